From an optimization exercise on the open Yosys and OpenROAD flow, aimed at a short achievable clock period and few clock cycles; shortcuts taken in it are not production practice. Where RTL was checked, it was by simulation tests only, not by an equivalence proof against the original. Runs are listed by start time; runs that overlapped did not see each other's results, and the first one shown may already differ from the original design. Not every run is shown, and edits may drop behaviour that the tests do not exercise. For run 2, only the layout was checked, not whether the RTL still works. Power is estimated from default activity; no workload was simulated.

### flow/config.mk
export PLATFORM = sky130hd
export DESIGN_NAME = y86_pipe
export DESIGN_NICKNAME = y86_pipe
export VERILOG_FILES = /design/flow/design.v
export SDC_FILE = /design/flow/constraint.sdc
export NUM_CORES = 4
export LEC_CHECK = 0
export CAP_MARGIN = 20
export CORE_MARGIN = 2
export CORE_UTILIZATION = 40
export SLEW_MARGIN = 20
### flow/constraint.sdc
create_clock -name core_clock -period 7.0 [get_ports {clock}]
set_input_delay 1.4000 -clock core_clock [delete_from_list [all_inputs] [get_ports {clock}]]
set_output_delay 1.4000 -clock core_clock [all_outputs]
set_load 0.01 [all_outputs]
### flow/design.v
module split(ibyte, icode, ifun);
input [7:0] ibyte;
output [3:0] icode;
output [3:0] ifun;
assign icode = ibyte[7:4];
assign ifun = ibyte[3:0];
endmodule
module align(ibytes, need_regids, rA, rB, valC);
input [71:0] ibytes;
input need_regids;
output [ 3:0] rA;
output [ 3:0] rB;
output [63:0] valC;
assign rA = ibytes[71:68];
assign rB = ibytes[67:64];
assign valC = need_regids ? ibytes[63:0] : ibytes[71:8];
endmodule
module pc_increment(pc, need_regids, need_valC, valP);
input [63:0] pc;
input need_regids;
input need_valC;
output [63:0] valP;
assign valP = pc + 1 + 8*need_valC + need_regids;
endmodule
 module cenrreg(out, in, enable, reset, resetval, clock);
 parameter width = 8;
 output [width-1:0] out;
 reg [width-1:0] out;
 input [width-1:0] in;
 input enable;
 input reset;
 input [width-1:0] resetval;
 input clock;
 always @(posedge clock) begin
    if (reset)
        out <= resetval;
    else if (enable)
        out <= in;
    end
 endmodule
 module preg(out, in, stall, bubble, bubbleval, clock);
 parameter width = 8;
 output [width-1:0] out;
 input [width-1:0] in;
 input stall, bubble;
 input [width-1:0] bubbleval;
 input clock;
 cenrreg #(width) r(out, in, ~stall, bubble, bubbleval, clock);
 endmodule
 module regfile(dstE, valE, dstM, valM, srcA, valA, srcB, valB, reset, clock,
 rax, rcx, rdx, rbx, rsp, rbp, rsi, rdi,
 r8, r9, r10, r11, r12, r13, r14);
 input [ 3:0] dstE;
 input [63:0] valE;
 input [ 3:0] dstM;
 input [63:0] valM;
 input [ 3:0] srcA;
 output [63:0] valA;
 input [ 3:0] srcB;
 output [63:0] valB;
 input reset;  
 input clock;
 output [63:0] rax, rcx, rdx, rbx, rsp, rbp, rsi, rdi,
 r8, r9, r10, r11, r12, r13, r14;
parameter RRAX = 4'h0;
parameter RRCX = 4'h1;
parameter RRDX = 4'h2;
parameter RRBX = 4'h3;
parameter RRSP = 4'h4;
parameter RRBP = 4'h5;
parameter RRSI = 4'h6;
parameter RRDI = 4'h7;
parameter R8 = 4'h8;
parameter R9 = 4'h9;
parameter R10 = 4'ha;
parameter R11 = 4'hb;
parameter R12 = 4'hc;
parameter R13 = 4'hd;
parameter R14 = 4'he;
parameter RRNONE = 4'hf;
 wire [63:0] rax_dat, rcx_dat, rdx_dat, rbx_dat,
 rsp_dat, rbp_dat, rsi_dat, rdi_dat,
 r8_dat, r9_dat, r10_dat, r11_dat,
 r12_dat, r13_dat, r14_dat;
 wire rax_wrt, rcx_wrt, rdx_wrt, rbx_wrt,
 rsp_wrt, rbp_wrt, rsi_wrt, rdi_wrt,
 r8_wrt, r9_wrt, r10_wrt, r11_wrt,
 r12_wrt, r13_wrt, r14_wrt;
 cenrreg #(64) rax_reg(rax, rax_dat, rax_wrt, 1'b0, 64'b0, clock);
 cenrreg #(64) rcx_reg(rcx, rcx_dat, rcx_wrt, 1'b0, 64'b0, clock);
 cenrreg #(64) rdx_reg(rdx, rdx_dat, rdx_wrt, 1'b0, 64'b0, clock);
 cenrreg #(64) rbx_reg(rbx, rbx_dat, rbx_wrt, 1'b0, 64'b0, clock);
 cenrreg #(64) rsp_reg(rsp, rsp_dat, rsp_wrt, 1'b0, 64'b0, clock);
 cenrreg #(64) rbp_reg(rbp, rbp_dat, rbp_wrt, 1'b0, 64'b0, clock);
 cenrreg #(64) rsi_reg(rsi, rsi_dat, rsi_wrt, 1'b0, 64'b0, clock);
 cenrreg #(64) rdi_reg(rdi, rdi_dat, rdi_wrt, 1'b0, 64'b0, clock);
 cenrreg #(64) r8_reg(r8, r8_dat, r8_wrt, 1'b0, 64'b0, clock);
 cenrreg #(64) r9_reg(r9, r9_dat, r9_wrt, 1'b0, 64'b0, clock);
 cenrreg #(64) r10_reg(r10, r10_dat, r10_wrt, 1'b0, 64'b0, clock);
 cenrreg #(64) r11_reg(r11, r11_dat, r11_wrt, 1'b0, 64'b0, clock);
 cenrreg #(64) r12_reg(r12, r12_dat, r12_wrt, 1'b0, 64'b0, clock);
 cenrreg #(64) r13_reg(r13, r13_dat, r13_wrt, 1'b0, 64'b0, clock);
 cenrreg #(64) r14_reg(r14, r14_dat, r14_wrt, 1'b0, 64'b0, clock);
 assign valA =
 srcA == RRAX ? rax :
 srcA == RRCX ? rcx :
 srcA == RRDX ? rdx :
 srcA == RRBX ? rbx :
 srcA == RRSP ? rsp :
 srcA == RRBP ? rbp :
 srcA == RRSI ? rsi :
 srcA == RRDI ? rdi :
 srcA == R8 ? r8 :
 srcA == R9 ? r9 :
 srcA == R10 ? r10 :
 srcA == R11 ? r11 :
 srcA == R12 ? r12 :
 srcA == R13 ? r13 :
 srcA == R14 ? r14 :
 0;
 assign valB =
 srcB == RRAX ? rax :
 srcB == RRCX ? rcx :
 srcB == RRDX ? rdx :
 srcB == RRBX ? rbx :
 srcB == RRSP ? rsp :
 srcB == RRBP ? rbp :
 srcB == RRSI ? rsi :
 srcB == RRDI ? rdi :
 srcB == R8 ? r8 :
 srcB == R9 ? r9 :
 srcB == R10 ? r10 :
 srcB == R11 ? r11 :
 srcB == R12 ? r12 :
 srcB == R13 ? r13 :
 srcB == R14 ? r14 :
 0;
 assign rax_dat = dstM == RRAX ? valM : valE;
 assign rcx_dat = dstM == RRCX ? valM : valE;
 assign rdx_dat = dstM == RRDX ? valM : valE;
 assign rbx_dat = dstM == RRBX ? valM : valE;
 assign rsp_dat = dstM == RRSP ? valM : valE;
 assign rbp_dat = dstM == RRBP ? valM : valE;
 assign rsi_dat = dstM == RRSI ? valM : valE;
 assign rdi_dat = dstM == RRDI ? valM : valE;
 assign r8_dat = dstM == R8 ? valM : valE;
 assign r9_dat = dstM == R9 ? valM : valE;
 assign r10_dat = dstM == R10 ? valM : valE;
 assign r11_dat = dstM == R11 ? valM : valE;
 assign r12_dat = dstM == R12 ? valM : valE;
 assign r13_dat = dstM == R13 ? valM : valE;
 assign r14_dat = dstM == R14 ? valM : valE;
 assign rax_wrt = dstM == RRAX | dstE == RRAX;
 assign rcx_wrt = dstM == RRCX | dstE == RRCX;
 assign rdx_wrt = dstM == RRDX | dstE == RRDX;
 assign rbx_wrt = dstM == RRBX | dstE == RRBX;
 assign rsp_wrt = dstM == RRSP | dstE == RRSP;
 assign rbp_wrt = dstM == RRBP | dstE == RRBP;
 assign rsi_wrt = dstM == RRSI | dstE == RRSI;
 assign rdi_wrt = dstM == RRDI | dstE == RRDI;
 assign r8_wrt = dstM == R8 | dstE == R8;
 assign r9_wrt = dstM == R9 | dstE == R9;
 assign r10_wrt = dstM == R10 | dstE == R10;
 assign r11_wrt = dstM == R11 | dstE == R11;
 assign r12_wrt = dstM == R12 | dstE == R12;
 assign r13_wrt = dstM == R13 | dstE == R13;
 assign r14_wrt = dstM == R14 | dstE == R14;
 endmodule
module preg2(out, in, stall, bubble, bubbleval, reset, clock);
 parameter width = 8;
 output reg [width-1:0] out;
 input [width-1:0] in;
 input stall;
 input bubble;
 input [width-1:0] bubbleval;
 input reset;
 input clock;
 always @(posedge clock) begin
    if (reset | bubble)
        out <= bubbleval;
    else if (!stall)
        out <= in;
    end
 endmodule
module alu(aluA, aluB, alufun, valE, new_cc);
input [63:0] aluA, aluB;  
input [ 3:0] alufun;  
output [63:0] valE;  
output [ 2:0] new_cc;  
parameter ALUADD = 4'h0;
parameter ALUSUB = 4'h1;
parameter ALUAND = 4'h2;
parameter ALUXOR = 4'h3;
assign valE =
    alufun == ALUSUB ? aluB - aluA :
    alufun == ALUAND ? aluB & aluA :
    alufun == ALUXOR ? aluB ^ aluA :
    aluB + aluA;
assign new_cc[2] = (valE == 0);  
assign new_cc[1] = valE[63];  
assign new_cc[0] =  
    alufun == ALUADD ?
        (aluA[63] == aluB[63]) & (aluA[63] != valE[63]) :
    alufun == ALUSUB ?
        (~aluA[63] == aluB[63]) & (aluB[63] != valE[63]) :
    0;
endmodule
module cc(cc, new_cc, set_cc, reset, clock);
output[2:0] cc;
input [2:0] new_cc;
input set_cc;
input reset;
input clock;
preg2 #(3) c(cc, new_cc, ~set_cc, 1'b0, 3'b100, reset, clock);
endmodule
module cond(ifun, cc, Cnd);
input [3:0] ifun;
input [2:0] cc;
output Cnd;
wire zf = cc[2];
wire sf = cc[1];
wire of = cc[0];
parameter C_YES = 4'h0;
parameter C_LE = 4'h1;
parameter C_L = 4'h2;
parameter C_E = 4'h3;
parameter C_NE = 4'h4;
parameter C_GE = 4'h5;
parameter C_G = 4'h6;
assign Cnd =
(ifun == C_YES) | 
(ifun == C_LE & ((sf^of)|zf)) |  
(ifun == C_L & (sf^of)) |  
(ifun == C_E & zf) |  
(ifun == C_NE & ~zf) |  
(ifun == C_GE & (~sf^of)) |  
(ifun == C_G & (~sf^of)&~zf);  
endmodule
module y86_pipe(clock, reset, imem_addr, imem_data, dmem_addr, dmem_wdata, dmem_we, dmem_rdata, W_stat);
    input clock;
    input reset;
    output [63:0] imem_addr;
    input [79:0] imem_data;
    output [63:0] dmem_addr;
    output [63:0] dmem_wdata;
    output dmem_we;
    input [63:0] dmem_rdata;
    output [2:0] W_stat;
    parameter IHALT = 4'h0;
    parameter INOP = 4'h1;
    parameter IRRMOVQ = 4'h2;
    parameter IIRMOVQ = 4'h3;
    parameter IRMMOVQ = 4'h4;
    parameter IMRMOVQ = 4'h5;
    parameter IOPQ = 4'h6;
    parameter IJXX = 4'h7;
    parameter ICALL = 4'h8;
    parameter IRET = 4'h9;
    parameter IPUSHQ = 4'hA;
    parameter IPOPQ = 4'hB;
    parameter IIADDQ = 4'hC;
    parameter ILEAVE = 4'hD;
    parameter IPOP2 = 4'hE;
    parameter FNONE = 4'h0;
    parameter UNCOND = 4'h0;
    parameter RRSP = 4'h4;
    parameter RRBP = 4'h5;
    parameter RNONE = 4'hF;
    parameter ALUADD = 4'h0;
    parameter SBUB = 3'h0;
    parameter SAOK = 3'h1;
    parameter SHLT = 3'h2;
    parameter SADR = 3'h3;
    parameter SINS = 3'h4;
    wire [63:0] f_predPC, F_predPC, f_pc;
    wire f_ok;
    wire imem_error;
    wire [ 2:0] f_stat;
    wire [7:0] f_ibyte;
    wire[71:0] f_ibytes;
    wire [ 3:0] f_icode;
    wire [ 3:0] f_ifun;
    wire [ 3:0] f_rA;
    wire [ 3:0] f_rB;
    wire [63:0] f_valC;
    wire [63:0] f_valP;
    wire need_regids;
    wire need_valC;
    wire instr_valid;
    wire F_stall, F_bubble, F_reset;
    wire [ 2:0] D_stat;
    wire [63:0] D_pc;
    wire [ 3:0] D_icode;
    wire [ 3:0] D_ifun;
    wire [ 3:0] D_rA;
    wire [ 3:0] D_rB;
    wire [63:0] D_valC;
    wire [63:0] D_valP;
    wire [63:0] d_valA;
    wire [63:0] d_valB;
    wire [63:0] d_rvalA;
    wire [63:0] d_rvalB;
    wire [ 3:0] d_dstE;
    wire [ 3:0] d_dstM;
    wire [ 3:0] d_srcA;
    wire [ 3:0] d_srcB;
    wire D_stall , D_bubble, D_reset;
    wire [ 2:0] M_stat;
    wire [63:0] M_pc;
    wire [ 3:0] M_icode;
    wire [ 3:0] M_ifun;
    wire M_Cnd;
    wire [63:0] M_valE;
    wire [63:0] M_valA;
    wire [ 3:0] M_dstE;
    wire [ 3:0] M_dstM;
    wire [ 2:0] m_stat;
    wire [63:0] mem_addr;
    wire [63:0] mem_data;
    wire mem_read;
    wire mem_write;
    wire dmem_error;
    wire [63:0] m_valM;
    wire M_stall, M_bubble,M_reset;
    wire m_ok;
    wire [ 2:0] W_stat;
    wire [63:0] W_pc;
    wire [ 3:0] W_icode;
    wire [63:0] W_valE;
    wire [63:0] W_valM;
    wire [ 3:0] W_dstE;
    wire [ 3:0] W_dstM;
    wire [63:0] w_valE;
    wire [63:0] w_valM;
    wire [ 3:0] w_dstE;
    wire [ 3:0] w_dstM;
    wire W_stall, W_bubble, resetting;
    assign resetting = reset;
    wire [ 2:0] E_stat;
    wire [63:0] E_pc;
    wire [ 3:0] E_icode;
    wire [ 3:0] E_ifun;
    wire [63:0] E_valC;
    wire [63:0] E_valA;
    wire [63:0] E_valB;
    wire [ 3:0] E_dstE;
    wire [ 3:0] E_dstM;
    wire [ 3:0] E_srcA;
    wire [ 3:0] E_srcB;
    wire [63:0] aluA;
    wire [63:0] aluB;
    wire set_cc;
    wire [ 2:0] cc;
    wire [ 2:0] new_cc;
    wire [ 3:0] alufun;
    wire e_Cnd;
    wire [63:0] e_valE;
    wire [63:0] e_valA;
    wire [ 3:0] e_dstE;
    wire E_stall, E_bubble;
    assign imem_error = 1'b0;
    assign dmem_error = 1'b0;
    assign f_pc =(((M_icode == IJXX) & ~M_Cnd) ? M_valA : (W_icode == IRET) ? W_valM :F_predPC);
    assign instr_valid = 
    f_icode == INOP ? 1'b1 :
    f_icode == IHALT ? 1'b1 :
    f_icode == IRRMOVQ ? 1'b1 :
    f_icode == IIRMOVQ ? 1'b1 :
    f_icode == IRMMOVQ ? 1'b1 :
    f_icode == IMRMOVQ ? 1'b1 :
    f_icode == IOPQ ? 1'b1 :
    f_icode == IJXX ? 1'b1 :
    f_icode == ICALL ? 1'b1 :
    f_icode == IRET ? 1'b1 :
    f_icode == IPUSHQ ? 1'b1 :
    f_icode == IPOPQ ? 1'b1 : 1'b0;
    assign f_stat =(imem_error ? SADR : ~instr_valid ? SINS : (f_icode == IHALT) ? SHLT :SAOK);
    assign need_regids =
    f_icode == IRRMOVQ ? 1'b1:
    f_icode == IOPQ ? 1'b1:
    f_icode == IPUSHQ ? 1'b1:
    f_icode ==IPOPQ ? 1'b1:
    f_icode == IIRMOVQ ? 1'b1:
    f_icode == IRMMOVQ ? 1'b1:
    f_icode == IMRMOVQ ? 1'b1: 1'b0;
    assign need_valC =(f_icode == IIRMOVQ | f_icode == IRMMOVQ | f_icode == IMRMOVQ | f_icode== IJXX | f_icode == ICALL);
    assign f_predPC =((f_icode == IJXX | f_icode == ICALL) ? f_valC : f_valP);
    assign d_srcA =
    D_icode == IRRMOVQ ? D_rA: 
    D_icode == IRMMOVQ ? D_rA:
    D_icode == IOPQ ? D_rA:
    D_icode== IPUSHQ ? D_rA :
    D_icode == IPOPQ ? RRSP:
    D_icode == IRET ? RRSP :RNONE;
    assign d_srcB =
    D_icode == IOPQ ? D_rB:
    D_icode == IRMMOVQ ? D_rB:
    D_icode == IMRMOVQ ? D_rB :
    D_icode == IPUSHQ ? RRSP:
    D_icode == IPOPQ ? RRSP:
    D_icode == ICALL ? RRSP:  
    D_icode== IRET ? RRSP : RNONE;
    assign d_dstE =
    D_icode == IRRMOVQ ? D_rB:
    D_icode == IIRMOVQ ? D_rB :
    D_icode == IOPQ ? D_rB :
    D_icode == IPUSHQ ? RRSP:
    D_icode == IPOPQ ? RRSP:
    D_icode == ICALL ? RRSP: 
    D_icode== IRET ? RRSP : RNONE;
    assign d_dstM =((D_icode == IMRMOVQ | D_icode == IPOPQ) ? D_rA : RNONE);
    assign d_valA =
    D_icode == ICALL ? D_valP: 
    D_icode == IJXX ? D_valP :
    d_srcA == e_dstE ? e_valE : 
    d_srcA == M_dstM ? m_valM : 
    d_srcA == M_dstE ? M_valE :
    d_srcA == W_dstM ? W_valM : 
    d_srcA == W_dstE ? W_valE : d_rvalA;
    assign d_valB =
    d_srcB == e_dstE ? e_valE : 
    d_srcB == M_dstM ? m_valM : 
    d_srcB== M_dstE ? M_valE : 
    d_srcB == W_dstM ? W_valM : 
    d_srcB ==W_dstE ? W_valE : d_rvalB;
    assign aluA =
    E_icode == IRRMOVQ ? E_valA: 
    E_icode == IOPQ ? E_valA : 
    E_icode == IIRMOVQ ? E_valC:
    E_icode == IRMMOVQ ? E_valC: 
    E_icode == IMRMOVQ ? E_valC : 
    E_icode ==ICALL ? -8:
    E_icode == IPUSHQ ? -8 : 
    E_icode == IRET ? 8:
    E_icode == IPOPQ ? 8 : 0;
    assign aluB =
    E_icode == IRMMOVQ ? E_valB:
    E_icode == IMRMOVQ ? E_valB:
    E_icode == IOPQ ? E_valB:
    E_icode== ICALL ? E_valB:
    E_icode == IPUSHQ ? E_valB:
    E_icode == IRET ? E_valB:
    E_icode == IPOPQ ? E_valB : 
    E_icode == IRRMOVQ ? 0:
    E_icode == IIRMOVQ ? 0 : 0;
    assign alufun =((E_icode == IOPQ) ? E_ifun : ALUADD);
    assign set_cc =(((E_icode == IOPQ) & ~(m_stat == SADR | m_stat == SINS | m_stat ==SHLT)) & ~(W_stat == SADR | W_stat == SINS | W_stat == SHLT));
    assign e_valA =E_valA;
    assign e_dstE =(((E_icode == IRRMOVQ) & ~e_Cnd) ? RNONE : E_dstE);
    assign mem_addr =
    M_icode == IRMMOVQ ? M_valE :
    M_icode == IPUSHQ ? M_valE :
    M_icode == ICALL ? M_valE :
    M_icode == IMRMOVQ ? M_valE : 
    M_icode == IPOPQ ? M_valA : 
    M_icode == IRET ? M_valA : 0;
    assign mem_read =(M_icode == IMRMOVQ | M_icode == IPOPQ | M_icode == IRET);
    assign mem_write =(M_icode == IRMMOVQ | M_icode == IPUSHQ | M_icode == ICALL);
    assign m_stat =(dmem_error ? SADR : M_stat);
    assign w_dstE =W_dstE;
    assign w_valE =W_valE;
    assign w_dstM =W_dstM;
    assign w_valM =W_valM;
    assign F_bubble =0;
    assign F_stall =(((E_icode == IMRMOVQ | E_icode == IPOPQ) & (E_dstM == d_srcA | E_dstM == d_srcB)) | (IRET == D_icode | IRET == E_icode | IRET == M_icode));
    assign D_stall =((E_icode == IMRMOVQ | E_icode == IPOPQ) & (E_dstM == d_srcA | E_dstM == d_srcB));
    assign D_bubble =(((E_icode == IJXX) & ~e_Cnd) | (~((E_icode == IMRMOVQ | E_icode ==IPOPQ) & (E_dstM == d_srcA | E_dstM == d_srcB)) & (IRET ==D_icode | IRET == E_icode | IRET == M_icode)));
    assign E_stall =0;
    assign E_bubble =(((E_icode == IJXX) & ~e_Cnd) | ((E_icode == IMRMOVQ | E_icode == IPOPQ) & (E_dstM == d_srcA | E_dstM == d_srcB)));
    assign M_stall =0;
    assign M_bubble =((m_stat == SADR | m_stat == SINS | m_stat == SHLT) | (W_stat == SADR | W_stat == SINS | W_stat == SHLT));
    assign W_stall =(W_stat == SADR | W_stat == SINS | W_stat == SHLT);
    assign W_bubble =0;
    preg2 #(64) F_predPC_reg(F_predPC, f_predPC, F_stall, 1'b0, 64'b0, reset, clock);
    preg2 #(3) D_stat_reg(D_stat, f_stat, D_stall, D_bubble, SBUB, reset, clock);
    preg2 #(64) D_pc_reg(D_pc, f_pc, D_stall, D_bubble, 64'b0, reset, clock);
    preg2 #(4) D_icode_reg(D_icode, f_icode, D_stall, D_bubble, INOP, reset, clock);
    preg2 #(4) D_ifun_reg(D_ifun, f_ifun, D_stall, D_bubble, FNONE, reset, clock);
    preg2 #(4) D_rA_reg(D_rA, f_rA, D_stall, D_bubble, RNONE, reset, clock);
    preg2 #(4) D_rB_reg(D_rB, f_rB, D_stall, D_bubble, RNONE, reset, clock);
    preg2 #(64) D_valC_reg(D_valC, f_valC, D_stall, D_bubble, 64'b0, reset, clock);
    preg2 #(64) D_valP_reg(D_valP, f_valP, D_stall, D_bubble, 64'b0, reset, clock);
    preg2 #(3) E_stat_reg(E_stat, D_stat, E_stall, E_bubble, SBUB, reset, clock);
    preg2 #(64) E_pc_reg(E_pc, D_pc, E_stall, E_bubble, 64'b0, reset, clock);
    preg2 #(4) E_icode_reg(E_icode, D_icode, E_stall, E_bubble, INOP, reset, clock);
    preg2 #(4) E_ifun_reg(E_ifun, D_ifun, E_stall, E_bubble, FNONE, reset, clock);
    preg2 #(64) E_valC_reg(E_valC, D_valC, E_stall, E_bubble, 64'b0, reset, clock);
    preg2 #(64) E_valA_reg(E_valA, d_valA, E_stall, E_bubble, 64'b0, reset, clock);
    preg2 #(64) E_valB_reg(E_valB, d_valB, E_stall, E_bubble, 64'b0, reset, clock);
    preg2 #(4) E_dstE_reg(E_dstE, d_dstE, E_stall, E_bubble, RNONE, reset, clock);
    preg2 #(4) E_dstM_reg(E_dstM, d_dstM, E_stall, E_bubble, RNONE, reset, clock);
    preg2 #(4) E_srcA_reg(E_srcA, d_srcA, E_stall, E_bubble, RNONE, reset, clock);
    preg2 #(4) E_srcB_reg(E_srcB, d_srcB, E_stall, E_bubble, RNONE, reset, clock);
    preg2 #(3) M_stat_reg(M_stat, E_stat, M_stall, M_bubble, SBUB, reset, clock);
    preg2 #(64) M_pc_reg(M_pc, E_pc, M_stall, M_bubble, 64'b0, reset, clock);
    preg2 #(4) M_icode_reg(M_icode, E_icode, M_stall, M_bubble, INOP, reset, clock);
    preg2 #(4) M_ifun_reg(M_ifun, E_ifun, M_stall, M_bubble, FNONE, reset, clock);
    preg2 #(1) M_Cnd_reg(M_Cnd, e_Cnd, M_stall, M_bubble, 1'b0, reset, clock);
    preg2 #(64) M_valE_reg(M_valE, e_valE, M_stall, M_bubble, 64'b0, reset, clock);
    preg2 #(64) M_valA_reg(M_valA, e_valA, M_stall, M_bubble, 64'b0, reset, clock);
    preg2 #(4) M_dstE_reg(M_dstE, e_dstE, M_stall, M_bubble, RNONE, reset, clock);
    preg2 #(4) M_dstM_reg(M_dstM, E_dstM, M_stall, M_bubble, RNONE, reset, clock);
    preg2 #(3) W_stat_reg(W_stat, m_stat, W_stall, W_bubble, SBUB, reset, clock);
    preg2 #(64) W_pc_reg(W_pc, M_pc, W_stall, W_bubble, 64'b0, reset, clock);
    preg2 #(4) W_icode_reg(W_icode, M_icode, W_stall, W_bubble, INOP, reset, clock);
    preg2 #(64) W_valE_reg(W_valE, M_valE, W_stall, W_bubble, 64'b0, reset, clock);
    preg2 #(64) W_valM_reg(W_valM, m_valM, W_stall, W_bubble, 64'b0, reset, clock);
    preg2 #(4) W_dstE_reg(W_dstE, M_dstE, W_stall, W_bubble, RNONE, reset, clock);
    preg2 #(4) W_dstM_reg(W_dstM, M_dstM, W_stall, W_bubble, RNONE, reset, clock);
    assign imem_addr = f_pc;
    assign f_ibyte = imem_data[79:72];
    assign f_ibytes = imem_data[71:0];
    split split(f_ibyte[7:0], f_icode, f_ifun);
    align align(f_ibytes[71:0], need_regids, f_rA, f_rB, f_valC);
    pc_increment pci(f_pc, need_regids, need_valC, f_valP);
    wire [63:0] rax, rcx, rdx, rbx, rsp, rbp, rsi, rdi, r8, r9, r10, r11, r12, r13, r14;
    regfile regf(w_dstE, w_valE, w_dstM, w_valM,
    d_srcA, d_rvalA, d_srcB, d_rvalB, resetting, clock,
    rax, rcx, rdx, rbx, rsp, rbp, rsi, rdi,
    r8, r9, r10, r11, r12, r13, r14);
    alu alu(aluA, aluB, alufun, e_valE, new_cc);
    cc ccreg(cc, new_cc,set_cc, resetting, clock);
    cond cond_check(E_ifun, cc, e_Cnd);
    assign dmem_addr = mem_addr;
    assign dmem_wdata = M_valA;
    assign dmem_we = mem_write;
    assign m_valM = dmem_rdata;
endmodule
### flow/run.sh
#!/bin/bash
# synth_recipe.tcl (not shown) runs the flow's synth.tcl, then flattens the netlist and writes it again
# the make line also repeats each setting of config.mk as NAME=value (left out here)
make -C /OpenROAD-flow-scripts/flow DESIGN_CONFIG=/design/flow/config.mk WORK_HOME=/design/flow/orfs CLKGATE_MAP_FILE= SYNTH_SCRIPT=/design/flow/synth_recipe.tcl finish
==> flow_summary.toml, run 1 <==
[setup_path]
cp_max_fo = 31
cp-end-kind = "flip-flop"
required_ns = 7.75
arrival_ns = 7.49
cp-start-kind = "flip-flop"
criticalPathCategory = "reg -> reg"

[synthesis]
synth.distinct_cells = 100
synth_edf_count = 960
syn_area_per_cell_um2 = 9.53
ys_ff_latch = 1672
synth_top_family_by_area = "compound AO/OA/AOI/OAI gates"
ys.flop_type = "edfxtp_1"
synth_mux_area_share_pct = 12.7
synth_seq_area_share_pct = 44.2
ys_warn_count = 5
async_reset_ff_share_pct = 0
synth_nets = 10519
synth_compound_area_share_pct = 22.2
syn_inst = 10241
synth_xor_area_share_pct = 1.16
synth_adder_area_share_pct = 1.71
synth_area_um2 = 97600
synth-simple-area-share_pct = 13.1

[place]
place_area_um2 = 106000
place.gp.congestion = 1.06
port_buffers = 341
place_hpwl_um = 383000
place_inst = 13197

[layout]
final-instance-count-excl-fill = 13563
multiInputGateArea_um2 = 50500
design_area_um2 = 112000
drive_gt1_share_pct = 18.8
final_nets = 10462
synthToLayoutAreaGrowth_pct = 14.9
final-seq-area_um2 = 43100
final_util_pct = 46.2
num-fill-cells = 23098

[sta]
rsz0062_at_grt = "false"
maxSlewHeadroom_pct = 14.3
fin_crit_sh_pct = 96.4
holdWs_ns = 0.422
min_period_ns = 6.75
drv_slew = 0
worst_pin_slew_ns = 1.28
fmax_mhz = 148
fin_skew_ns = 0.0844
hold_viol_final = 0
setup_viol = 0

[routing]
drt_iter0_drc = 16397
via_per_inst = 7.04
drc = 0
drt-total-wl_um = 535000
wl_per_cell_um = 39.5
ant_nets = 0
dr.pass1.iters = 12
vias = 95417

[clock_tree]
cts_made_buffers = 187
cts_root_buffer = "clkbuf_16"
clockBufferDepth = 3
cts_tree = "built"
htree_levels = 4
clk_pin_slew_worst_paths_ns = 0.07
cts.sinks = 1672
clk_latency_ns = 0.90

[die]
design.core.area_um2 = 243000
num_rows = 181
dieArea_um2 = 248000
initial_core_util_pct = 40.2
dieWidth_um = 498
die_h_um = 498
num_io_pins = 342

[min_path]
hold_path.class = "reg -> reg"

[power]
pwr_density_cell_nw_per_um2 = 266
p_leak_uw = 0.0406
power_uw = 29900
ir_drop_mv = 0.198

[flow_run]
drv_cap = 0

[outcome]
outcome = "no timing/DRC/antenna violations"

[global_route]
track_usage_pct = 41.1
antenna_found_initial = 36
grt_overflow = 0
grt_pass1_vias = 90150
grt_max_degree = 233
grt_first_pass_wirelength_um = 728000
[what timing repair did]
item                                    in CTS  in global routing
gates cloned                                 0                  0
gates resized for setup                      1                  4
hold buffers                                 0                  0
endpoints found under the setup margin       1                  5
buffers inserted                             0                  0
[routing by layer]
metal | share of wire (%) | vias up | global-route usage (%)
met4 | 7.8 | 32 | 26.6
met3 | 12 | 1686 | 9.63
met5 | 0.042 | - | 0
li1 | - | 38766 | -
met2 | 43 | 7614 | 62.1
met1 | 37 | 47319 | 52.7
[report_power, final]
group          leakage (uW)  switching (uW)  total [uW]  internal, uW
Clock               0.00298            4540       10200          5640
Sequential           0.0147             762       11600         10900
Combinational        0.0230            5560        8060          2510
[area by class of cell]
cell class / count / share of cell area (%)
clock inverters: 98 / 0.991
clock buffers: 245 / 4.54
diodes: 23 / 0.0513
well taps: 3202 / 3.57
repair buffers: 844 / 6.80
multi-input cells: 7309 / 45.1
flip-flops and latches: 1672 / 38.4
inverters: 170 / 0.569
[per-stage QoR]
| stage | setup WS [ns] | TNS [ns] |
|---|---|---|
| 6_report | 0.253 | 0 |
| 5_1_grt | 0.00776 | 0 |
| 4_1_cts | 0.248 | 0 |
| 3_5_place_dp | 0.0605 | 0 |
| 3_3_place_gp | -0.434 | -1.05 |
| 2_1_floorplan | 1.25 | 0 |
[cell usage after synthesis (45+ instances only)]
| master | number | area [um2] |
|---|---|---|
| mux2_2 | 971 | 10900 |
| clkbuf_1 | 960 | 3600 |
| edfxtp_1 | 960 | 28800 |
| nor2_1 | 836 | 3140 |
| a21oi_1 | 819 | 4100 |
| nand2_1 | 760 | 2850 |
| dfxtp_1 | 712 | 14300 |
| o21ai_0 | 492 | 2460 |
| a22oi_1 | 331 | 2480 |
| a211oi_1 | 275 | 2060 |
| nor3_1 | 207 | 1040 |
| o22ai_1 | 201 | 1260 |
| nand3_1 | 180 | 901 |
| and2_1 | 169 | 1060 |
| inv_1 | 167 | 627 |
| mux2i_1 | 142 | 1420 |
| a222oi_1 | 130 | 1300 |
| ha_1 | 130 | 1630 |
| and3_1 | 118 | 738 |
| nand4_1 | 116 | 726 |
| a221oi_1 | 105 | 920 |
| nor2b_1 | 96 | 601 |
| a31oi_1 | 94 | 588 |
| a22o_1 | 93 | 815 |
| buf_1 | 93 | 349 |
| xnor2_1 | 82 | 718 |
| o211ai_1 | 80 | 601 |
| o221ai_1 | 73 | 639 |
| nor4_1 | 66 | 413 |
| o22a_1 | 63 | 552 |
| xor2_1 | 47 | 412 |
| a21o_1 | 46 | 345 |
| o31ai_1 | 45 | 338 |
[worst max-delay path, cell delays in order, from the launching register on]
cell	delay, ns
dfxtp_1	0.50
nand2_1	0.19
o21a_1	0.24
nor2_4	0.13
buf_4	0.35
buf_4	0.41
and2_1	0.18
o22a_1	0.15
ha_1	0.51
nand4_1	0.40
nor3_2	0.50
nand4_1	0.25
a21oi_2	0.51
nor3b_1	0.30
o21ai_0	0.25
nand3_1	0.20
o221a_2	0.33
o22ai_1	0.24
nand4_1	0.13
buf_4	0.20
and4b_1	0.29
nand4b_1	0.12
o31ai_1	0.19
[worst paths after layout]
check        cells past startpoint                 to          startpoint  slack (ns)
max                             22     ccreg.c.out[2]  E_icode_reg.out[1]        0.25
min                              1  M_stat_reg.out[1]   E_stat_reg.out[1]        0.42
max reg2reg                     22     ccreg.c.out[2]  E_icode_reg.out[1]        0.25
min reg2reg                      1  M_stat_reg.out[1]   E_stat_reg.out[1]        0.42
[cell usage in the layout, fill, tap and decap left out, types with 272 or more instances in the layout]
cell type / instances
a21oi_1: 813
a211oi_1: 272
mux2_2: 971
dfxtp_1: 709
a22oi_1: 331
o21ai_0: 483
nand2_1: 749
clkdlybuf4s50_1: 340
nor2_1: 816
edfxtp_1: 960
buf_4: 467
[cells by family after synthesis]
logic type | Yosys count
xor+xnor | 129
simple gates | 2729
mux | 1116
flops | 1672
buf+inv | 1260
fa+ha+maj | 132
compound gates | 3203
Testbench counts, summed over its fixed seeds: cycles 57,485.
==> run 2: changes to the inputs <==
==> flow/design.v (replaced) <==
module predecode(ibytes, icode, ifun, rA, rB, valC, need_regids, need_valC,
                 stat, srcA, useA, srcB, useB, dstE, dstM);
input  [79:0] ibytes;
output [3:0] icode, ifun, rA, rB;
output [63:0] valC;
output need_regids, need_valC;
output [2:0] stat;
output [3:0] srcA, srcB, dstE, dstM;
output useA, useB;
assign icode = ibytes[79:76];
assign ifun  = ibytes[75:72];
assign rA    = ibytes[71:68];
assign rB    = ibytes[67:64];
wire i_halt = icode == 4'h0;
wire i_rrm  = icode == 4'h2;
wire i_irm  = icode == 4'h3;
wire i_rmm  = icode == 4'h4;
wire i_mrm  = icode == 4'h5;
wire i_op   = icode == 4'h6;
wire i_jxx  = icode == 4'h7;
wire i_call = icode == 4'h8;
wire i_ret  = icode == 4'h9;
wire i_push = icode == 4'hA;
wire i_pop  = icode == 4'hB;
assign need_regids = i_rrm | i_irm | i_rmm | i_mrm | i_op | i_push | i_pop;
assign need_valC   = i_irm | i_rmm | i_mrm | i_jxx | i_call;
assign valC = need_regids ? ibytes[63:0] : ibytes[71:8];
assign stat = i_halt ? 3'd2 : (icode[3] & icode[2]) ? 3'd4 : 3'd1;
assign useA = i_rrm | i_rmm | i_op | i_push;
assign srcA = useA ? rA : 4'hF;
assign useB = i_op | i_rmm | i_mrm | i_push | i_pop | i_call | i_ret;
assign srcB = (i_op | i_rmm | i_mrm) ? rB : useB ? 4'h4 : 4'hF;
assign dstE = (i_rrm | i_irm | i_op) ? rB :
              (i_push | i_pop | i_call | i_ret) ? 4'h4 : 4'hF;
assign dstM = (i_mrm | i_pop) ? rA : 4'hF;
endmodule
module regfile(dstE, valE, dstM, valM, wen, srcA, valA, srcB, valB, clock);
input [3:0] dstE, dstM, srcA, srcB;
input [63:0] valE, valM;
input wen;
output [63:0] valA, valB;
input clock;
reg [64*15-1:0] r;
wire [64*16-1:0] rall = {64'b0, r};
integer i;
always @(posedge clock)
  for (i = 0; i < 15; i = i + 1)
    if (wen & (dstM == i))
      r[i*64 +: 64] <= valM;
    else if (wen & (dstE == i))
      r[i*64 +: 64] <= valE;
assign valA = rall[srcA*64 +: 64];
assign valB = rall[srcB*64 +: 64];
endmodule
module alu(aluA, aluB, cin, f_and, f_xor, arith, valE, of);
input [63:0] aluA, aluB;
input cin, f_and, f_xor, arith;
output [63:0] valE;
output of;
wire [63:0] sum = aluB + aluA + {63'b0, cin};
assign valE = f_and ? (aluB & aluA) : f_xor ? (aluB ^ aluA) : sum;
assign of = arith & (aluA[63] == aluB[63]) & (sum[63] != aluB[63]);
endmodule
module cond(ifun, zf, sf, of, Cnd);
input [3:0] ifun;
input zf, sf, of;
output Cnd;
assign Cnd =
    (ifun == 4'h0) |
    (ifun == 4'h1 & ((sf ^ of) | zf)) |
    (ifun == 4'h2 & (sf ^ of)) |
    (ifun == 4'h3 & zf) |
    (ifun == 4'h4 & ~zf) |
    (ifun == 4'h5 & ~(sf ^ of)) |
    (ifun == 4'h6 & ~(sf ^ of) & ~zf);
endmodule
module y86_pipe(clock, reset, imem_addr, imem_data, dmem_addr, dmem_wdata, dmem_we, dmem_rdata, W_stat);
    input clock;
    input reset;
    output [63:0] imem_addr;
    input [79:0] imem_data;
    output [63:0] dmem_addr;
    output [63:0] dmem_wdata;
    output dmem_we;
    input [63:0] dmem_rdata;
    output reg [2:0] W_stat;
    localparam RNONE = 4'hF;
    reg [63:0] F_pc;
    reg [63:0] ras0, ras1, ras2, ras3;
    reg [1:0]  ras_ptr;
    reg [2:0]  D_stat;
    reg        D_rrm, D_irm, D_rmm, D_mrm, D_op, D_jxx, D_call, D_ret, D_push, D_pop;
    reg [3:0]  D_ifun, D_srcA, D_srcB, D_dstE, D_dstM;
    reg        D_useA, D_useB;
    reg [63:0] D_valC, D_valP;
    reg [1:0]  D_rasptr;
    reg [2:0]  E_stat;
    reg [63:0] E_aluA, E_aluB, E_valA;
    reg        E_cin, E_and, E_xor, E_arith, E_setcc, E_jxx, E_cmov, E_load, E_store, E_popret, E_ret;
    reg [3:0]  E_ifun, E_dstE, E_dstM;
    reg [1:0]  E_rasptr;
    reg [63:0] CC_val;
    reg        CC_of;
    reg [63:0] M_valE, M_addr, M_wdata;
    reg        M_we, M_ret;
    reg [3:0]  M_dstE, M_dstM;
    reg [1:0]  M_rasptr;
    reg        ret_misp_q;
    reg [63:0] W_rettgt;
    reg [1:0]  W_rasptr;
    wire W_final = W_stat[1] | W_stat[2];
    wire [3:0]  f_icode, f_ifun, f_rA, f_rB, f_srcA, f_srcB, f_dstE, f_dstM;
    wire [63:0] f_valC;
    wire        need_regids, need_valC, f_useA, f_useB;
    wire [2:0]  f_stat;
    predecode pd(imem_data, f_icode, f_ifun, f_rA, f_rB, f_valC, need_regids, need_valC,
                 f_stat, f_srcA, f_useA, f_srcB, f_useB, f_dstE, f_dstM);
    wire f_jxx  = f_icode == 4'h7;
    wire f_call = f_icode == 4'h8;
    wire f_ret  = f_icode == 4'h9;
    wire [63:0] pc_p1  = F_pc + 64'd1;
    wire [63:0] pc_p2  = F_pc + 64'd2;
    wire [63:0] pc_p9  = F_pc + 64'd9;
    wire [63:0] pc_p10 = F_pc + 64'd10;
    wire [63:0] f_valP = need_valC ? (need_regids ? pc_p10 : pc_p9) : (need_regids ? pc_p2 : pc_p1);
    reg [63:0] ras_top;
    always @(*)
        case (ras_ptr)
            2'd0: ras_top = ras0;
            2'd1: ras_top = ras1;
            2'd2: ras_top = ras2;
            default: ras_top = ras3;
        endcase
    wire [63:0] f_pred = (f_jxx | f_call) ? imem_data[71:8] : f_ret ? ras_top : f_valP;
    wire [1:0]  f_rasptr = f_call ? ras_ptr + 2'd1 : f_ret ? ras_ptr - 2'd1 : ras_ptr;
    wire [63:0] e_valE;
    wire        e_of, e_cnd;
    alu alu(E_aluA, E_aluB, E_cin, E_and, E_xor, E_arith, e_valE, e_of);
    cond cond_check(E_ifun, CC_val == 64'b0, CC_val[63], CC_of, e_cnd);
    wire [3:0] e_dstE = (E_cmov & ~e_cnd) ? RNONE : E_dstE;
    wire e_misp = E_jxx & ~e_cnd;
    wire flush = e_misp | ret_misp_q;
    wire lu = E_load & ((D_useA & (E_dstM == D_srcA)) | (D_useB & (E_dstM == D_srcB)));
    wire stall = lu & ~flush;
    wire [63:0] rfA, rfB;
    regfile regf(M_dstE, M_valE, M_dstM, dmem_rdata, ~ret_misp_q, D_srcA, rfA, D_srcB, rfB, clock);
    wire [63:0] mA = (D_srcA == M_dstM) ? dmem_rdata : (D_srcA == M_dstE) ? M_valE : rfA;
    wire [63:0] mB = (D_srcB == M_dstM) ? dmem_rdata : (D_srcB == M_dstE) ? M_valE : rfB;
    wire eA = D_srcA == e_dstE;
    wire eB = D_srcB == e_dstE;
    wire [63:0] fwdA = eA ? e_valE : mA;
    wire [63:0] fwdB = eB ? e_valE : mB;
    wire d_sub = D_op & (D_ifun == 4'h1);
    wire [63:0] inv = {64{d_sub}};
    wire [63:0] d_aluA =
        (D_op | D_rrm) ? (fwdA ^ inv) :
        (D_irm | D_rmm | D_mrm) ? D_valC :
        (D_call | D_push) ? 64'hFFFFFFFFFFFFFFF8 :
        (D_ret | D_pop) ? 64'd8 : 64'd0;
    wire [63:0] d_aluB = (D_op | D_rmm | D_mrm | D_call | D_push | D_ret | D_pop) ? fwdB : 64'd0;
    wire [63:0] d_valA = (D_rmm | D_push) ? fwdA : D_ret ? D_valC : D_valP;
    always @(posedge clock) begin
        if (reset) F_pc <= 64'd0;
        else if (ret_misp_q) F_pc <= W_rettgt;
        else if (e_misp) F_pc <= E_valA;
        else if (!stall) F_pc <= f_pred;
        if (reset) ras_ptr <= 2'd0;
        else if (ret_misp_q) ras_ptr <= W_rasptr;
        else if (e_misp) ras_ptr <= E_rasptr;
        else if (!stall) ras_ptr <= f_rasptr;
        if (!reset & !flush & !stall & f_call)
            case (f_rasptr)
                2'd0: ras0 <= pc_p9;
                2'd1: ras1 <= pc_p9;
                2'd2: ras2 <= pc_p9;
                default: ras3 <= pc_p9;
            endcase
        if (reset | flush) begin
            D_stat <= 3'd0;
            {D_rrm, D_irm, D_rmm, D_mrm, D_op, D_jxx, D_call, D_ret, D_push, D_pop} <= 10'b0;
            D_useA <= 1'b0; D_useB <= 1'b0;
            D_srcA <= RNONE; D_srcB <= RNONE; D_dstE <= RNONE; D_dstM <= RNONE;
        end else if (!stall) begin
            D_stat <= f_stat;
            D_rrm <= f_icode == 4'h2; D_irm <= f_icode == 4'h3; D_rmm <= f_icode == 4'h4;
            D_mrm <= f_icode == 4'h5; D_op <= f_icode == 4'h6; D_jxx <= f_jxx;
            D_call <= f_call; D_ret <= f_ret; D_push <= f_icode == 4'hA; D_pop <= f_icode == 4'hB;
            D_useA <= f_useA; D_useB <= f_useB;
            D_srcA <= f_srcA; D_srcB <= f_srcB; D_dstE <= f_dstE; D_dstM <= f_dstM;
        end
        if (!stall) begin
            D_ifun <= f_ifun;
            D_valC <= f_ret ? ras_top : f_valC;
            D_valP <= f_valP;
            D_rasptr <= f_rasptr;
        end
        if (reset | flush | stall) begin
            E_stat <= 3'd0;
            {E_setcc, E_arith, E_and, E_xor, E_cin, E_jxx, E_cmov, E_load, E_store, E_popret, E_ret} <= 11'b0;
            E_dstE <= RNONE; E_dstM <= RNONE;
        end else begin
            E_stat <= D_stat;
            E_setcc <= D_op;
            E_arith <= D_op & ~D_ifun[1];
            E_and <= D_op & (D_ifun == 4'h2);
            E_xor <= D_op & (D_ifun == 4'h3);
            E_cin <= d_sub;
            E_jxx <= D_jxx;
            E_cmov <= D_rrm;
            E_load <= D_mrm | D_pop;
            E_store <= D_rmm | D_push | D_call;
            E_popret <= D_pop | D_ret;
            E_ret <= D_ret;
            E_dstE <= D_dstE; E_dstM <= D_dstM;
        end
        E_aluA <= d_aluA;
        E_aluB <= d_aluB;
        E_valA <= d_valA;
        E_ifun <= D_ifun;
        E_rasptr <= D_rasptr;
        if (reset) begin
            CC_val <= 64'd0; CC_of <= 1'b0;
        end else if (E_setcc & ~ret_misp_q) begin
            CC_val <= e_valE; CC_of <= e_of;
        end
        if (reset | ret_misp_q) begin
            M_we <= 1'b0; M_ret <= 1'b0;
            M_dstE <= RNONE; M_dstM <= RNONE;
        end else begin
            M_we <= E_store; M_ret <= E_ret;
            M_dstE <= e_dstE; M_dstM <= E_dstM;
        end
        M_valE <= e_valE;
        M_addr <= E_popret ? E_aluB : e_valE;
        M_wdata <= E_valA;
        M_rasptr <= E_rasptr;
        if (reset) ret_misp_q <= 1'b0;
        else ret_misp_q <= M_ret & ~ret_misp_q & (dmem_rdata != M_wdata);
        W_rettgt <= dmem_rdata;
        W_rasptr <= M_rasptr;
        if (reset) W_stat <= 3'd0;
        else if (!W_final)
            W_stat <= (ret_misp_q | (M_ret & (dmem_rdata != M_wdata))) ? 3'd0 : E_stat;
    end
    assign imem_addr = F_pc;
    assign dmem_addr = M_addr;
    assign dmem_wdata = M_wdata;
    assign dmem_we = M_we & ~ret_misp_q & ~W_final;
endmodule
--- a/flow/config.mk
+++ b/flow/config.mk
@@ -7,2 +7,3 @@
 export LEC_CHECK = 0
+export ABC_CLOCK_PERIOD_IN_PS = 2800
 export CAP_MARGIN = 20
@@ -10,2 +11,3 @@
 export CORE_UTILIZATION = 40
+export SETUP_SLACK_MARGIN = 4.2
 export SLEW_MARGIN = 20
==> run 2 against run 1 <==
  * Now fails the layout checks on antenna rules
  * Critical endpoint is now E_aluA[58]
  * Hold slack got worse by 0.11 ns
  * Core utilization rose by 6.9 points
  * Register-to-register slack improved by 2.9 ns
  * Clock-buffer cell count rose by 67
  * Cell count fell by 3.2%
  * Clock power rose by 19%
  * Critical path depth fell by 5
  * Clock skew rose by 0.044 ns
  * First-iteration DRC count fell by 8.7%
  * Setup slack improved by 2.9 ns
  * Synthesized cell count fell by 16%
  * Global-route usage fell by 5.1 points
==> flow_summary.toml, run 2 <==
[routing]
dr.pass1.iters = 9
via_per_inst = 6.76
drc = 0
drt-total-wl_um = 508000
drt_iter0_drc = 14963
wl_per_cell_um = 38.7
vias = 88723
ant_nets = 1

[synthesis]
synth_edf_count = 1350
synth_seq_area_share_pct = 50.6
yosys-top-cells-count = "edfxtp_1 (1350), mux2_2 (1046), clkbuf_1 (683)"
synth_area_leaders = "edfxtp_1 (38%), dfxtp_1 (12%), mux2_2 (11%), mux4_2 (11%), mux2i_1 (3.3%)"
ys.flop_type = "edfxtp_1"
yosys.area.top_type = "edfxtp_1"
synth.distinct_cells = 117
ys_ff_latch = 2006
synth_top_area_share_pct = 38.2
synth_nets = 8772
syn_area_per_cell_um2 = 12.4
synth_area_um2 = 106000
syn_inst = 8554
async_reset_ff_share_pct = 0
ys_warn_count = 2
yosysMostFrequentCell = "edfxtp_1"

[die]
design.core.area_um2 = 263000
num_rows = 188
initial_core_util_pct = 40.3
dieWidth_um = 519
num_io_pins = 342
die_h_um = 519
dieArea_um2 = 269000

[sta]
hold_viol_final = 0
fin_setup_tns_ns = 0
rsz0062_at_grt = "true"
min_period_ns = 3.83
setup_viol = 0
maxSlewHeadroom_pct = 6.64
worst_pin_slew_ns = 1.40
fmax_mhz = 261
drv_slew = 0
fin_skew_ns = 0.129
fin_crit_sh_pct = 54.7

[setup_path]
criticalPathCategory = "reg -> reg"
cp-end-kind = "flip-flop"
crit_chain = "inv_2 > fa_2 > inv_2 > fa_2 > a211oi_4 > o21ai_4 > o211ai_4 > a2111oi_4 > buf_6 > o31ai_4 > o2111ai_4 > nand3_4 > buf_12 > a21oi_4 > o21ai_4 > mux2i_1 > a211oi_2"
arrival_ns = 4.63
cp_max_fo = 5
required_ns = 7.80
crit_slowest_cell = "o31ai_4"
max_stage_delay_ns = 0.48
cp-start-kind = "flip-flop"

[layout]
drive_gt1_share_pct = 46.6
top_register = "regf.r"
layout_commonest_cell = "edfxtp_1"
synthToLayoutAreaGrowth_pct = 31.6
layout_common_cells = "edfxtp_1 (1350), mux2_2 (988), nand2_1 (600), buf_4 (554), mux4_2 (512)"
final_nets = 9612
num-fill-cells = 21864
final-instance-count-excl-fill = 13129
largest_reg_flops = 960

[power]
p_leak_uw = 0.0530
pwr_density_cell_nw_per_um2 = 244
netSwitchingFraction_pct = 30.1
internal_power_uw = 23800
ir_drop_mv = 0.267
pwr-share-comb_pct = 22.1
p_seq_share_pct = 42.2
p_clk_share_pct = 35.7
p_switching_uw = 10300

[clock_tree]
cts.sinks = 2006
cts_made_buffers = 218
cts_tree = "built"
cts_root_buffer = "clkbuf_16"
clk_latency_ns = 0.95
postCtsHoldBufs = 0
htree_levels = 4
clk_pin_slew_worst_paths_ns = 0.07
clockBufferDepth = 3

[outcome]
so_faults = "antenna rules"
outcome = "failed layout checks"

[global_route]
grt_overflow = 0
grt_pass1_vias = 84297
grt_first_pass_wirelength_um = 681000
grt_max_degree = 89
track_usage_pct = 36.0
antenna_found_initial = 23

[min_path]
hold_path.class = "reg -> reg"

[place]
port_buffers = 341
place.gp.congestion = 1.01
place_hpwl_um = 296000
place_inst = 11806

[flow_run]
drv_cap = 0
run 2: cell types whose count changed in the layout (fill, tap and decap cells not counted), moves of 149 or more:
cell / delta
mux4_2: +512
a21oi_1: -493
nor2_1: -402
edfxtp_1: +390
buf_6: +384
a22oi_1: -327
dfxtp_1: -243
clkdlybuf4s50_1: -233
o21ai_0: -226
mux2i_1: +199
o22ai_1: -182
a211oi_1: -176
and2_1: -155
nand2_1: -149
run 2: what timing repair did:
action                                  in CTS  in global routing
endpoints found under the setup margin    3082               1600
pin swaps                                  370                309
cloned                                      90                 18
buffers inserted                           590                184
resized for setup                         2654                624
run 2: metrics by stage:
step           total power [uW]  cell area [um2]  util (%)  hold WS (ns)  worst slack (ns)
3_5_place_dp              19900           114000      43.3         0.322              1.43
4_1_cts                   33200           135000      51.2         0.316              3.23
2_1_floorplan             17500           107000         -         0.310              3.25
3_3_place_gp              19800           114000      43.3         0.312              1.52
5_1_grt                   34700           139000      53.0         0.325              3.10
6_report                  34000           140000      53.1         0.314              3.17
run 2: routing by layer:
metal	GRT usage, %	vias up	wire length, um
met2	51.2	7487	210000
met4	21.5	21	38200
met1	47.0	44954	184000
met5	0	-	238
li1	-	34382	-
met3	12.7	1879	75400
run 2: worst paths after layout:
check,start,end,slack (ns),cells past startpoint
worst min-delay path,E_valA[22],M_wdata[22],0.31,0
worst min register to register,E_valA[22],M_wdata[22],0.31,0
worst max-delay path,E_aluA[0],E_aluA[58],3.17,17
worst max register to register,E_aluA[0],E_aluA[58],3.17,17
run 2: power groups by stage:
stage / Sequential, uW / Clock (uW) / Combinational [uW]
floorplan: 14100 / 0 / 3470
finish: 14400 / 12100 / 7510
CTS: 14300 / 12100 / 6730
detailed placement: 14600 / 0 / 5310
global route: 14400 / 12600 / 7680
global placement: 14600 / 0 / 5230
run 2: kinds of logic (layout without fill, tap and decap cells):
logic type / Yosys count / in the layout / synth area share [%]
flops: 2006 / 2006 / 50.6
mux: 1914 / 1915 / 25.4
simple gates: 1761 / 1785 / 7.55
compound gates: 1555 / 1555 / 9.43
buf+inv: 936 / 1948 / 3.61
xor+xnor: 308 / 308 / 2.54
fa+ha+maj: 74 / 74 / 0.883
other cells: 0 / 23 / 0
run 2: critical path, delay by kind of cell, from the launching register on:
family	cells	cell delay [ns]
AO/OA/AOI/OAI	9	1.82
adder cells (fa/ha/maj)	2	0.59
buffers and inverters	4	0.38
flip-flops	1	0.33
multiplexers	1	0.33
AND/OR/NAND/NOR	1	0.21
run 2: cell type report:
| type | instances | area [um2] | share of cell area [%] |
|---|---|---|---|
| tap | 3515 | 4400 | 3.15 |
| timing repair inverter | 13 | 246 | 0.177 |
| inverter | 60 | 267 | 0.191 |
| timing repair buffer | 1458 | 17000 | 12.2 |
| clock inverter | 105 | 1230 | 0.885 |
| clock buffer | 312 | 6270 | 4.49 |
| multi-input combinational | 5637 | 55700 | 40.0 |
| sequential | 2006 | 54300 | 38.9 |
| antenna | 23 | 57.6 | 0.0413 |
==> run 3: changes to the inputs <==
--- a/flow/design.v
+++ b/flow/design.v
@@ -54,3 +54,3 @@
 endmodule
-module alu(aluA, aluB, cin, f_and, f_xor, arith, valE, of);
+module alu(aluA, aluB, cin, f_and, f_xor, arith, valE, zf, of);
 input [63:0] aluA, aluB;
@@ -58,5 +58,12 @@
 output [63:0] valE;
-output of;
-wire [63:0] sum = aluB + aluA + {63'b0, cin};
-assign valE = f_and ? (aluB & aluA) : f_xor ? (aluB ^ aluA) : sum;
+output zf, of;
+wire [64:0] s65 = {aluB, 1'b1} + {aluA, cin};
+wire [63:0] sum = s65[64:1];
+wire [63:0] t = aluA ^ aluB;
+wire [63:0] k = aluA | aluB;
+wire zsum = ~|(t ^ {k[62:0], cin});
+wire zand = ~|(aluA & aluB);
+wire zxor = ~|t;
+assign valE = f_and ? (aluB & aluA) : f_xor ? t : sum;
+assign zf = f_and ? zand : f_xor ? zxor : zsum;
 assign of = arith & (aluA[63] == aluB[63]) & (sum[63] != aluB[63]);
@@ -101,4 +108,3 @@
     reg [1:0]  E_rasptr;
-    reg [63:0] CC_val;
-    reg        CC_of;
+    reg [2:0]  CC;
     reg [63:0] M_valE, M_addr, M_wdata;
@@ -107,5 +113,2 @@
     reg [1:0]  M_rasptr;
-    reg        ret_misp_q;
-    reg [63:0] W_rettgt;
-    reg [1:0]  W_rasptr;
     wire W_final = W_stat[1] | W_stat[2];
@@ -133,11 +136,21 @@
         endcase
-    wire [63:0] f_pred = (f_jxx | f_call) ? imem_data[71:8] : f_ret ? ras_top : f_valP;
+    wire f_cnd;
+    cond f_cond(f_ifun, CC[2], CC[1], CC[0], f_cnd);
+    wire f_known = ~D_op & ~E_setcc;
+    wire f_jtaken = ~f_known | f_cnd;
+    wire [63:0] f_pred = ((f_jxx & f_jtaken) | f_call) ? imem_data[71:8] : f_ret ? ras_top : f_valP;
     wire [1:0]  f_rasptr = f_call ? ras_ptr + 2'd1 : f_ret ? ras_ptr - 2'd1 : ras_ptr;
     wire [63:0] e_valE;
-    wire        e_of, e_cnd;
-    alu alu(E_aluA, E_aluB, E_cin, E_and, E_xor, E_arith, e_valE, e_of);
-    cond cond_check(E_ifun, CC_val == 64'b0, CC_val[63], CC_of, e_cnd);
+    wire        e_zf, e_of, e_cnd;
+    alu alu(E_aluA, E_aluB, E_cin, E_and, E_xor, E_arith, e_valE, e_zf, e_of);
+    cond cond_check(E_ifun, CC[2], CC[1], CC[0], e_cnd);
     wire [3:0] e_dstE = (E_cmov & ~e_cnd) ? RNONE : E_dstE;
     wire e_misp = E_jxx & ~e_cnd;
-    wire flush = e_misp | ret_misp_q;
+    wire d_cnd;
+    cond d_cond(D_ifun, CC[2], CC[1], CC[0], d_cnd);
+    wire d_resolve = D_jxx & ~E_setcc;
+    wire d_misp = d_resolve & ~d_cnd;
+    wire ret_misp = M_ret & (dmem_rdata != M_wdata);
+    wire flush = e_misp | ret_misp;
+    wire fflush = flush | d_misp;
     wire lu = E_load & ((D_useA & (E_dstM == D_srcA)) | (D_useB & (E_dstM == D_srcB)));
@@ -145,3 +158,3 @@
     wire [63:0] rfA, rfB;
-    regfile regf(M_dstE, M_valE, M_dstM, dmem_rdata, ~ret_misp_q, D_srcA, rfA, D_srcB, rfB, clock);
+    regfile regf(M_dstE, M_valE, M_dstM, dmem_rdata, 1'b1, D_srcA, rfA, D_srcB, rfB, clock);
     wire [63:0] mA = (D_srcA == M_dstM) ? dmem_rdata : (D_srcA == M_dstE) ? M_valE : rfA;
@@ -163,10 +176,12 @@
         if (reset) F_pc <= 64'd0;
-        else if (ret_misp_q) F_pc <= W_rettgt;
+        else if (ret_misp) F_pc <= dmem_rdata;
         else if (e_misp) F_pc <= E_valA;
+        else if (d_misp) F_pc <= D_valP;
         else if (!stall) F_pc <= f_pred;
         if (reset) ras_ptr <= 2'd0;
-        else if (ret_misp_q) ras_ptr <= W_rasptr;
+        else if (ret_misp) ras_ptr <= M_rasptr;
         else if (e_misp) ras_ptr <= E_rasptr;
+        else if (d_misp) ras_ptr <= D_rasptr;
         else if (!stall) ras_ptr <= f_rasptr;
-        if (!reset & !flush & !stall & f_call)
+        if (f_call)
             case (f_rasptr)
@@ -177,3 +192,3 @@
             endcase
-        if (reset | flush) begin
+        if (reset | fflush) begin
             D_stat <= 3'd0;
@@ -185,3 +200,3 @@
             D_rrm <= f_icode == 4'h2; D_irm <= f_icode == 4'h3; D_rmm <= f_icode == 4'h4;
-            D_mrm <= f_icode == 4'h5; D_op <= f_icode == 4'h6; D_jxx <= f_jxx;
+            D_mrm <= f_icode == 4'h5; D_op <= f_icode == 4'h6; D_jxx <= f_jxx & ~f_known;
             D_call <= f_call; D_ret <= f_ret; D_push <= f_icode == 4'hA; D_pop <= f_icode == 4'hB;
@@ -207,3 +222,3 @@
             E_cin <= d_sub;
-            E_jxx <= D_jxx;
+            E_jxx <= D_jxx & ~d_resolve;
             E_cmov <= D_rrm;
@@ -220,8 +235,5 @@
         E_rasptr <= D_rasptr;
-        if (reset) begin
-            CC_val <= 64'd0; CC_of <= 1'b0;
-        end else if (E_setcc & ~ret_misp_q) begin
-            CC_val <= e_valE; CC_of <= e_of;
-        end
-        if (reset | ret_misp_q) begin
+        if (reset) CC <= 3'b100;
+        else if (E_setcc & ~ret_misp) CC <= {e_zf, e_valE[63], e_of};
+        if (reset | ret_misp) begin
             M_we <= 1'b0; M_ret <= 1'b0;
@@ -229,3 +241,3 @@
         end else begin
-            M_we <= E_store; M_ret <= E_ret;
+            M_we <= E_store & ~W_final; M_ret <= E_ret;
             M_dstE <= e_dstE; M_dstM <= E_dstM;
@@ -236,9 +248,4 @@
         M_rasptr <= E_rasptr;
-        if (reset) ret_misp_q <= 1'b0;
-        else ret_misp_q <= M_ret & ~ret_misp_q & (dmem_rdata != M_wdata);
-        W_rettgt <= dmem_rdata;
-        W_rasptr <= M_rasptr;
         if (reset) W_stat <= 3'd0;
-        else if (!W_final)
-            W_stat <= (ret_misp_q | (M_ret & (dmem_rdata != M_wdata))) ? 3'd0 : E_stat;
+        else if (!W_final) W_stat <= ret_misp ? 3'd0 : E_stat;
     end
@@ -247,3 +254,3 @@
     assign dmem_wdata = M_wdata;
-    assign dmem_we = M_we & ~ret_misp_q & ~W_final;
-endmodule
+    assign dmem_we = M_we;
+endmodule
--- a/flow/config.mk
+++ b/flow/config.mk
@@ -7,3 +7,2 @@
 export LEC_CHECK = 0
-export ABC_CLOCK_PERIOD_IN_PS = 2800
 export CAP_MARGIN = 20
@@ -11,3 +10,3 @@
 export CORE_UTILIZATION = 40
-export SETUP_SLACK_MARGIN = 4.2
+export SETUP_SLACK_MARGIN = 4.5
 export SLEW_MARGIN = 20
==> run 3 against run 2 <==
  * Now clean on timing, DRC and antenna
  * Critical path depth shrank 3
  * Power is 1.9% higher
  * Synthesized cell count increased by 3.1%
  * Core utilization rose by 2.2 points
  * Critical path type unchanged
  * Largest power group unchanged
==> flow_summary.toml, run 3 <==
[sta]
drv_slew = 0
fin_skew_ns = 0.0884
holdWs_ns = 0.344
fmax_mhz = 252
rsz0062_at_grt = "true"
hold_viol_final = 0
min_period_ns = 3.97
worst_pin_slew_ns = 1.39
maxSlewHeadroom_pct = 6.26
fin_setup_tns_ns = 0
fin_crit_sh_pct = 56.7
setup_viol = 0

[flow_run]
drv_cap = 0

[layout]
final-instance-count-excl-fill = 13650
layout_commonest_cell = "edfxtp_1"
layout_common_cells = "edfxtp_1 (1350), mux2_2 (897), buf_4 (669), nand2_1 (610)"
largest_reg_flops = 960
top_register = "regf.r"
synthToLayoutAreaGrowth_pct = 37.8
final_nets = 10202
drive_gt1_share_pct = 49.9

[clock_tree]
htree_levels = 4
cts_root_buffer = "clkbuf_16"
clk_latency_ns = 0.94
postCtsHoldBufs = 0
clockBufferDepth = 3
cts_made_buffers = 208
cts_tree = "built"
clk_pin_slew_worst_paths_ns = 0.07
cts.sinks = 1877

[place]
place.gp.congestion = 1.08
place_hpwl_um = 362000
place_inst = 12093
port_buffers = 341

[global_route]
grt_max_degree = 102
antenna_found_initial = 51
grt_first_pass_wirelength_um = 785000
track_usage_pct = 43.5
grt_overflow = 0
grt_pass1_vias = 88061

[min_path]
worstHoldStart = "E_valA[31]"
hold_end = "M_wdata[31]"
hold_path.class = "reg -> reg"
hold_path_depth = 0

[outcome]
outcome = "no timing/DRC/antenna violations"

[synthesis]
synth_top_area_share_pct = 38.6
synth_area_leaders = "edfxtp_1 (39%), mux4_2 (11%), mux2_2 (10%), dfxtp_1 (10%), mux2i_1 (3.6%)"
ys_warn_count = 2
yosysMostFrequentCell = "edfxtp_1"
yosys-top-cells-count = "edfxtp_1 (1350), mux2_2 (951), clkbuf_1 (753)"
synth_area_um2 = 105000
synth_nets = 9096
syn_inst = 8816
synth.distinct_cells = 90
async_reset_ff_share_pct = 0
ys_ff_latch = 1877
ys.flop_type = "edfxtp_1"
synth_seq_area_share_pct = 48.6
yosys.area.top_type = "edfxtp_1"
syn_area_per_cell_um2 = 11.9
synth_edf_count = 1350

[setup_path]
cp-start-kind = "flip-flop"
crit_slowest_cell = "or4_4"
arrival_ns = 4.79
criticalPathCategory = "reg -> reg"
crit_chain = "inv_2 > ha_4 > nand4_4 > or3_4 > or4_4 > a31oi_4 > a211oi_2 > buf_4 > a2111o_1 > a211oi_4 > xnor2_1 > mux2_4 > a21oi_4 > nor2_4"
r2r_end = "E_aluB[53]"
reg2reg_depth = 14
cp-end-kind = "flip-flop"
required_ns = 7.82
max_stage_delay_ns = 0.50
r2r_start = "E_aluA[24]"
cp_max_fo = 3
rrSetupSlack_ns = 3.03

[routing]
ant_nets = 0
drt_iter0_drc = 18189
wl_per_cell_um = 44.5
vias = 95674
drt-total-wl_um = 607000
dr.pass1.iters = 11
via_per_inst = 7.01
drc = 0

[power]
power_uw = 34700
pwr_density_cell_nw_per_um2 = 240
p_leak_uw = 0.0542
ir_drop_mv = 0.325

[die]
design.core.area_um2 = 262000
dieWidth_um = 516
die_h_um = 516
initial_core_util_pct = 40.1
num_io_pins = 342
dieArea_um2 = 267000
num_rows = 188
run 3: changes by cell type after synthesis, sizes merged, moves of 22 or more:
cell	change
inv	+146
o21ai	+142
dfxtp	-129
mux2	-96
ha	+63
clkbuf	+57
a21oi	-42
a31oi	+29
buf	-29
nor4	+24
xor2	+22
run 3: how the worst max path moves through the flow:
stage,from,endpoint,slack [ns],cells past startpoint
after floorplan,imem_data[79],ras1[0],2.76,4
after CTS,E_aluA[24],M_addr[53],3.15,13
after global placement,dmem_rdata[0],F_pc[16],0.71,12
after detailed placement,dmem_rdata[0],F_pc[44],0.84,12
after global routing,E_aluA[23],E_aluA[61],3.00,15
final,E_aluA[24],E_aluB[53],3.03,14
run 3: critical path, delay by kind of cell, from the launching register on:
| family | cells | cell delay (ns) |
|---|---|---|
| xor+xnor | 1 | 0.18 |
| mux | 1 | 0.29 |
| flops | 1 | 0.38 |
| simple gates | 4 | 1.30 |
| fa+ha+maj | 1 | 0.30 |
| buf+inv | 2 | 0.21 |
| compound gates | 5 | 1.20 |
run 3: cells by family after synthesis:
kind of cell	Yosys count	share of synthesized area, %
adders and majority gates	137	1.63
AOI/OAI and AO/OA	1752	10.6
muxes	1838	24.7
xor gates and xnor gates	342	2.85
DFF	1877	48.6
buffers and inverters	1108	4.01
and+or+nand+nor	1762	7.56
run 3: repair_timing:
| item | CTS | global route |
|---|---|---|
| cloned | 102 | 21 |
| pin swaps | 470 | 380 |
| setup buffers | 718 | 292 |
| setup endpoints to repair | 2960 | 1298 |
| gates resized for setup | 3534 | 900 |
run 3: per-layer routing:
layer  part of all wire [%]  up-vias  GRT usage, %
met5                   0.15        -          1.59
met4                     11       36          38.8
met3                     16     2603          19.1
met2                     39     9340          59.0
met1                     33    47822          51.6
li1                       -    35873             -
run 3: report_power, final:
group,internal [uW],switching (uW),total [uW]
Clock,6480,5110,11600
Combinational,4090,5390,9480
Sequential,12700,914,13600
run 3: layout make-up:
cell class / count / area, um2
sequential: 1877 / 51700
tap: 3515 / 4400
multi-input combinational: 5851 / 59500
antenna: 29 / 72.6
timing repair inverter: 4 / 67.6
inverter: 207 / 857
timing repair buffer: 1773 / 21100
clock buffer: 289 / 5840
fill: 21143 / 117000
clock inverter: 105 / 1240
run 3: through the flow:
step,setup slack (ns),area (um2),utilization (%)
6_report,3.03,145000,55.3
5_1_grt,3.00,145000,55.3
4_1_cts,3.15,138000,52.7
3_5_place_dp,0.842,113000,43.1
3_3_place_gp,0.715,113000,43.0
2_1_floorplan,2.76,105000,-
Testbench counts for the RTL of run 3, summed over its fixed seeds: cycles 51,435.
==> run 4: changes to the inputs <==
--- a/flow/design.v
+++ b/flow/design.v
@@ -103,2 +103,5 @@
     reg [1:0]  D_rasptr;
+    reg        D_ptk;               
+    reg        D_kill;              
+    reg [3:0]  D_bidx;              
     reg [2:0]  E_stat;
@@ -108,2 +111,4 @@
     reg [1:0]  E_rasptr;
+    reg        E_ptk;
+    reg [3:0]  E_bidx;
     reg [2:0]  CC;
@@ -111,2 +116,5 @@
     reg        M_we, M_ret;
+    reg        ret_misp_q;
+    reg [63:0] W_rettgt;
+    reg [1:0]  W_rasptr;
     reg [3:0]  M_dstE, M_dstM;
@@ -139,4 +147,9 @@
     wire f_known = ~D_op & ~E_setcc;
-    wire f_jtaken = ~f_known | f_cnd;
+    reg [31:0] bht;
+    wire [3:0] f_bidx = F_pc[3:0];
+    wire [1:0] bht_f = bht[f_bidx*2 +: 2];
+    wire f_bht = bht_f[1];
+    wire f_jtaken = f_known ? f_cnd : f_bht;
     wire [63:0] f_pred = ((f_jxx & f_jtaken) | f_call) ? imem_data[71:8] : f_ret ? ras_top : f_valP;
+    wire [63:0] f_alt = (f_jxx & f_jtaken) ? f_valP : imem_data[71:8];
     wire [1:0]  f_rasptr = f_call ? ras_ptr + 2'd1 : f_ret ? ras_ptr - 2'd1 : ras_ptr;
@@ -147,10 +160,10 @@
     wire [3:0] e_dstE = (E_cmov & ~e_cnd) ? RNONE : E_dstE;
-    wire e_misp = E_jxx & ~e_cnd;
+    wire e_misp = E_jxx & (e_cnd != E_ptk);
+    wire d_zf = E_setcc ? e_zf : CC[2];
     wire d_cnd;
-    cond d_cond(D_ifun, CC[2], CC[1], CC[0], d_cnd);
-    wire d_resolve = D_jxx & ~E_setcc;
-    wire d_misp = d_resolve & ~d_cnd;
-    wire ret_misp = M_ret & (dmem_rdata != M_wdata);
-    wire flush = e_misp | ret_misp;
-    wire fflush = flush | d_misp;
+    cond d_cond(D_ifun, d_zf, CC[1], CC[0], d_cnd);
+    wire d_resolve = D_jxx & ~D_kill & (~E_setcc | (D_ifun == 4'h0) | (D_ifun == 4'h3) | (D_ifun == 4'h4));
+    wire d_misp = d_resolve & (d_cnd != D_ptk);
+    wire ret_misp = M_ret & ~ret_misp_q & (dmem_rdata != M_wdata);
+    wire flush = e_misp | ret_misp_q;
     wire lu = E_load & ((D_useA & (E_dstM == D_srcA)) | (D_useB & (E_dstM == D_srcB)));
@@ -174,5 +187,8 @@
     wire [63:0] d_valA = (D_rmm | D_push) ? fwdA : D_ret ? D_valC : D_valP;
+    function [1:0] ctr_next(input [1:0] c, input t);
+        ctr_next = t ? ((c == 2'b11) ? c : c + 2'b01) : ((c == 2'b00) ? c : c - 2'b01);
+    endfunction
     always @(posedge clock) begin
         if (reset) F_pc <= 64'd0;
-        else if (ret_misp) F_pc <= dmem_rdata;
+        else if (ret_misp_q) F_pc <= W_rettgt;
         else if (e_misp) F_pc <= E_valA;
@@ -181,3 +197,3 @@
         if (reset) ras_ptr <= 2'd0;
-        else if (ret_misp) ras_ptr <= M_rasptr;
+        else if (ret_misp_q) ras_ptr <= W_rasptr;
         else if (e_misp) ras_ptr <= E_rasptr;
@@ -192,3 +208,5 @@
             endcase
-        if (reset | fflush) begin
+        if (reset | flush) D_kill <= 1'b0;
+        else if (!stall) D_kill <= d_misp;
+        if (reset | flush) begin
             D_stat <= 3'd0;
@@ -208,6 +226,8 @@
             D_valC <= f_ret ? ras_top : f_valC;
-            D_valP <= f_valP;
+            D_valP <= (f_jxx & ~f_call) ? f_alt : f_valP;
+            D_ptk <= f_jtaken;
+            D_bidx <= f_bidx;
             D_rasptr <= f_rasptr;
         end
-        if (reset | flush | stall) begin
+        if (reset | flush | stall | D_kill) begin
             E_stat <= 3'd0;
@@ -235,5 +255,14 @@
         E_rasptr <= D_rasptr;
+        E_ptk <= D_ptk;
+        E_bidx <= D_bidx;
+        if (reset) bht <= {16{2'b10}};
+        else begin
+            if (E_jxx & ~ret_misp & ~ret_misp_q)
+                bht[E_bidx*2 +: 2] <= ctr_next(bht[E_bidx*2 +: 2], e_cnd);
+            if (d_resolve & ~flush)
+                bht[D_bidx*2 +: 2] <= ctr_next(bht[D_bidx*2 +: 2], d_cnd);
+        end
         if (reset) CC <= 3'b100;
-        else if (E_setcc & ~ret_misp) CC <= {e_zf, e_valE[63], e_of};
-        if (reset | ret_misp) begin
+        else if (E_setcc & ~ret_misp & ~ret_misp_q) CC <= {e_zf, e_valE[63], e_of};
+        if (reset | ret_misp | ret_misp_q) begin
             M_we <= 1'b0; M_ret <= 1'b0;
@@ -249,3 +278,7 @@
         if (reset) W_stat <= 3'd0;
-        else if (!W_final) W_stat <= ret_misp ? 3'd0 : E_stat;
+        else if (!W_final) W_stat <= (ret_misp | ret_misp_q) ? 3'd0 : E_stat;
+        if (reset) ret_misp_q <= 1'b0;
+        else ret_misp_q <= ret_misp;
+        W_rettgt <= dmem_rdata;
+        W_rasptr <= M_rasptr;
     end
==> run 4 against run 3 <==
  * Wire length increased by 1.9%
  * Clock power increased by 5%
  * Maximum frequency decreased by 0.88%
==> flow_summary.toml, run 4 <==
[outcome]
outcome = "no timing/DRC/antenna violations"

[clock_tree]
cts_root_buffer = "clkbuf_16"
clk_pin_slew_worst_paths_ns = 0.07
clockBufferDepth = 4
cts.sinks = 1987
clk_latency_ns = 0.98
htree_levels = 4
cts_made_buffers = 222
cts_tree = "built"
postCtsHoldBufs = 0

[setup_path]
required_ns = 7.85
cp_max_fo = 7
cp-start-kind = "flip-flop"
arrival_ns = 4.85
cp-end-kind = "flip-flop"
r2r_start = "D_srcA[0]"
startpoint = "D_srcA[0]"
criticalPathCategory = "reg -> reg"

[global_route]
grt_pass1_vias = 94266
grt_overflow = 0
track_usage_pct = 41.6
grt_max_degree = 105
antenna_found_initial = 65
grt_first_pass_wirelength_um = 813000

[place]
port_buffers = 341
place.gp.congestion = 1.04
place_hpwl_um = 363000

[power]
internal_power_uw = 24500
p_clk_share_pct = 33.9
p_seq_share_pct = 39.5
netSwitchingFraction_pct = 31.8
p_leak_uw = 0.0592
p_switching_uw = 11400
pwr-share-comb_pct = 26.6
pwr_density_cell_nw_per_um2 = 229
ir_drop_mv = 0.205

[synthesis]
synth_top_area_share_pct = 36.6
synth_edf_count = 1355
yosys-top-cells-count = "edfxtp_1 (1355), mux2_2 (1055), clkbuf_1 (703)"
ys.flop_type = "edfxtp_1"
ys_ff_latch = 1987
synth_seq_area_share_pct = 47.9
ys_warn_count = 2
synth_area_leaders = "edfxtp_1 (37%), dfxtp_1 (11%), mux4_2 (11%), mux2_2 (11%), mux2i_1 (3.4%)"
syn_area_per_cell_um2 = 11.9
synth_nets = 9656
synth.distinct_cells = 109
yosys.area.top_type = "edfxtp_1"
synth_area_um2 = 111000
yosysMostFrequentCell = "edfxtp_1"
async_reset_ff_share_pct = 0
syn_inst = 9372

[routing]
vias = 101525
drt_iter0_drc = 18476
via_per_inst = 6.94
dr.pass1.iters = 10
drc = 0
wl_per_cell_um = 42.3
ant_nets = 0
drt-total-wl_um = 619000

[die]
num_rows = 193
die_h_um = 531
dieWidth_um = 531
dieArea_um2 = 282000
num_io_pins = 342
design.core.area_um2 = 276000
initial_core_util_pct = 40.2

[sta]
fin_skew_ns = 0.108
fin_crit_sh_pct = 57.2
maxSlewHeadroom_pct = 13.2
hold_viol_final = 0
setup_viol = 0
min_period_ns = 4.00
drv_slew = 0
fin_setup_tns_ns = 0
fmax_mhz = 250
rsz0062_at_grt = "true"
worst_pin_slew_ns = 1.30

[layout]
synthToLayoutAreaGrowth_pct = 40.8
final_nets = 10999
largest_reg_flops = 960
final_util_pct = 56.7
layout_commonest_cell = "edfxtp_1"
top_register = "regf.r"
layout_common_cells = "edfxtp_1 (1355), mux2_2 (980), buf_4 (791), buf_6 (563), mux4_2 (530)"
drive_gt1_share_pct = 50.7

[min_path]
worstHoldStart = "M_rasptr[1]"
hold_path.class = "reg -> reg"

[flow_run]
drv_cap = 0
==> run 4: cell count changes in the layout (fill, tap and decap cells not counted), moves of 48 or more <==
cell / change
nor2_1: +167
mux2i_1: -48
o21ai_0: -82
nand2_1: -134
o211ai_1: +59
buf_4: +122
dfxtp_1: +95
buf_6: +51
buf_12: +57
mux2_2: +83
==> run 4: timing repair <==
action                     4_1_cts  5_1_grt
pin swaps                      568      486
gates cloned                   141       20
setup buffers                  937      317
resized for setup             3882      847
setup endpoints to repair     3188     1368
==> run 4: path summary, 6_finish.rpt <==
check	endpoint	slack, ns	cells after the start
setup / recovery	E_aluA[20]	3.00	14
hold / removal	W_rasptr[1]	0.33	0
setup reg to reg	E_aluA[20]	3.00	14
hold reg to reg	W_rasptr[1]	0.33	0
==> run 4: final cells by class <==
class | instances | area (um2)
fill | 21911 | 120000
multi-input combinational | 6215 | 64600
sequential | 1987 | 54000
timing repair buffer | 2048 | 25100
clock buffer | 320 | 6360
tap | 3705 | 4640
inverter | 239 | 967
clock inverter | 88 | 921
antenna | 30 | 75.1
timing repair inverter | 2 | 31.3
==> run 4: cells by family (layout without fill, tap and decap cells) <==
group / count (synthesis) / in the layout / share of synthesized area, %
simple gates: 1940 / 1951 / 8.05
mux: 1965 / 1965 / 24.8
other cells: 0 / 30 / 0
compound gates: 1808 / 1818 / 10.7
flops: 1987 / 1987 / 47.9
fa+ha+maj: 141 / 142 / 1.59
xor+xnor: 339 / 339 / 2.67
buf+inv: 1192 / 2697 / 4.22
==> run 4: worst max-delay path, stage by stage (launching register included) <==
cell	delay [ns]
dfxtp_4	0.57
buf_6	0.16
buf_6	0.09
buf_6	0.09
buf_6	0.11
buf_12	0.14
buf_16	0.15
mux4_2	0.54
mux4_2	0.50
mux2i_2	0.21
nand2_1	0.09
o211ai_1	0.52
o21ai_4	0.19
xnor2_2	0.22
a21oi_4	0.30
==> run 4: power by group through the flow <==
stage / clock (uW) / combinational (uW) / sequential, uW
2_1_floorplan: 0 / 3510 / 13900
3_3_place_gp: 0 / 5920 / 14400
3_5_place_dp: 0 / 5990 / 14400
4_1_cts: 12100 / 8440 / 14100
5_1_grt: 12500 / 9600 / 14200
6_report: 12200 / 9570 / 14200
==> run 4: per-stage QoR <==
stage | setup WS, ns | instances | area (um2) | hold slack [ns] | power, uW
global route | 3.09 | 14613 | 157000 | 0.343 | 36300
global placement | 0.373 | 12781 | 119000 | 0.311 | 20300
finish | 3.00 | 14634 | 157000 | 0.335 | 35900
detailed placement | 0.605 | 12781 | 119000 | 0.314 | 20400
floorplan | 2.76 | 9372 | 111000 | 0.310 | 17400
CTS | 3.34 | 14267 | 150000 | 0.333 | 34600
==> run 4: per-layer routing <==
layer,vias to the layer above,GRT usage (%),wire length [um]
li1,38529,-,-
met1,50748,51.8,213000
met2,9599,56.5,243000
met3,2593,18.9,103000
met4,56,29.5,59200
met5,-,0.877,1160
Testbench counts for the RTL of run 4, summed over its fixed seeds: cycles 49,423.
==> run 5: changes to the inputs <==
--- a/flow/design.v
+++ b/flow/design.v
@@ -36,10 +36,10 @@
 endmodule
-module regfile(dstE, valE, dstM, valM, wen, srcA, valA, srcB, valB, clock);
-input [3:0] dstE, dstM, srcA, srcB;
+module regfile(dstE, valE, dstM, valM, wen, selA_lo, selA_hin, valA, selB_lo, selB_hin, valB, clock);
+input [3:0] dstE, dstM;
 input [63:0] valE, valM;
 input wen;
-output [63:0] valA, valB;
+input [14:0] selA_lo, selA_hin, selB_lo, selB_hin;
+output reg [63:0] valA, valB;
 input clock;
 reg [64*15-1:0] r;
-wire [64*16-1:0] rall = {64'b0, r};
 integer i;
@@ -51,4 +51,12 @@
       r[i*64 +: 64] <= valE;
-assign valA = rall[srcA*64 +: 64];
-assign valB = rall[srcB*64 +: 64];
+always @(*) begin
+  valA = 64'b0;
+  valB = 64'b0;
+  for (i = 0; i < 15; i = i + 1) begin
+    valA[31:0]  = valA[31:0]  | ({32{ selA_lo[i]}}  & r[i*64 +: 32]);
+    valA[63:32] = valA[63:32] | ({32{~selA_hin[i]}} & r[i*64+32 +: 32]);
+    valB[31:0]  = valB[31:0]  | ({32{ selB_lo[i]}}  & r[i*64 +: 32]);
+    valB[63:32] = valB[63:32] | ({32{~selB_hin[i]}} & r[i*64+32 +: 32]);
+  end
+end
 endmodule
@@ -100,2 +108,3 @@
     reg [3:0]  D_ifun, D_srcA, D_srcB, D_dstE, D_dstM;
+    reg [14:0] D_selA_lo, D_selA_hin, D_selB_lo, D_selB_hin;    
     reg        D_useA, D_useB;
@@ -104,2 +113,4 @@
     reg        D_ptk;               
+    reg        D_zq;                
+    reg        D_mz1, D_mz0;        
     reg        D_kill;              
@@ -113,3 +124,3 @@
     reg [3:0]  E_bidx;
-    reg [2:0]  CC;
+    reg [2:0]  CC, CC_bak;
     reg [63:0] M_valE, M_addr, M_wdata;
@@ -154,2 +165,8 @@
     wire [63:0] f_alt = (f_jxx & f_jtaken) ? f_valP : imem_data[71:8];
+    wire [14:0] f_ohA, f_ohB;
+    genvar gi;
+    generate for (gi = 0; gi < 15; gi = gi + 1) begin : oh
+        assign f_ohA[gi] = f_srcA == gi;
+        assign f_ohB[gi] = f_srcB == gi;
+    end endgenerate
     wire [1:0]  f_rasptr = f_call ? ras_ptr + 2'd1 : f_ret ? ras_ptr - 2'd1 : ras_ptr;
@@ -161,7 +178,10 @@
     wire e_misp = E_jxx & (e_cnd != E_ptk);
-    wire d_zf = E_setcc ? e_zf : CC[2];
-    wire d_cnd;
-    cond d_cond(D_ifun, d_zf, CC[1], CC[0], d_cnd);
-    wire d_resolve = D_jxx & ~D_kill & (~E_setcc | (D_ifun == 4'h0) | (D_ifun == 4'h3) | (D_ifun == 4'h4));
-    wire d_misp = d_resolve & (d_cnd != D_ptk);
+    wire e_add = ~E_cin & ~E_and & ~E_xor;
+    wire e_zfast = E_cin ? &(E_aluA ^ E_aluB) : E_and ? ~|(E_aluA & E_aluB) : ~|(E_aluA ^ E_aluB);
+    wire d_ccnd;
+    cond d_cond(D_ifun, CC[2], CC[1], CC[0], d_ccnd);
+    wire d_zres = E_setcc & ~e_add & D_zq;
+    wire d_resolve = D_jxx & ~D_kill & (~E_setcc | d_zres);
+    wire d_cnd = E_setcc ? ((D_ifun == 4'h0) | ((D_ifun == 4'h3) & e_zfast) | ((D_ifun == 4'h4) & ~e_zfast)) : d_ccnd;
+    wire d_misp = D_jxx & ~D_kill & (E_setcc ? (d_zres & (e_zfast ? D_mz1 : D_mz0)) : (d_ccnd != D_ptk));
     wire ret_misp = M_ret & ~ret_misp_q & (dmem_rdata != M_wdata);
@@ -171,3 +191,4 @@
     wire [63:0] rfA, rfB;
-    regfile regf(M_dstE, M_valE, M_dstM, dmem_rdata, 1'b1, D_srcA, rfA, D_srcB, rfB, clock);
+    regfile regf(M_dstE, M_valE, M_dstM, dmem_rdata, ~ret_misp_q,
+                 D_selA_lo, D_selA_hin, rfA, D_selB_lo, D_selB_hin, rfB, clock);
     wire [63:0] mA = (D_srcA == M_dstM) ? dmem_rdata : (D_srcA == M_dstE) ? M_valE : rfA;
@@ -190,8 +211,7 @@
     endfunction
+    wire d_redirect = d_misp & ~reset & ~ret_misp_q & ~e_misp;
+    wire [63:0] f_next_other = reset ? 64'd0 : ret_misp_q ? W_rettgt : e_misp ? E_valA : stall ? F_pc : f_pred;
+    wire [63:0] f_next = d_redirect ? D_valP : f_next_other;
     always @(posedge clock) begin
-        if (reset) F_pc <= 64'd0;
-        else if (ret_misp_q) F_pc <= W_rettgt;
-        else if (e_misp) F_pc <= E_valA;
-        else if (d_misp) F_pc <= D_valP;
-        else if (!stall) F_pc <= f_pred;
+        F_pc <= f_next;
         if (reset) ras_ptr <= 2'd0;
@@ -215,2 +235,3 @@
             D_srcA <= RNONE; D_srcB <= RNONE; D_dstE <= RNONE; D_dstM <= RNONE;
+            D_selA_lo <= 15'b0; D_selB_lo <= 15'b0;
         end else if (!stall) begin
@@ -222,4 +243,6 @@
             D_srcA <= f_srcA; D_srcB <= f_srcB; D_dstE <= f_dstE; D_dstM <= f_dstM;
+            D_selA_lo <= f_ohA; D_selB_lo <= f_ohB;
         end
         if (!stall) begin
+            D_selA_hin <= ~f_ohA; D_selB_hin <= ~f_ohB;
             D_ifun <= f_ifun;
@@ -228,2 +251,5 @@
             D_ptk <= f_jtaken;
+            D_zq <= (f_ifun == 4'h0) | (f_ifun == 4'h3) | (f_ifun == 4'h4);
+            D_mz1 <= ((f_ifun == 4'h0) | (f_ifun == 4'h3)) != f_jtaken;
+            D_mz0 <= ((f_ifun == 4'h0) | (f_ifun == 4'h4)) != f_jtaken;
             D_bidx <= f_bidx;
@@ -259,3 +285,3 @@
         else begin
-            if (E_jxx & ~ret_misp & ~ret_misp_q)
+            if (E_jxx)
                 bht[E_bidx*2 +: 2] <= ctr_next(bht[E_bidx*2 +: 2], e_cnd);
@@ -265,8 +291,11 @@
         if (reset) CC <= 3'b100;
-        else if (E_setcc & ~ret_misp & ~ret_misp_q) CC <= {e_zf, e_valE[63], e_of};
-        if (reset | ret_misp | ret_misp_q) begin
-            M_we <= 1'b0; M_ret <= 1'b0;
+        else if (ret_misp_q) CC <= CC_bak;
+        else if (E_setcc) CC <= {e_zf, e_valE[63], e_of};
+        CC_bak <= CC;
+        M_we <= ~reset & ~ret_misp & ~ret_misp_q & E_store & ~W_final;
+        if (reset | ret_misp_q) begin
+            M_ret <= 1'b0;
             M_dstE <= RNONE; M_dstM <= RNONE;
         end else begin
-            M_we <= E_store & ~W_final; M_ret <= E_ret;
+            M_ret <= E_ret;
             M_dstE <= e_dstE; M_dstM <= E_dstM;
==> run 5 against run 4 <==
  * Flip-flop and latch count grew 66
  * Sequential power grew 6%
  * Clock power grew 5%
  * Via count grew 10%
  * Non-clock buffer count shrank 186
  * Wire length grew 17%
  * Critical path type unchanged
  * Critical endpoint is now F_pc[2]
  * Largest power group unchanged
==> flow_summary.toml, run 5 <==
[setup_path]
required_ns = 7.72
cp-end-kind = "flip-flop"
crit_family = "simple AND/OR/NAND/NOR gates"
cp_max_fo = 8
arrival_ns = 5.03
max_stage_delay_ns = 0.66
cp-start-kind = "flip-flop"
criticalPathCategory = "reg -> reg"
rrSetupSlack_ns = 2.69
crit_chain = "ha_1 > nor4_4 > nand4_1 > nor3_4 > a22oi_2 > a21o_1 > a311oi_4 > and2b_4 > buf_8 > buf_12 > nor2_4 > a22o_1"
crit_buf_inv = 2
crit_slowest_cell = "nor4_4"

[layout]
layout_commonest_cell = "edfxtp_1"
multiInputGateArea_um2 = 58200
drive_gt1_share_pct = 40.8
synthToLayoutAreaGrowth_pct = 36.4
largest_reg_flops = 960
final_util_pct = 54.9
final_nets = 11411
num-fill-cells = 22879
final-seq-area_um2 = 56200
layout_common_cells = "edfxtp_1 (1452), mux2_2 (992), buf_4 (848), nand2_1 (666), buf_6 (502)"
top_register = "regf.r"

[routing]
drc = 0
dr.pass1.iters = 13
wl_per_cell_um = 48.5
vias = 111945
ant_nets = 0
drt_iter0_drc = 25685
via_per_inst = 7.48
drt-total-wl_um = 726000

[synthesis]
yosys-top-cells-count = "edfxtp_1 (1452), mux2_2 (1025), clkbuf_1 (810)"
syn_inst = 9983
synth_area_leaders = "edfxtp_1 (40%), dfxtp_1 (11%), mux2_2 (11%), clkbuf_1 (2.8%), nand2_1 (2.6%)"
synth_seq_area_share_pct = 51.0
ys.flop_type = "edfxtp_1"
syn_area_per_cell_um2 = 10.9
ys_ff_latch = 2053
yosys.area.top_type = "edfxtp_1"
synth_edf_count = 1452
synth.distinct_cells = 106
ys_warn_count = 2
async_reset_ff_share_pct = 0
synth_nets = 10273
yosysMostFrequentCell = "edfxtp_1"
synth_area_um2 = 109000
synth_top_area_share_pct = 40.0

[place]
place_ws_ns = 1.44
place_hpwl_um = 437000
place.gp.congestion = 1.09
port_buffers = 341

[global_route]
grt_first_pass_wirelength_um = 930000
grt_overflow = 0
grt_max_degree = 75
antenna_found_initial = 109
track_usage_pct = 49.6
grt_pass1_vias = 100991

[clock_tree]
clk_latency_ns = 1.03
htree_levels = 4
cts_tree = "built"
cts.sinks = 2053
clockBufferDepth = 4
cts_made_buffers = 230
clk_pin_slew_worst_paths_ns = 0.07
cts_root_buffer = "clkbuf_16"
postCtsHoldBufs = 0

[die]
num_rows = 191
design.core.area_um2 = 271000
num_io_pins = 342
dieWidth_um = 526
initial_core_util_pct = 40.2
dieArea_um2 = 277000
die_h_um = 526

[sta]
hold_viol_final = 0
maxSlewHeadroom_pct = 7.35
setup_viol = 0
worst_pin_slew_ns = 1.39
setup_slack_ns = 2.69
holdWs_ns = 0.307
fin_setup_tns_ns = 0
rsz0062_at_grt = "true"
fin_skew_ns = 0.0762
min_period_ns = 4.31
fin_crit_sh_pct = 61.5
fmax_mhz = 232
drv_slew = 0

[min_path]
hold_path.class = "reg -> reg"

[outcome]
outcome = "no timing/DRC/antenna violations"

[power]
pwr_density_cell_nw_per_um2 = 255
power_uw = 38000
p_leak_uw = 0.0550
ir_drop_mv = 0.275

[flow_run]
drv_cap = 0
run 5: cell types whose count changed in the layout (fill, tap and decap cells not counted), moves of 97 or more:
cell | previous run | this run
mux4_2 | 530 | 22
a22oi_1 | 9 | 306
a22o_1 | 2 | 244
a221oi_1 | 18 | 238
nand2_1 | 476 | 666
mux2i_1 | 299 | 116
nand4_1 | 103 | 240
a222oi_1 | 64 | 185
nor2_1 | 528 | 420
edfxtp_1 | 1355 | 1452
nand3_1 | 74 | 171
run 5: worst paths after layout:
kind,startpoint,to,depth (start not counted)
worst max register to register,E_aluA[13],F_pc[2],12
worst min register to register,E_valA[4],M_wdata[4],0
worst min-delay path,E_valA[4],M_wdata[4],0
worst max-delay path,E_aluA[13],F_pc[2],12
run 5: logic make-up (layout without fill, tap and decap cells):
family                   after synthesis  in the layout  synth area share, %
flip-flops                          2053           2053                 51.0
XOR/XNOR                             361            361                 2.91
buffers and inverters               1247           2551                 4.48
other                                  0             77                    0
AO/OA/AOI/OAI                       2625           2625                 17.2
multiplexers                        1179           1180                 12.3
adder cells (fa/ha/maj)              149            149                 1.71
AND/OR/NAND/NOR                     2369           2401                 10.4
run 5: per-layer routing:
layer | global-route usage, % | vias to the layer above | share of wire (%)
met5 | 1.61 | - | 0.16
met4 | 43.0 | 60 | 12
li1 | - | 40846 | -
met3 | 27.3 | 3845 | 18
met1 | 57.9 | 54459 | 33
met2 | 64.5 | 12735 | 37
run 5: area by class of cell:
class                      instances  area share [%]
antenna                           77           0.130
multi-input combinational       6716            39.1
clock buffer                     334            4.44
timing repair buffer            1862            14.1
clock inverter                    97           0.721
inverter                         258           0.700
sequential                      2053            37.8
tap                             3570            3.00
run 5: timing repair:
| action | in CTS | in global routing |
|---|---|---|
| buffers inserted | 795 | 255 |
| gates resized for setup | 3295 | 651 |
| hold endpoints to repair | 0 | 0 |
| gates cloned | 88 | 20 |
| pin swaps | 385 | 285 |
| endpoints found under the setup margin | 3375 | 2037 |
run 5: power by group:
part / internal, uW / switching, uW
combinational: 4210 / 5890
sequential: 14000 / 1150
clock: 7150 / 5610
total: 25300 / 12700
run 5: stage by stage:
stage,area [um2],instances
final,149000,14967
after CTS,143000,14612
after global placement,117000,13295
after detailed placement,117000,13298
after global routing,149000,14915
after floorplan,110000,9983
Testbench counts for the RTL of run 5, summed over its fixed seeds: cycles 49,476.

what the ideal ports hide:
The flow's constraints put no driver on any port. The routed layouts listed below were extracted and timed again, unchanged, in two steps. Step 1: set_driving_cell puts a clkbuf_16 on clock and a buf_2 on each other input, an assumption about the parent block. Step 2, shift: input delay + t, output delay - t, t = (earliest + latest rising clock arrival at the registers) / 2. This alone moves slack from input paths to output paths. Three values: ideal, step 1, step 2; two values: the first two.
run | t (ns) | setup slack, ns | hold slack, ns | latest minus earliest clock arrival (ns) | slew at the worst register clock pin (ns)
run 1 | 0.935 | 0.253 / 0.253 / 0.174 | 0.422 / 0.422 / 0.422 | 0.085 / 0.085 | 0.07 / 0.07
run 2 | 0.971 | 3.169 / 3.169 / 2.827 | 0.314 / 0.314 / 0.314 | 0.134 / 0.135 | 0.07 / 0.07
run 3 | 1.000 | 3.031 / 3.031 / 2.244 | 0.344 / 0.344 / 0.344 | 0.092 / 0.092 | 0.08 / 0.08
run 4 | 1.032 | 2.996 / 2.996 / 2.202 | 0.335 / 0.335 / 0.335 | 0.112 / 0.113 | 0.07 / 0.07
run 5 | 1.105 | 2.694 / 2.694 / 1.943 | 0.307 / 0.307 / 0.307 | 0.077 / 0.078 | 0.07 / 0.07
For run 4, which loses most, drivers alone change the setup slack by 0.000 ns; drivers and shift together by -0.794 ns.
